This is an optimization exercise on Yosys and OpenROAD, whose aim is small area, not a production implementation. Where RTL was checked, it was by simulation tests only, not by an equivalence proof against the original. Runs are listed by start time; runs that overlapped did not see each other's results, and the first one shown may already differ from the original design. Not every run is shown, and edits may drop behaviour that the tests do not exercise. The RTL of runs 3 and 5 was laid out without a check of its function. In runs 8, 9 and 11 the design's own scripts or RTL, not TritonCTS, make the clock network. The clock port is modelled as an ideal driver, which makes a skipped or thinned clock tree look cheaper than it is; a real chip needs a root buffer or a tree.

<file path="constraint.sdc">
create_clock -name core_clock -period 8.0 [get_ports {clk_in}]
set_input_delay 1.6000 -clock core_clock [delete_from_list [all_inputs] [get_ports {clk_in}]]
set_output_delay 1.6000 -clock core_clock [all_outputs]
set_load 0.01 [all_outputs]
</file>
<file path="run.sh">
#!/bin/bash
# synth_recipe.tcl (not shown) runs the flow's synth.tcl, then flattens the netlist and writes it again
# the make line also repeats each setting of config.mk as NAME=value (left out here)
make -C /OpenROAD-flow-scripts/flow DESIGN_CONFIG=/design/flow/config.mk WORK_HOME=/design/flow/orfs CLKGATE_MAP_FILE= SYNTH_SCRIPT=/design/flow/synth_recipe.tcl finish
</file>
<file path="config.mk">
export PLATFORM = sky130hd
export DESIGN_NAME = traffic_light_controller
export DESIGN_NICKNAME = traffic_light_controller
export VERILOG_FILES = /design/flow/design.v
export SDC_FILE = /design/flow/constraint.sdc
export NUM_CORES = 4
export LEC_CHECK = 0
export CAP_MARGIN = 20
export CORE_MARGIN = 2
export CORE_UTILIZATION = 40
export SLEW_MARGIN = 20
</file>
<file path="design.v">
module Clock_divider(clock_in,reset,tick
    );
input clock_in; 
input reset;
output tick; 
reg[31:0] counter;
parameter DIVISOR = 32'd16;
always @(posedge clock_in)
begin
 if (reset)
  counter <= 32'd0;
 else begin
  counter <= counter + 32'd1;
  if(counter>=(DIVISOR-1))
   counter <= 32'd0;
 end
end
assign tick = (counter == 32'd0);
endmodule
module traffic_light_controller(
    input clk_in,
    input rst,
    input sw0,
    input sw1,
    input [2:0] btn,
    output reg [6:0] seg,
    output reg red,
    output reg yellow,
    output reg green,
    output reg red2,
    output reg yellow2,
    output reg green2 
);
wire tick;
Clock_divider m1(clk_in, rst, tick);
parameter RED = 3'b001;
parameter YELLOW = 3'b010;
parameter GREEN = 3'b100;
reg [2:0] state;
reg [23:0] timer;
reg [23:0] count;
integer red_time;
integer yellow_time;
integer green_time;
always @(posedge clk_in) begin
    if (rst) begin
        red_time = 6;
        yellow_time = 1;
        green_time = 2;
        state <= RED;
        timer <= 0;
        count <= red_time;
        red <= 1;
        yellow <= 0;
        green <= 0;
        red2 <= 0;
        yellow2 <= 0;
        green2 <= 1;
    end else if (tick) begin
    if (!sw1) begin
        if(btn[0]) red_time = red_time-1;
        if(btn[1]) yellow_time = yellow_time-1;
        if(btn[2]) green_time = green_time-1;
    end else begin
        if(btn[0]) red_time = red_time+1;
        if(btn[1]) yellow_time = yellow_time+1;
        if(btn[2]) green_time = green_time+1;
    end
         if (!sw0) begin
            case (state)
                RED: begin
                    if(timer == 2)begin 
                        red2 <= 0; 
                        yellow2 <= 1; 
                        green2 <= 0;
                        end
                    if(timer == 4)begin 
                        red2 <= 1; 
                        yellow2 <= 0; 
                        green2 <= 0;
                        end
                    if (timer == red_time) begin
                        state <= GREEN;
                        timer <= 0;
                        count <= green_time;
                        red <= 0;
                        yellow <= 0;
                        green <= 1;
                        red2 <= 1;
                        yellow2 <= 0;
                        green2 <= 0;
                    end else begin
                        timer <= timer + 1;
                        count <= count - 1;
                    end
                end
                GREEN: begin
                    if (timer == green_time) begin
                        state <= YELLOW;
                        timer <= 0;
                        count <= yellow_time;
                        red <= 0;
                        yellow <= 1;
                        green <= 0;
                        red2 <= 1;
                        yellow2 <= 0;
                        green2 <= 0;
                    end else begin
                        timer <= timer + 1; 
                        count <= count - 1; 
                    end 
                end 
                YELLOW: begin 
                    if (timer == yellow_time) begin 
                        red <= 1; 
                        yellow <= 0; 
                        green <= 0;
                        red2 <= 1; 
                        yellow2 <= 0; 
                        green2 <= 0;
                        count <= red_time;
                        timer <= timer + 1; 
                    end
                    else if (timer == yellow_time + 1) begin 
                        state <= RED; 
                        timer <= 0; 
                        red <= 1; 
                        yellow <= 0; 
                        green <= 0;
                        red2 <= 0; 
                        yellow2 <= 0; 
                        green2 <= 1;
                    end else begin 
                        timer <= timer + 1; 
                        count <= count - 1; 
                    end 
                end 
            endcase 
        end else if (sw0) begin 
		  red <= 0;
		  green <= 0;
		  red2 <= 0;
		  green2 <= 0;
		  count <= 10;
		  yellow <= 0;
		  yellow2 <= 1;
            if (timer == 1) begin 
                yellow <= ~yellow;
                yellow2 <= ~yellow2;
                timer <= 0;
            end else if(timer > 1) begin
                timer <= 0;
            end else begin 
                timer <= timer + 1;
            end  
        end  
    end  
end  
always @(*) begin
    case(count)
        4'd0: seg = 7'b1000000;  
        4'd1: seg = 7'b1111001;  
        4'd2: seg = 7'b0100100;  
        4'd3: seg = 7'b0110000;  
        4'd4: seg = 7'b0011001; 
	    4'd5: seg = 7'b0010010;
	    4'd6: seg = 7'b0000010;
	    4'd7: seg = 7'b1111000;
	    4'd8: seg = 7'b0000000;
	    4'd9: seg = 7'b0010000;
        default: seg = 7'b1111111;  
    endcase
end
endmodule
</file>
==> results of run 1 <==
## metrics by stage
stage / std cells / instance area [um^2] / setup WS [ns] / util
2_1_floorplan: 2130 / 16000 / 1.53 / -
3_3_place_gp: 2540 / 16400 / 0.527 / 0.417
3_5_place_dp: 2540 / 16400 / 0.460 / 0.417
4_1_cts: 2572 / 17100 / 0.980 / 0.432
5_1_grt: 2572 / 17100 / 0.553 / 0.432
6_report: 2573 / 17100 / 0.832 / 0.432
## flip-flops by register name, summed over array words and instances (netlist names), named ones only
signal and flops:
yellow2 1, timer 24, count 24, red2 1, yellow 1, green 1, m1.counter 32, green2 1
red 1, red_time 32, state 3, yellow_time 32, green_time 32
## path summary, 6_finish.rpt
path         endpoint  depth (start not counted)
max          register                         20
max reg2reg  register                         22
min reg2reg    green2                          2
min            green2                          2
## cells in the mapped netlist, types with 26 or more instances
cell type,count
nor2_1,213
dfxtp_1,192
xnor2_1,150
nand2_1,148
clkbuf_1,135
a21oi_1,99
nor3_1,94
xor2_1,93
nor4_1,79
o21ai_0,79
or3_1,72
nand3_1,71
nand4_1,54
inv_1,48
mux2i_1,46
and3_1,37
a31oi_1,27
or4_1,26
## cell type report
cell class	count	area, um^2	area share
timing repair buffer	59	483	0.0283
sequential	192	3840	0.225
multi-input combinational	1716	11300	0.661
clock inverter	13	168	0.00982
inverter	48	180	0.0106
antenna	1	2.50	0.000147
clock buffer	19	453	0.0265
tap	525	657	0.0385
## logic make-up (layout without fill, tap and decap cells)
logic type,after synthesis,after routing,synth area share
and+or+nand+nor,962,962,0.327
AOI/OAI and AO/OA,390,390,0.164
xor gates and xnor gates,260,260,0.158
buffers and inverters,222,139,0.0554
DFF,192,192,0.242
muxes,56,56,0.0370
adders and majority gates,20,20,0.0158
other,1,29,0.000236
## routing by layer
| layer | routed length (um) | up-vias |
|---|---|---|
| li1 | - | 7496 |
| met1 | 25100 | 7670 |
| met2 | 26900 | 645 |
| met3 | 4260 | 127 |
| met4 | 2970 | 0 |
| met5 | 0 | - |
## tightest hold or removal path, delay by kind of cell, from the launching register on
kind	cells	cell delay [ns]
flops	1	0.32
simple gates	2	0.09
==> metrics.csv, run 1 <==
metric,value,unit
CP arrival,7.61,ns
Starting Density,0.403,
slowest cell delay on critical path,0.60,ns
"Cell Area, Synth",15900,um^2
H-Tree Depth,4,
worst r2r src,yellow_time[0],
CP bufs+invs,1,
Total Nets Final,2061,
max frequency,140,MHz
"Hold-fix buffers, CTS",0,
Fin. Hold Viols,0,
CTS tree,yes,
crit-path max FO,9,
global route overflow,0,
met2 usage,0.461,
Final Slew Violations,0,
initial antenna violation count,0,
clk latency of the worst-skew pair,0.51,ns
hold path startpoint,green2,
met3 Use GR,0.0582,
"leading cell type in the layout, fill and taps excluded",nor2_1,
Routed wire per std cell,23.0,um
DRT iter0 DRCs,1543,
dpl hpwl,43700,um
result of the run,timing/DRC/antenna clean,
CP max-delay cell,clkdlybuf4s50_1,
drt total wl,59200,um
cts bufs inserted,17,
Hold Slack,0.446,ns
Fin Clk Skew,0.0195,ns
Setup Viol. Count Final,0,
RSZ-0062 raised after global routing,false,
"FFs w/ async S/R, synth",0,
crit-path most repeated cell,nor2_1,
Core Footprint,39500,um^2
Detail Route Antenna Nets,0,
register-to-register setup slack,1.52,ns
max capacitance violation total,0,
yosys warns,2,
crit start category,primary input,
Placer Congestion,0.991,
hold crit path type,reg -> reg,
drt drc,0,
GR peak layer,met2,
Rel. slew slack,0.263,
vias in the first global route,14751,
Synth Register Bits,192,
post-synth top area share,0.242,
Synth area leaders,"dfxtp_1 (24%), xnor2_1 (8.3%), xor2_1 (5.1%)",
IO Port Bufs,19,
CTS Sinks,192,
first-pass GRT wire length,90600,um
CP required,8.44,ns
top cell family by delay on the critical path,simple AND/OR/NAND/NOR gates,
Post-Synthesis Mean Instance Area,7.55,um^2
"Reg clk slew, reported paths",0.08,ns
post-CTS setup buffers,0,
Row Count,73,
met1 GRT Util,0.370,
Die ar.,41300,um^2
clock root cell,clkbuf_16,
"area leader, netlist",dfxtp_1,
period utilisation layout,0.896,
count of cell types in the netlist,91,
crit-path cells,clkdlybuf4s50_1 -> or4b_1 -> nor3_1 -> nor3_1 -> a211oi_1 -> nand3_1 -> o31a_1 -> nor4_1 -> o211ai_1 -> or4_1 -> or2_0 -> o41a_2 -> mux2i_1 -> nor2_1 -> ha_1 -> nor2_1 -> a21oi_1 -> nor2_1 -> a21o_1 -> a21oi_1,
total number of vias,15938,
Mapped Cells,2103,
sequential area share after synthesis,0.242,
pin count of the biggest net entering global routing,94,
I/O pin cnt,20,
Worst setup startpoint,btn[1],
endpoint class of the critical path,register,
Post-synth EDFFs,0,
Worst Max-Slew Pin Slew,1.10,ns
min cycle time layout,7.17,ns
WS Path Type,in -> reg,
Die Width,203,um
Synth Flop Type,dfxtp_1,
Fill cells,4133,
Final TNS setup,0,ns
vias per std cell,6.19,
fraction of layout cells with a size suffix above 1,0.0655,
"commonest cells after routing, fill and taps aside","nor2_1 (213), dfxtp_1 (192), xnor2_1 (150)",
Clock Path Buffers,2,
drt pass-1 iters,5,
Post-CTS Resized,0,
Area Growth Syn to Fin,7.43,%
GRT Total Usage,0.289,
Die Y,203,um
Power of run 1 is not shown: the default activity estimate is doubtful for this run.
==> run 2, diff against run 1 <==
==> design.v (replaced) <==
module traffic_light_controller(
    input clk_in,
    input rst,
    input sw0,
    input sw1,
    input [2:0] btn,
    output reg [6:0] seg,
    output reg red,
    output reg yellow,
    output reg green,
    output reg red2,
    output reg yellow2,
    output reg green2
);
localparam RED = 2'd0, GREEN = 2'd1, YELLOW = 2'd2;
reg [3:0] cnt;
wire tick = (cnt == 4'd0);
always @(posedge clk_in)
    if (rst) cnt <= 4'd0;
    else     cnt <= cnt + 4'd1;
reg rst_d;      
reg fresh;      
always @(posedge clk_in) begin
    rst_d <= rst;
    fresh <= rst | (fresh & ~(tick & ~rst_d));
end
wire c0     = (cnt == 4'd1);                   
wire c1     = (cnt == 4'd2);                   
wire c2     = (cnt == 4'd3);                   
wire act_t8 = (cnt >= 4'd1) && (cnt <= 4'd8);   
wire act_t4 = (cnt >= 4'd9) && (cnt <= 4'd12);  
wire act_t  = act_t8 | act_t4;                  
wire act_c8 = (cnt >= 4'd3) && (cnt <= 4'd10);  
wire act_c2 = (cnt == 4'd11) || (cnt == 4'd12); 
wire act_c  = act_c8 | act_c2;                  
reg [2:0] q_btn;
reg       q_up;
reg       q_tclr, q_tinc;    
reg [1:0] q_csrc;            
reg       q_cclr;            
reg       q_cb;              
wire [3:0] r_lo, y_lo, g_lo;
wire rn0, rn1, yn0, yn1, gn0, gn1;
tl_time u_r (.clk(clk_in), .c0(c0), .fresh(fresh), .k0(c1), .k1(c0),
             .en(q_btn[0]), .up(q_up), .n0(rn0), .n1(rn1), .lo(r_lo));
tl_time u_y (.clk(clk_in), .c0(c0), .fresh(fresh), .k0(c0), .k1(1'b0),
             .en(q_btn[1]), .up(q_up), .n0(yn0), .n1(yn1), .lo(y_lo));
tl_time u_g (.clk(clk_in), .c0(c0), .fresh(fresh), .k0(1'b0), .k1(c0),
             .en(q_btn[2]), .up(q_up), .n0(gn0), .n1(gn1), .lo(g_lo));
reg [1:0] st;
reg xn0, xn1, ln0, ln1;
reg [3:0] l_lo;
always @(*) begin
    case (st)
        GREEN:   begin xn0 = gn0; xn1 = gn1; ln0 = yn0; ln1 = yn1; l_lo = y_lo; end
        YELLOW:  begin xn0 = yn0; xn1 = yn1; ln0 = rn0; ln1 = rn1; l_lo = r_lo; end
        default: begin xn0 = rn0; xn1 = rn1; ln0 = gn0; ln1 = gn1; l_lo = g_lo; end
    endcase
end
reg [7:0] te8, to8;      
reg [3:0] te4, to4;      
reg       tc;            
wire ta0 = (act_t8 ? te8[0] : te4[0]) & ~(fresh | q_tclr);
wire ta1 = (act_t8 ? to8[0] : to4[0]) & ~(fresh | q_tclr);
wire tcin = c0 ? q_tinc : tc;
wire tn0 = ta0 ^ tcin;
wire tk  = tcin & ta0;
wire tn1 = ta1 ^ tk;
always @(posedge clk_in) begin
    tc  <= tk & ta1;
    te8 <= {act_t8 ? tn0 : te8[0], te8[7:1]};
    to8 <= {act_t8 ? tn1 : to8[0], to8[7:1]};
    te4 <= {act_t4 ? tn0 : te4[0], te4[3:1]};
    to4 <= {act_t4 ? tn1 : to4[0], to4[3:1]};
end
wire tb0 = act_t & tn0;
wire tb1 = act_t & tn1;
reg tz3;
always @(posedge clk_in)
    if (c1)         tz3 <= ~tn1;
    else if (act_t) tz3 <= tz3 & ~tn0 & ~tn1;
reg [3:0] clo;           
reg       cz;            
reg [7:0] ce8, co8;      
reg [1:0] ce2, co2;      
reg       cbr;           
wire ca0 = (act_c8 ? ce8[0] : ce2[0]) & ~(fresh | q_cclr);
wire ca1 = (act_c8 ? co8[0] : co2[0]) & ~(fresh | q_cclr);
wire cbin = c2 ? q_cb : cbr;
wire ck  = cbin & ~ca0;
reg cn0, cn1;
always @(*) begin
    case (q_csrc)
        2'd1:    begin cn0 = rn0; cn1 = rn1; end
        2'd2:    begin cn0 = yn0; cn1 = yn1; end
        2'd3:    begin cn0 = gn0; cn1 = gn1; end
        default: begin cn0 = ca0 ^ cbin; cn1 = ca1 ^ ck; end
    endcase
end
always @(posedge clk_in) begin
    cbr <= ck & ~ca1;
    ce8 <= {act_c8 ? cn0 : ce8[0], ce8[7:1]};
    co8 <= {act_c8 ? cn1 : co8[0], co8[7:1]};
    ce2 <= {act_c2 ? cn0 : ce2[0], ce2[1]};
    co2 <= {act_c2 ? cn1 : co2[0], co2[1]};
end
reg c1f;
always @(posedge clk_in)
    if (c2)         c1f <= cn0 & ~cn1;
    else if (act_c) c1f <= c1f & ~cn0 & ~cn1;
reg lz, l1, lf;
always @(posedge clk_in)
    if (c2) begin
        lz <= ~ln0 & ~ln1;
        l1 <= ln0 & ~ln1;
        lf <= ln0 & ln1;
    end else if (act_c) begin
        lz <= lz & ~ln0 & ~ln1;
        l1 <= l1 & ~ln0 & ~ln1;
        lf <= lf & ln0 & ln1;
    end
reg db;                  
reg [1:0] dlo;           
reg dz, dones;           
wire dbin = c0 ? 1'b0 : db;
wire d0  = tb0 ^ xn0 ^ dbin;
wire db1 = (~tb0 & xn0) | (~(tb0 ^ xn0) & dbin);
wire d1  = tb1 ^ xn1 ^ db1;
always @(posedge clk_in) begin
    db <= (~tb1 & xn1) | (~(tb1 ^ xn1) & db1);
    if (c0) begin
        dlo   <= {d1, d0};
        dz    <= 1'b1;
        dones <= 1'b1;
    end else begin
        dz    <= dz & ~d0 & ~d1;
        dones <= dones & d0 & d1;
    end
end
wire dz_f  = ~rst_d & dz & ~d0 & ~d1;
wire do_f  = ~rst_d & dones & d0 & d1;
wire is_m1 = do_f & (dlo == 2'd3);
wire is_0  = dz_f & (dlo == 2'd0);
wire is_1  = dz_f & (dlo == 2'd1);
wire is_2  = dz_f & (dlo == 2'd2);
wire [2:0] tlo = rst_d ? 3'd0 : {te8[2], to8[1], te8[1]};
wire tz  = rst_d | tz3;
wire t_0 = tz & (tlo == 3'd0);
wire t_1 = tz & (tlo == 3'd1);
wire t_2 = tz & (tlo == 3'd2);
wire t_4 = tz & (tlo == 3'd4);
reg en_x, en_l;
always @(*) begin
    case (st)
        GREEN:   begin en_x = btn[2]; en_l = btn[1]; end
        YELLOW:  begin en_x = btn[1]; en_l = btn[0]; end
        default: begin en_x = btn[0]; en_l = btn[2]; end
    endcase
end
wire eq_a = ~en_x ? is_0 : (sw1 ? is_1 : is_m1);    
wire eq_b = ~en_x ? is_1 : (sw1 ? is_2 : is_0);     
wire [3:0] l_new = l_lo + (en_l ? (sw1 ? 4'd1 : 4'd15) : 4'd0);
wire l_cy = en_l & sw1 & (l_lo == 4'd15);
wire l_bw = en_l & ~sw1 & (l_lo == 4'd0);
wire c_bw = (clo == 4'd0);
always @(posedge clk_in) begin
    if (tick) begin
        q_btn <= btn;
        q_up  <= sw1;
    end
    if (rst) begin
        st <= RED;
        clo <= 4'd6;
        cz  <= 1'b1;
        red <= 1'b1; yellow <= 1'b0; green <= 1'b0;
        red2 <= 1'b0; yellow2 <= 1'b0; green2 <= 1'b1;
    end else if (tick) begin
        q_tclr <= 1'b0;
        q_tinc <= 1'b1;
        q_csrc <= 2'd0;
        q_cclr <= 1'b0;
        q_cb   <= c_bw;
        clo    <= clo - 4'd1;
        if (c_bw) cz <= c1f & ~rst_d;
        if (sw0) begin
            red <= 1'b0; green <= 1'b0; red2 <= 1'b0; green2 <= 1'b0;
            q_cclr <= 1'b1;
            q_cb   <= 1'b0;
            clo    <= 4'd10;
            cz     <= 1'b1;
            q_tclr <= 1'b1;
            q_tinc <= t_0;
            if (t_1) begin
                yellow  <= ~yellow;
                yellow2 <= ~yellow2;
            end else begin
                yellow  <= 1'b0;
                yellow2 <= 1'b1;
            end
        end else begin
            if (eq_a) begin
                q_csrc <= (st == GREEN) ? 2'd2 : (st == YELLOW) ? 2'd1 : 2'd3;
                q_cb   <= 1'b0;
                clo    <= l_new;
                cz     <= l_cy ? lf : l_bw ? l1 : lz;
            end
            case (st)
                GREEN: begin
                    if (eq_a) begin
                        st <= YELLOW;
                        q_tclr <= 1'b1; q_tinc <= 1'b0;
                        red <= 1'b0; yellow <= 1'b1; green <= 1'b0;
                        red2 <= 1'b1; yellow2 <= 1'b0; green2 <= 1'b0;
                    end
                end
                YELLOW: begin
                    if (eq_a) begin
                        red <= 1'b1; yellow <= 1'b0; green <= 1'b0;
                        red2 <= 1'b1; yellow2 <= 1'b0; green2 <= 1'b0;
                    end else if (eq_b) begin
                        st <= RED;
                        q_tclr <= 1'b1; q_tinc <= 1'b0;
                        q_cb <= 1'b0;
                        clo <= clo;
                        cz  <= cz;
                        red <= 1'b1; yellow <= 1'b0; green <= 1'b0;
                        red2 <= 1'b0; yellow2 <= 1'b0; green2 <= 1'b1;
                    end
                end
                default: begin
                    if (t_2) begin
                        red2 <= 1'b0; yellow2 <= 1'b1; green2 <= 1'b0;
                    end
                    if (t_4) begin
                        red2 <= 1'b1; yellow2 <= 1'b0; green2 <= 1'b0;
                    end
                    if (eq_a) begin
                        st <= GREEN;
                        q_tclr <= 1'b1; q_tinc <= 1'b0;
                        red <= 1'b0; yellow <= 1'b0; green <= 1'b1;
                        red2 <= 1'b1; yellow2 <= 1'b0; green2 <= 1'b0;
                    end
                end
            endcase
        end
    end
end
always @(*) begin
    if (!cz) seg = 7'b1111111;
    else case (clo)
        4'd0: seg = 7'b1000000;
        4'd1: seg = 7'b1111001;
        4'd2: seg = 7'b0100100;
        4'd3: seg = 7'b0110000;
        4'd4: seg = 7'b0011001;
        4'd5: seg = 7'b0010010;
        4'd6: seg = 7'b0000010;
        4'd7: seg = 7'b1111000;
        4'd8: seg = 7'b0000000;
        4'd9: seg = 7'b0010000;
        default: seg = 7'b1111111;
    endcase
end
endmodule
module tl_time(
    input clk,
    input c0,            
    input fresh,         
    input k0,
    input k1,
    input en,            
    input up,            
    output n0,           
    output n1,
    output [3:0] lo      
);
reg [15:0] e, o;
reg cy;
wire a0 = fresh ? k0 : e[0];
wire a1 = fresh ? k1 : o[0];
wire cin = c0 ? en : cy;
assign n0 = a0 ^ cin;
wire k = cin & ~(a0 ^ up);
assign n1 = a1 ^ k;
always @(posedge clk) begin
    cy <= k & ~(a1 ^ up);
    e <= {n0, e[15:1]};
    o <= {n1, o[15:1]};
end
assign lo = {o[2], e[2], o[1], e[1]};
endmodule
--- a/config.mk
+++ b/config.mk
@@ -5,6 +5,7 @@
 export SDC_FILE = /design/flow/constraint.sdc
 export NUM_CORES = 4
 export LEC_CHECK = 0
+export ABC_AREA = 1
 export CAP_MARGIN = 20
 export CORE_MARGIN = 2
 export CORE_UTILIZATION = 40
==> run 2 against run 1 <==
Effect of this change:
- maximum frequency increased by 40%
- global-route usage decreased by 14 points
- utilization increased by 3.8 points
- first-iteration DRC count decreased by 82%
- sequential share of layout area increased by 31 points
- synthesized cell count decreased by 68%
- via count decreased by 73%
- register-to-register slack improved by 1.3 ns
- clock-buffer cell count increased by 1
- largest cell class is now registers
==> metrics.csv, run 2 <==
metric,value,unit,change
slowest cell delay on critical path,0.50,ns,was 0.60 ns
Synth Register Bits,191,,was 192
result of the run,timing/DRC/antenna clean,,unchanged
RSZ-0062 raised after global routing,false,,unchanged
Mapped Cells,666,,was 2103
period utilisation layout,0.642,,was 0.896
Synth area leaders,"dfxtp_1 (54%), nand2_1 (8.2%), edfxtp_1 (7.9%)",,"was dfxtp_1 (24%), xnor2_1 (8.3%), xor2_1 (5.1%)"
max capacitance violation total,0,,unchanged
"FFs w/ async S/R, synth",0,,unchanged
post-CTS setup buffers,0,,unchanged
hold path cells,0,,was 2
Die ar.,17100,um^2,was 41300 um^2
Setup Viol. Count Final,0,,unchanged
Synth Flop Type,dfxtp_1,,unchanged
Starting Density,0.407,,was 0.403
clk latency of the worst-skew pair,0.43,ns,was 0.51 ns
Clock Path Buffers,2,,unchanged
clock root cell,clkbuf_16,,unchanged
H-Tree Depth,4,,unchanged
final core occ,0.471,,was 0.432
Row Count,46,,was 73
CTS tree,yes,,unchanged
"area leader, netlist",dfxtp_1,,unchanged
Fin Clk Skew,0.00675,ns,was 0.0195 ns
Routed wire per std cell,13.0,um,was 23.0 um
global route overflow,0,,unchanged
Die Width,131,um,was 203 um
WS Path Type,reg -> reg,,was in -> reg
dpl hpwl,8700,um,was 43700 um
count of cell types in the netlist,39,,was 91
CP required,8.32,ns,was 8.44 ns
Total Nets Final,728,,was 2061
Die Y,131,um,was 203 um
IO Port Bufs,19,,unchanged
crit-path max FO,12,,was 9
Fin. Hold Viols,0,,unchanged
CP arrival,5.46,ns,was 7.61 ns
CTS Sinks,191,,was 192
I/O pin cnt,20,,unchanged
Final Slew Violations,0,,unchanged
first-pass GRT wire length,19700,um,was 90600 um
hold path startpoint,u_r.e[4],,was green2
fraction of layout cells with a size suffix above 1,0.100,,was 0.0655
"Hold-fix buffers, CTS",0,,unchanged
vias in the first global route,4075,,was 14751
Final Instance Area,7430,um^2,was 17100 um^2
hold crit path type,reg -> reg,,unchanged
vias per std cell,4.62,,was 6.19
R2R cell count,30,,was 22
min cycle time layout,5.14,ns,was 7.17 ns
Post-synth top cells,"dfxtp_1 (174), nand2_1 (141), inv_1 (70), nor2_1 (52), nand3_1 (48)",,"was nor2_1 (213), dfxtp_1 (192), xnor2_1 (150), nand2_1 (148), clkbuf_1 (135)"
Core Footprint,15800,um^2,was 39500 um^2
max frequency,195,MHz,was 140 MHz
"leading cell type in the layout, fill and taps excluded",dfxtp_1,,was nor2_1
register-to-register setup slack,2.86,ns,was 1.52 ns
Post-synth EDFFs,17,,was 0
pin count of the biggest net entering global routing,22,,was 94
Detail Route Antenna Nets,0,,unchanged
yosys warns,2,,unchanged
cts bufs inserted,17,,unchanged
drt total wl,12100,um,was 59200 um
Placed Area,6850,um^2,was 16400 um^2
crit start category,register,,was primary input
GRT Total Usage,0.153,,was 0.289
hold path endpoint,u_r.e[3],,was green2
"Reg clk slew, reported paths",0.07,ns,was 0.08 ns
"commonest cells after routing, fill and taps aside","dfxtp_1 (174), nand2_1 (141), inv_1 (70)",,"was nor2_1 (213), dfxtp_1 (192), xnor2_1 (150)"
initial antenna violation count,0,,unchanged
Post-Synthesis Mean Instance Area,9.64,um^2,was 7.55 um^2
Area Growth Syn to Fin,15.6,%,was 7.43%
drt drc,0,,unchanged
Post-CTS Resized,0,,unchanged
sequential area share after synthesis,0.622,,was 0.242
endpoint class of the critical path,register,,unchanged
Rel. slew slack,0.539,,was 0.263
Placer Congestion,0.913,,was 0.991
Final TNS setup,0,ns,unchanged
"Cell Area, Synth",6420,um^2,was 15900 um^2
most common cell in the netlist,dfxtp_1,,was nor2_1
drt pass-1 iters,5,,unchanged
CP max-delay cell,nor2_2,,was clkdlybuf4s50_1
ant diodes,0,,was 1
worst r2r src,cnt[0],,was yellow_time[0]
total number of vias,4280,,was 15938
DRT iter0 DRCs,283,,was 1543
post-synth top area share,0.542,,was 0.242
Worst Max-Slew Pin Slew,0.688,ns,was 1.10 ns
## run 2: cell types whose count changed after synthesis, moves of 86 or more
| cell | before | now |
|---|---|---|
| nor2_1 | 213 | 52 |
| xnor2_1 | 150 | 4 |
| clkbuf_1 | 135 | 5 |
| nor3_1 | 94 | 4 |
| a21oi_1 | 99 | 13 |
| xor2_1 | 93 | 7 |
## run 2: cell families after synthesis
logic type | Yosys count | synth area share
flip-flops | 191 | 0.622
AND/OR/NAND/NOR | 288 | 0.204
buffers and inverters | 89 | 0.0534
XOR/XNOR | 12 | 0.0175
adder cells (fa/ha/maj) | 24 | 0.0503
AO/OA/AOI/OAI | 62 | 0.0526
## run 2: final cells by class
cell class,instances,area [um^2]
timing repair buffer,19,190
multi-input combinational,386,2090
tap,216,270
sequential,191,3990
inverter,82,308
clock inverter,12,123
clock buffer,20,457
fill,1438,8340
## run 2: worst max-delay path: cells and delay by family, from the launching register on
family,cells,cell delay [ns]
AO/OA/AOI/OAI,3,0.39
adder cells (fa/ha/maj),5,1.57
AND/OR/NAND/NOR,16,2.23
buffers and inverters,6,0.49
flip-flops,1,0.36
## run 2: worst max-delay path by stage
stage / cells past startpoint / from / endpoint
4_1_cts: 30 / cnt[0] / register
3_5_place_dp: 30 / cnt[0] / register
3_3_place_gp: 29 / cnt[0] / register
5_1_grt: 30 / cnt[0] / register
6_report: 30 / cnt[0] / register
2_1_floorplan: 30 / cnt[0] / register
## run 2: metal layers
metal	global-route usage	vias up	wire length, um
met2	0.249	80	5660
met4	0.0688	0	226
met5	0	-	0
met1	0.190	2009	5690
met3	0.0432	17	503
li1	-	2174	-
## run 2: through the flow
step                setup slack (ns)  hold slack (ns)  cells
CTS                             2.88            0.326    926
detailed placement              2.93            0.312    894
floorplan                       3.64            0.310    666
global placement                3.17            0.310    894
global route                    2.39            0.331    926
finish                          2.86            0.323    926
Power of run 2 is not shown: the default activity estimate is doubtful for this run.
==> run 3, diff against run 2 <==
--- a/design.v
+++ b/design.v
@@ -33,20 +33,18 @@
 wire act_c8 = (cnt >= 4'd3) && (cnt <= 4'd10);  
 wire act_c2 = (cnt == 4'd11) || (cnt == 4'd12); 
 wire act_c  = act_c8 | act_c2;                  
-reg [2:0] q_btn;
 reg       q_up;
-reg       q_tclr, q_tinc;    
+reg       q_tclr;            
 reg [1:0] q_csrc;            
 reg       q_cclr;            
-reg       q_cb;              
 wire [3:0] r_lo, y_lo, g_lo;
 wire rn0, rn1, yn0, yn1, gn0, gn1;
-tl_time u_r (.clk(clk_in), .c0(c0), .fresh(fresh), .k0(c1), .k1(c0),
-             .en(q_btn[0]), .up(q_up), .n0(rn0), .n1(rn1), .lo(r_lo));
-tl_time u_y (.clk(clk_in), .c0(c0), .fresh(fresh), .k0(c0), .k1(1'b0),
-             .en(q_btn[1]), .up(q_up), .n0(yn0), .n1(yn1), .lo(y_lo));
-tl_time u_g (.clk(clk_in), .c0(c0), .fresh(fresh), .k0(1'b0), .k1(c0),
-             .en(q_btn[2]), .up(q_up), .n0(gn0), .n1(gn1), .lo(g_lo));
+tl_time u_r (.clk(clk_in), .fresh(fresh), .k0(c1), .k1(c0),
+             .tick(tick), .en(btn[0]), .up(q_up), .n0(rn0), .n1(rn1), .lo(r_lo));
+tl_time u_y (.clk(clk_in), .fresh(fresh), .k0(c0), .k1(1'b0),
+             .tick(tick), .en(btn[1]), .up(q_up), .n0(yn0), .n1(yn1), .lo(y_lo));
+tl_time u_g (.clk(clk_in), .fresh(fresh), .k0(1'b0), .k1(c0),
+             .tick(tick), .en(btn[2]), .up(q_up), .n0(gn0), .n1(gn1), .lo(g_lo));
 reg [1:0] st;
 reg xn0, xn1, ln0, ln1;
 reg [3:0] l_lo;
@@ -62,12 +60,12 @@
 reg       tc;            
 wire ta0 = (act_t8 ? te8[0] : te4[0]) & ~(fresh | q_tclr);
 wire ta1 = (act_t8 ? to8[0] : to4[0]) & ~(fresh | q_tclr);
-wire tcin = c0 ? q_tinc : tc;
+wire tcin = tc;
 wire tn0 = ta0 ^ tcin;
 wire tk  = tcin & ta0;
 wire tn1 = ta1 ^ tk;
 always @(posedge clk_in) begin
-    tc  <= tk & ta1;
+    tc  <= tick ? t_inc : (tk & ta1);
     te8 <= {act_t8 ? tn0 : te8[0], te8[7:1]};
     to8 <= {act_t8 ? tn1 : to8[0], to8[7:1]};
     te4 <= {act_t4 ? tn0 : te4[0], te4[3:1]};
@@ -84,9 +82,9 @@
 reg [7:0] ce8, co8;      
 reg [1:0] ce2, co2;      
 reg       cbr;           
-wire ca0 = (act_c8 ? ce8[0] : ce2[0]) & ~(fresh | q_cclr);
-wire ca1 = (act_c8 ? co8[0] : co2[0]) & ~(fresh | q_cclr);
-wire cbin = c2 ? q_cb : cbr;
+wire ca0 = (act_c8 ? ce8[0] : act_c2 & ce2[0]) & ~(fresh | q_cclr);
+wire ca1 = (act_c8 ? co8[0] : act_c2 & co2[0]) & ~(fresh | q_cclr);
+wire cbin = cbr;
 wire ck  = cbin & ~ca0;
 reg cn0, cn1;
 always @(*) begin
@@ -98,7 +96,7 @@
     endcase
 end
 always @(posedge clk_in) begin
-    cbr <= ck & ~ca1;
+    cbr <= tick ? c_b : (ck & ~ca1);
     ce8 <= {act_c8 ? cn0 : ce8[0], ce8[7:1]};
     co8 <= {act_c8 ? cn1 : co8[0], co8[7:1]};
     ce2 <= {act_c2 ? cn0 : ce2[0], ce2[1]};
@@ -122,12 +120,12 @@
 reg db;                  
 reg [1:0] dlo;           
 reg dz, dones;           
-wire dbin = c0 ? 1'b0 : db;
+wire dbin = db;
 wire d0  = tb0 ^ xn0 ^ dbin;
 wire db1 = (~tb0 & xn0) | (~(tb0 ^ xn0) & dbin);
 wire d1  = tb1 ^ xn1 ^ db1;
 always @(posedge clk_in) begin
-    db <= (~tb1 & xn1) | (~(tb1 ^ xn1) & db1);
+    db <= ~tick & ((~tb1 & xn1) | (~(tb1 ^ xn1) & db1));
     if (c0) begin
         dlo   <= {d1, d0};
         dz    <= 1'b1;
@@ -163,11 +161,11 @@
 wire l_cy = en_l & sw1 & (l_lo == 4'd15);
 wire l_bw = en_l & ~sw1 & (l_lo == 4'd0);
 wire c_bw = (clo == 4'd0);
-always @(posedge clk_in) begin
-    if (tick) begin
-        q_btn <= btn;
-        q_up  <= sw1;
-    end
+wire t_inc = sw0 ? t_0 :
+             ~(eq_a & (st != YELLOW)) & ~((st == YELLOW) & ~eq_a & eq_b);
+wire c_b   = ~sw0 & ~eq_a & ~((st == YELLOW) & eq_b) & c_bw;
+always @(posedge clk_in) begin
+    if (tick) q_up <= sw1;
     if (rst) begin
         st <= RED;
         clo <= 4'd6;
@@ -176,20 +174,16 @@
         red2 <= 1'b0; yellow2 <= 1'b0; green2 <= 1'b1;
     end else if (tick) begin
         q_tclr <= 1'b0;
-        q_tinc <= 1'b1;
         q_csrc <= 2'd0;
         q_cclr <= 1'b0;
-        q_cb   <= c_bw;
         clo    <= clo - 4'd1;
         if (c_bw) cz <= c1f & ~rst_d;
         if (sw0) begin
             red <= 1'b0; green <= 1'b0; red2 <= 1'b0; green2 <= 1'b0;
             q_cclr <= 1'b1;
-            q_cb   <= 1'b0;
             clo    <= 4'd10;
             cz     <= 1'b1;
             q_tclr <= 1'b1;
-            q_tinc <= t_0;
             if (t_1) begin
                 yellow  <= ~yellow;
                 yellow2 <= ~yellow2;
@@ -200,7 +194,6 @@
         end else begin
             if (eq_a) begin
                 q_csrc <= (st == GREEN) ? 2'd2 : (st == YELLOW) ? 2'd1 : 2'd3;
-                q_cb   <= 1'b0;
                 clo    <= l_new;
                 cz     <= l_cy ? lf : l_bw ? l1 : lz;
             end
@@ -208,7 +201,7 @@
                 GREEN: begin
                     if (eq_a) begin
                         st <= YELLOW;
-                        q_tclr <= 1'b1; q_tinc <= 1'b0;
+                        q_tclr <= 1'b1;
                         red <= 1'b0; yellow <= 1'b1; green <= 1'b0;
                         red2 <= 1'b1; yellow2 <= 1'b0; green2 <= 1'b0;
                     end
@@ -219,8 +212,7 @@
                         red2 <= 1'b1; yellow2 <= 1'b0; green2 <= 1'b0;
                     end else if (eq_b) begin
                         st <= RED;
-                        q_tclr <= 1'b1; q_tinc <= 1'b0;
-                        q_cb <= 1'b0;
+                        q_tclr <= 1'b1;
                         clo <= clo;
                         cz  <= cz;
                         red <= 1'b1; yellow <= 1'b0; green <= 1'b0;
@@ -236,7 +228,7 @@
                     end
                     if (eq_a) begin
                         st <= GREEN;
-                        q_tclr <= 1'b1; q_tinc <= 1'b0;
+                        q_tclr <= 1'b1;
                         red <= 1'b0; yellow <= 1'b0; green <= 1'b1;
                         red2 <= 1'b1; yellow2 <= 1'b0; green2 <= 1'b0;
                     end
@@ -264,7 +256,7 @@
 endmodule
 module tl_time(
     input clk,
-    input c0,            
+    input tick,          
     input fresh,         
     input k0,
     input k1,
@@ -278,12 +270,12 @@
 reg cy;
 wire a0 = fresh ? k0 : e[0];
 wire a1 = fresh ? k1 : o[0];
-wire cin = c0 ? en : cy;
+wire cin = cy;
 assign n0 = a0 ^ cin;
 wire k = cin & ~(a0 ^ up);
 assign n1 = a1 ^ k;
 always @(posedge clk) begin
-    cy <= k & ~(a1 ^ up);
+    cy <= tick ? en : (k & ~(a1 ^ up));
     e <= {n0, e[15:1]};
     o <= {n1, o[15:1]};
 end
==> flow/run.sh (new file) <==
#!/bin/bash
# Own layout flow: the standard synthesis, then the combinational logic
# re-mapped for area (registers untouched), then the standard ORFS steps with
# a clock tree without dummy loads and minimum-size port buffers.
set -euo pipefail
W=$PWD
F=$W/flow
R=$W/orfs/results/$FLOW_PLATFORM/traffic_light_controller/base
LIB=$FLOW_HOME/platforms/$FLOW_PLATFORM/lib/sky130_fd_sc_hd__tt_025C_1v80.lib

bash standard.sh synth > $W/log_1_synth.log 2>&1
cp $R/1_2_yosys.v $W/std_1_2_yosys.v

REOPT_LIB=$LIB REOPT_IN=$W/std_1_2_yosys.v REOPT_OUT=$W/reopt.v REOPT_TOP=$FLOW_TOP \
REOPT_ABC=$F/abc.script REOPT_DONTUSE=$F/dontuse.txt REOPT_STAT=$W/reopt_stat.txt \
  yosys -c $F/reopt.tcl > $W/log_2_reopt.log 2>&1

cp $W/reopt.v $R/1_2_yosys.v
rm -f $R/1_synth.odb $R/1_synth.sdc

bash standard.sh \
  "CTS_ARGS=-sink_clustering_enable -repair_clock_nets -dont_use_dummy_load" \
  "BUFFER_PORTS_ARGS=-buffer_cell sky130_fd_sc_hd__buf_1" \
  finish > $W/log_3_layout.log 2>&1
==> flow/abc.script (new file) <==
strash; &get -n; &dch -f; &nf -a -R 1000; &put; topo
==> flow/dontuse.txt (new file) <==
-dont_use sky130_fd_sc_hd__probe_p_8 -dont_use sky130_fd_sc_hd__probec_p_8 -dont_use sky130_fd_sc_hd__lpflow_bleeder_1 -dont_use sky130_fd_sc_hd__lpflow_clkbufkapwr_1 -dont_use sky130_fd_sc_hd__lpflow_clkbufkapwr_16 -dont_use sky130_fd_sc_hd__lpflow_clkbufkapwr_2 -dont_use sky130_fd_sc_hd__lpflow_clkbufkapwr_4 -dont_use sky130_fd_sc_hd__lpflow_clkbufkapwr_8 -dont_use sky130_fd_sc_hd__lpflow_clkinvkapwr_1 -dont_use sky130_fd_sc_hd__lpflow_clkinvkapwr_16 -dont_use sky130_fd_sc_hd__lpflow_clkinvkapwr_2 -dont_use sky130_fd_sc_hd__lpflow_clkinvkapwr_4 -dont_use sky130_fd_sc_hd__lpflow_clkinvkapwr_8 -dont_use sky130_fd_sc_hd__lpflow_decapkapwr_12 -dont_use sky130_fd_sc_hd__lpflow_decapkapwr_3 -dont_use sky130_fd_sc_hd__lpflow_decapkapwr_4 -dont_use sky130_fd_sc_hd__lpflow_decapkapwr_6 -dont_use sky130_fd_sc_hd__lpflow_decapkapwr_8 -dont_use sky130_fd_sc_hd__lpflow_inputiso0n_1 -dont_use sky130_fd_sc_hd__lpflow_inputiso0p_1 -dont_use sky130_fd_sc_hd__lpflow_inputiso1n_1 -dont_use sky130_fd_sc_hd__lpflow_inputiso1p_1 -dont_use sky130_fd_sc_hd__lpflow_inputisolatch_1 -dont_use sky130_fd_sc_hd__lpflow_isobufsrc_1 -dont_use sky130_fd_sc_hd__lpflow_isobufsrc_16 -dont_use sky130_fd_sc_hd__lpflow_isobufsrc_2 -dont_use sky130_fd_sc_hd__lpflow_isobufsrc_4 -dont_use sky130_fd_sc_hd__lpflow_isobufsrc_8 -dont_use sky130_fd_sc_hd__lpflow_isobufsrckapwr_16 -dont_use sky130_fd_sc_hd__lpflow_lsbuf_lh_hl_isowell_tap_1 -dont_use sky130_fd_sc_hd__lpflow_lsbuf_lh_hl_isowell_tap_2 -dont_use sky130_fd_sc_hd__lpflow_lsbuf_lh_hl_isowell_tap_4 -dont_use sky130_fd_sc_hd__lpflow_lsbuf_lh_isowell_4 -dont_use sky130_fd_sc_hd__lpflow_lsbuf_lh_isowell_tap_1 -dont_use sky130_fd_sc_hd__lpflow_lsbuf_lh_isowell_tap_2 -dont_use sky130_fd_sc_hd__lpflow_lsbuf_lh_isowell_tap_4 
==> flow/reopt.tcl (new file) <==
# Re-map the combinational logic of the standard synthesis netlist with a
# plain area-oriented ABC script. Every register instance keeps its name and
# cell; only the gates between registers and ports change.
yosys -import
set lib $::env(REOPT_LIB)
# combinational cells as logic, sequential cells as black boxes
read_liberty -overwrite -ignore_miss_func $lib
delete sky130_fd_sc_hd__df* sky130_fd_sc_hd__edf* sky130_fd_sc_hd__sdf* sky130_fd_sc_hd__sedf* sky130_fd_sc_hd__dl* sky130_fd_sc_hd__conb*
read_liberty -lib -ignore_redef $lib
read_verilog $::env(REOPT_IN)
hierarchy -top $::env(REOPT_TOP)
scratchpad -set flatten.separator __
flatten -noscopeinfo
# nets get private names (cells keep theirs)
yosys rename -hide w:* i:* o:* %u %d
opt_clean -purge
yosys abc -script $::env(REOPT_ABC) -liberty $lib {*}[split [string trim [read [open $::env(REOPT_DONTUSE)]]]]
read_liberty -lib -ignore_redef $lib
opt_clean -purge
splitnets
opt_clean -purge
hilomap -singleton -hicell sky130_fd_sc_hd__conb_1 HI -locell sky130_fd_sc_hd__conb_1 LO
insbuf -buf sky130_fd_sc_hd__buf_4 A X
tee -o $::env(REOPT_STAT) stat -liberty $lib
check -assert
write_verilog -noattr -nohex -nodec $::env(REOPT_OUT)
==> standard.sh (new file) <==
#!/bin/bash
# synth_recipe.tcl (not shown) runs the flow's synth.tcl, then flattens the netlist and writes it again
# the make line also repeats each setting of config.mk as NAME=value (left out here)
make -C /OpenROAD-flow-scripts/flow DESIGN_CONFIG=/design/flow/config.mk WORK_HOME=/design/flow/orfs CLKGATE_MAP_FILE= SYNTH_SCRIPT=/design/flow/synth_recipe.tcl "${@:-finish}"
removed: run.sh
==> run 3 against run 2 <==
Effect of this change:
- clock skew grew 0.013 ns
- sequential cell count fell by 5
- hold slack worse by 0.012 ns
- register-to-register slack worse by 0.40 ns
- worst setup slack worse by 0.40 ns
- design area shrank 15%
- maximum frequency is 7.2% lower
- via count fell by 18%
- synthesized cell count down 27%
- area after synthesis shrank 13%
- first-iteration DRC count is 8.5% higher
- largest cell class unchanged
==> metrics.csv, run 3 <==
metric,value,unit,change
post-CTS setup buffers,0,,unchanged
H-Tree Depth,4,,unchanged
worst r2r src,cnt[0],,unchanged
result of the run,timing/DRC/antenna clean,,unchanged
Placer Congestion,0.838,,was 0.913
CP required,8.27,ns,was 8.32 ns
vias per std cell,4.96,,was 4.62
Area Growth Syn to Fin,13.4,%,was 15.6%
pin count of the biggest net entering global routing,22,,unchanged
"Hold-fix buffers, CTS",0,,unchanged
Detail Route Antenna Nets,0,,unchanged
DRT iter0 DRCs,307,,was 283
Final Slew Violations,0,,unchanged
Core Footprint,13700,um^2,was 15800 um^2
max capacitance violation total,0,,unchanged
dpl ws,2.55,ns,was 2.93 ns
Fin. Hold Viols,0,,unchanged
"Cell Area, Synth",5560,um^2,was 6420 um^2
cts bufs inserted,17,,unchanged
endpoint class of the critical path,register,,unchanged
Rel. slew slack,0.386,,was 0.539
"commonest cells after routing, fill and taps aside","dfxtp_1 (174), nor2_1 (51), o21ai_0 (36)",,"was dfxtp_1 (174), nand2_1 (141), inv_1 (70)"
crit-path max FO,9,,was 12
Total Nets Final,534,,was 728
clk latency of the worst-skew pair,0.43,ns,about the same
CP arrival,5.81,ns,was 5.46 ns
total number of vias,3500,,was 4280
hold crit path type,reg -> reg,,unchanged
CTS Sinks,186,,was 191
min cycle time layout,5.54,ns,was 5.14 ns
period utilisation layout,0.692,,was 0.642
fraction of layout cells with a size suffix above 1,0.0381,,was 0.100
WS Path Type,reg -> reg,,unchanged
"leading cell type in the layout, fill and taps excluded",dfxtp_1,,unchanged
"Reg clk slew, reported paths",0.06,ns,was 0.07 ns
vias in the first global route,3424,,was 4075
Post-Synthesis Mean Instance Area,11.4,um^2,was 9.64 um^2
Final TNS setup,0,ns,unchanged
drt pass-1 iters,5,,unchanged
hold path cells,0,,unchanged
CTS tree,yes,,unchanged
Die Y,122,um,was 131 um
I/O pin cnt,20,,unchanged
Die Width,122,um,was 131 um
Starting Density,0.405,,was 0.407
drt drc,0,,unchanged
PnR worst setup slack,2.46,ns,was 2.86 ns
dpl cells,688,,was 894
R2R cell count,19,,was 30
dpl hpwl,6950,um,was 8700 um
initial antenna violation count,0,,unchanged
first-pass GRT wire length,16500,um,was 19700 um
crit start category,register,,unchanged
yosys warns,2,,unchanged
hold path startpoint,u_y.o[3],,was u_r.e[4]
Setup Viol. Count Final,0,,unchanged
Die ar.,14900,um^2,was 17100 um^2
final cell count without fillers,705,,was 926
Post-CTS Resized,0,,unchanged
Mapped Cells,486,,was 666
Hold Slack,0.311,ns,was 0.323 ns
IO Port Bufs,19,,unchanged
Clock Path Buffers,2,,unchanged
GRT Total Usage,0.149,,was 0.153
Worst Max-Slew Pin Slew,0.908,ns,was 0.688 ns
clock root cell,clkbuf_16,,unchanged
register-to-register setup slack,2.46,ns,was 2.86 ns
max frequency,181,MHz,was 195 MHz
Row Count,43,,was 46
drt total wl,10000,um,was 12100 um
hold path endpoint,u_y.o[2],,was u_r.e[3]
ant diodes,0,,unchanged
global route overflow,0,,unchanged
RSZ-0062 raised after global routing,false,,unchanged
Fin Clk Skew,0.0198,ns,was 0.00675 ns
Routed wire per std cell,14.2,um,was 13.0 um
[run 3: cell type report]
class                           count  area (um^2)
Timing Repair Buffer               22         93.8
Tap cell                          180          225
Multi-Input combinational cell    288         1670
Inverter                           12         45.0
Clock buffer                       17          425
Fill cell                        1288         7420
Sequential cell                   186         3840
[run 3: metrics by stage]
step | area [um^2] | utilization
final | 6300 | 0.459
after global routing | 6300 | 0.459
after CTS | 6300 | 0.459
after detailed placement | 5880 | 0.428
after global placement | 5880 | 0.428
after floorplan | 5560 | -
[run 3: how the worst max path moves through the flow]
stage,from,end,depth (start not counted)
after global placement,cnt[3],register,21
after floorplan,cnt[0],register,19
after global routing,cnt[0],register,19
after CTS,cnt[0],register,19
after detailed placement,cnt[0],register,19
final,cnt[0],register,19
[run 3: per-layer routing]
metal	global-route usage	routed length, um	share of wire
met5	0	0	0
met4	0.0754	302	0.030
met3	0.0562	538	0.054
met2	0.221	4340	0.43
met1	0.189	4840	0.48
[run 3: worst max-delay path, stage by stage, from the launching register on]
cell	delay, ns
dfxtp_1	0.45
nor4b_1	0.77
and2_0	0.29
a21oi_1	0.09
xnor2_1	0.33
o22ai_1	0.14
nor2_1	0.20
maj3_1	0.29
xnor2_1	0.11
xnor2_1	0.18
nor2_1	0.16
nand2_1	0.09
nor4b_1	0.42
a21oi_1	0.21
o31ai_1	0.30
a21oi_1	0.07
a211oi_1	0.39
clkinv_1	0.23
o21ai_0	0.50
o21ai_0	0.17
Power of run 3 is not shown: the default activity estimate is doubtful for this run.
==> run 4, diff against run 3 <==
==> design.v (replaced) <==
module traffic_light_controller(
    input clk_in,
    input rst,
    input sw0,
    input sw1,
    input [2:0] btn,
    output reg [6:0] seg,
    output reg red,
    output reg yellow,
    output reg green,
    output reg red2,
    output reg yellow2,
    output reg green2
);
localparam RED = 2'd0, GREEN = 2'd1, YELLOW = 2'd2;
reg [3:0] p;                        
wire tick = (p == 4'd15);
always @(posedge clk_in)
    if (rst) p <= 4'd15;
    else     p <= p + 4'd1;
reg rst_d;      
reg fresh;      
always @(posedge clk_in) begin
    rst_d <= rst;
    fresh <= rst | (fresh & ~(tick & ~rst_d));
end
wire c0     = (p == 4'd0);             
wire c1     = (p == 4'd1);             
wire c2     = (p == 4'd2);             
wire act_t8 = ~p[3];                   
wire act_t4 = p[3] & ~p[2];            
wire act_t  = ~(p[3] & p[2]);          
wire act_c2 = ~p[3] & ~p[2] & p[1];    
wire act_c8 = p[3] ^ p[2];             
wire act_c  = act_c2 | act_c8;         
reg       q_up;              
reg       q_tclr;            
reg       q_cclr;            
reg       q_cload;           
wire      rot = q_tclr & ~q_cclr;    
wire [3:0] s0_lo, s1_lo, s2_lo;
wire s0n0, s0n1, s1n0, s1n1, s2n0, s2n1;
wire s0h0, s0h1, s1h0, s1h1, s2h0, s2h1;
reg  en0, en1, en2;          
tl_time u_s0 (.clk(clk_in), .tick(tick), .fresh(fresh), .k0(c1), .k1(c0),
              .rot(rot), .r0(s1h0), .r1(s1h1), .en(en0), .up(q_up),
              .h0(s0h0), .h1(s0h1), .n0(s0n0), .n1(s0n1), .lo(s0_lo));
tl_time u_s1 (.clk(clk_in), .tick(tick), .fresh(fresh), .k0(1'b0), .k1(c0),
              .rot(rot), .r0(s2h0), .r1(s2h1), .en(en1), .up(q_up),
              .h0(s1h0), .h1(s1h1), .n0(s1n0), .n1(s1n1), .lo(s1_lo));
tl_time u_s2 (.clk(clk_in), .tick(tick), .fresh(fresh), .k0(c0), .k1(1'b0),
              .rot(rot), .r0(s0h0), .r1(s0h1), .en(en2), .up(q_up),
              .h0(s2h0), .h1(s2h1), .n0(s2n0), .n1(s2n1), .lo(s2_lo));
reg [1:0] st;
reg [7:0] te8, to8;      
reg [3:0] te4, to4;      
reg       tc;            
wire ta0 = (act_t8 ? te8[0] : te4[0]) & ~(fresh | q_tclr);
wire ta1 = (act_t8 ? to8[0] : to4[0]) & ~(fresh | q_tclr);
wire tn0 = ta0 ^ tc;
wire tk  = tc & ta0;
wire tn1 = ta1 ^ tk;
reg  t_inc;
always @(posedge clk_in) begin
    tc  <= tick ? t_inc : (tk & ta1);
    te8 <= {act_t8 ? tn0 : te8[0], te8[7:1]};
    to8 <= {act_t8 ? tn1 : to8[0], to8[7:1]};
    te4 <= {act_t4 ? tn0 : te4[0], te4[3:1]};
    to4 <= {act_t4 ? tn1 : to4[0], to4[3:1]};
end
wire tb0 = act_t & tn0;
wire tb1 = act_t & tn1;
reg tz3;
always @(posedge clk_in)
    if (c1)         tz3 <= ~tn1;
    else if (act_t) tz3 <= tz3 & ~tn0 & ~tn1;
reg [3:0] clo;           
reg       cz;            
reg [1:0] ce2, co2;      
reg [7:0] ce8, co8;      
reg       cbr;           
wire ca0 = (act_c2 & ce2[0] | act_c8 & ce8[0]) & ~(fresh | q_cclr);
wire ca1 = (act_c2 & co2[0] | act_c8 & co8[0]) & ~(fresh | q_cclr);
wire ck  = cbr & ~ca0;
wire cn0 = q_cload ? (rot ? s0n0 : s1n0) : ca0 ^ cbr;
wire cn1 = q_cload ? (rot ? s0n1 : s1n1) : ca1 ^ ck;
reg  c_b;
always @(posedge clk_in) begin
    cbr <= tick ? c_b : (ck & ~ca1);
    ce2 <= {act_c2 ? cn0 : ce2[0], ce2[1]};
    co2 <= {act_c2 ? cn1 : co2[0], co2[1]};
    ce8 <= {act_c8 ? cn0 : ce8[0], ce8[7:1]};
    co8 <= {act_c8 ? cn1 : co8[0], co8[7:1]};
end
reg c1f;
always @(posedge clk_in)
    if (c2)         c1f <= cn0 & ~cn1;
    else if (act_c) c1f <= c1f & ~cn0 & ~cn1;
reg lz, l1, lf;
always @(posedge clk_in)
    if (c2) begin
        lz <= ~s1n0 & ~s1n1;
        l1 <= s1n0 & ~s1n1;
        lf <= s1n0 & s1n1;
    end else if (act_c) begin
        lz <= lz & ~s1n0 & ~s1n1;
        l1 <= l1 & ~s1n0 & ~s1n1;
        lf <= lf & s1n0 & s1n1;
    end
reg db;                  
reg [1:0] dlo;           
reg dz, dones;           
wire d0  = tb0 ^ s0n0 ^ db;
wire db1 = (~tb0 & s0n0) | (~(tb0 ^ s0n0) & db);
wire d1  = tb1 ^ s0n1 ^ db1;
always @(posedge clk_in) begin
    db <= ~tick & ((~tb1 & s0n1) | (~(tb1 ^ s0n1) & db1));
    if (c0) begin
        dlo   <= {d1, d0};
        dz    <= 1'b1;
        dones <= 1'b1;
    end else begin
        dz    <= dz & ~d0 & ~d1;
        dones <= dones & d0 & d1;
    end
end
wire dz_f  = ~rst_d & dz & ~d0 & ~d1;
wire do_f  = ~rst_d & dones & d0 & d1;
wire is_m1 = do_f & (dlo == 2'd3);
wire is_0  = dz_f & (dlo == 2'd0);
wire is_1  = dz_f & (dlo == 2'd1);
wire is_2  = dz_f & (dlo == 2'd2);
wire [2:0] tlo = rst_d ? 3'd0 : {te8[2], to8[1], te8[1]};
wire tz  = rst_d | tz3;
wire t_0 = tz & (tlo == 3'd0);
wire t_1 = tz & (tlo == 3'd1);
wire t_2 = tz & (tlo == 3'd2);
wire t_4 = tz & (tlo == 3'd4);
reg b0, b1, b2;
always @(*) begin
    case (st)
        GREEN:   begin b0 = btn[2]; b1 = btn[1]; b2 = btn[0]; end
        YELLOW:  begin b0 = btn[1]; b1 = btn[0]; b2 = btn[2]; end
        default: begin b0 = btn[0]; b1 = btn[2]; b2 = btn[1]; end
    endcase
end
wire eq_a = ~b0 ? is_0 : (sw1 ? is_1 : is_m1);    
wire eq_b = ~b0 ? is_1 : (sw1 ? is_2 : is_0);     
wire [3:0] l_new = s1_lo + (b1 ? (sw1 ? 4'd1 : 4'd15) : 4'd0);
wire l_cy = b1 & sw1 & (s1_lo == 4'd15);
wire l_bw = b1 & ~sw1 & (s1_lo == 4'd0);
wire c_bw = (clo == 4'd0);
wire go   = ~sw0 & eq_a & (st != YELLOW);                
wire back = ~sw0 & ~eq_a & eq_b & (st == YELLOW);         
wire move = go | back;
always @(*) begin
    t_inc = sw0 ? t_0 : ~move;
    c_b   = ~sw0 & ~eq_a & ~back & c_bw;
    en0   = move ? b1 : b0;
    en1   = move ? b2 : b1;
    en2   = move ? b0 : b2;
end
always @(posedge clk_in) begin
    if (tick) q_up <= sw1;
    if (rst) begin
        st <= RED;
        clo <= 4'd6;
        cz  <= 1'b1;
        red <= 1'b1; yellow <= 1'b0; green <= 1'b0;
        red2 <= 1'b0; yellow2 <= 1'b0; green2 <= 1'b1;
    end else if (tick) begin
        q_tclr  <= move;
        q_cclr  <= 1'b0;
        q_cload <= 1'b0;
        clo     <= clo - 4'd1;
        if (c_bw) cz <= c1f & ~rst_d;
        if (sw0) begin
            red <= 1'b0; green <= 1'b0; red2 <= 1'b0; green2 <= 1'b0;
            q_tclr <= 1'b1;
            q_cclr <= 1'b1;
            clo    <= 4'd10;
            cz     <= 1'b1;
            if (t_1) begin
                yellow  <= ~yellow;
                yellow2 <= ~yellow2;
            end else begin
                yellow  <= 1'b0;
                yellow2 <= 1'b1;
            end
        end else begin
            if (eq_a) begin
                q_cload <= 1'b1;
                clo     <= l_new;
                cz      <= l_cy ? lf : l_bw ? l1 : lz;
            end
            case (st)
                GREEN: begin
                    if (eq_a) begin
                        st <= YELLOW;
                        red <= 1'b0; yellow <= 1'b1; green <= 1'b0;
                        red2 <= 1'b1; yellow2 <= 1'b0; green2 <= 1'b0;
                    end
                end
                YELLOW: begin
                    if (eq_a) begin
                        red <= 1'b1; yellow <= 1'b0; green <= 1'b0;
                        red2 <= 1'b1; yellow2 <= 1'b0; green2 <= 1'b0;
                    end else if (eq_b) begin
                        st <= RED;
                        clo <= clo;
                        cz  <= cz;
                        red <= 1'b1; yellow <= 1'b0; green <= 1'b0;
                        red2 <= 1'b0; yellow2 <= 1'b0; green2 <= 1'b1;
                    end
                end
                default: begin
                    if (t_2) begin
                        red2 <= 1'b0; yellow2 <= 1'b1; green2 <= 1'b0;
                    end
                    if (t_4) begin
                        red2 <= 1'b1; yellow2 <= 1'b0; green2 <= 1'b0;
                    end
                    if (eq_a) begin
                        st <= GREEN;
                        red <= 1'b0; yellow <= 1'b0; green <= 1'b1;
                        red2 <= 1'b1; yellow2 <= 1'b0; green2 <= 1'b0;
                    end
                end
            endcase
        end
    end
end
always @(*) begin
    if (!cz) seg = 7'b1111111;
    else case (clo)
        4'd0: seg = 7'b1000000;
        4'd1: seg = 7'b1111001;
        4'd2: seg = 7'b0100100;
        4'd3: seg = 7'b0110000;
        4'd4: seg = 7'b0011001;
        4'd5: seg = 7'b0010010;
        4'd6: seg = 7'b0000010;
        4'd7: seg = 7'b1111000;
        4'd8: seg = 7'b0000000;
        4'd9: seg = 7'b0010000;
        default: seg = 7'b1111111;
    endcase
end
endmodule
module tl_time(
    input clk,
    input tick,          
    input fresh,         
    input k0,
    input k1,
    input rot,           
    input r0,
    input r1,
    input en,            
    input up,            
    output h0,           
    output h1,
    output n0,           
    output n1,
    output [3:0] lo      
);
reg [15:0] e, o;
reg cy;
assign h0 = e[0];
assign h1 = o[0];
wire a0 = fresh ? k0 : (rot ? r0 : e[0]);
wire a1 = fresh ? k1 : (rot ? r1 : o[0]);
assign n0 = a0 ^ cy;
wire k = cy & ~(a0 ^ up);
assign n1 = a1 ^ k;
always @(posedge clk) begin
    cy <= tick ? en : (k & ~(a1 ^ up));
    e <= {n0, e[15:1]};
    o <= {n1, o[15:1]};
end
assign lo = {o[2], e[2], o[1], e[1]};
endmodule
--- a/flow/run.sh
+++ b/flow/run.sh
@@ -19,6 +19,6 @@
 rm -f $R/1_synth.odb $R/1_synth.sdc
 
 bash standard.sh \
-  "CTS_ARGS=-sink_clustering_enable -repair_clock_nets -dont_use_dummy_load" \
+  "CTS_ARGS=-sink_clustering_enable -repair_clock_nets -dont_use_dummy_load -buf_list sky130_fd_sc_hd__clkbuf_8" \
   "BUFFER_PORTS_ARGS=-buffer_cell sky130_fd_sc_hd__buf_1" \
   finish > $W/log_3_layout.log 2>&1
==> run 4 against run 3 <==
Effect of this change:
- via count shrank 6.3%
- area after synthesis decreased by 2.0%
- maximum frequency is 5.7% higher
- final cell count down 3.0%
- worst setup slack improved by 0.30 ns
- synthesized cell count down 3.1%
- sequential cell count decreased by 1
- clock skew up 0.0025 ns
- non-clock buffer count is 2 lower
==> metrics.csv, run 4 <==
metric,value,unit,change
Clock Path Buffers,2,,unchanged
crit start category,register,,unchanged
"Hold-fix buffers, CTS",0,,unchanged
"Reg clk slew, reported paths",0.08,ns,was 0.06 ns
Fin. Hold Viols,0,,unchanged
Die Width,121,um,was 122 um
first-pass GRT wire length,14800,um,was 16500 um
dpl ws,2.83,ns,was 2.55 ns
area of the multi-input gates,1610,um^2,was 1670 um^2
Final Slew Violations,0,,unchanged
final core occ,0.450,,was 0.459
CP max-delay cell,nor4_1,,was nor4b_1
Total Nets Final,517,,was 534
Die ar.,14600,um^2,was 14900 um^2
post-CTS setup buffers,0,,unchanged
Placer Congestion,0.875,,was 0.838
CP arrival,5.51,ns,was 5.81 ns
max capacitance violation total,0,,unchanged
min cycle time layout,5.24,ns,was 5.54 ns
initial antenna violation count,1,,was 0
Row Count,42,,was 43
H-Tree Depth,4,,unchanged
hold crit path type,reg -> reg,,unchanged
GRT Total Usage,0.133,,was 0.149
endpoint class of the critical path,register,,unchanged
Post-CTS Resized,0,,unchanged
drt pass-1 iters,6,,was 5
DRT iter0 DRCs,216,,was 307
yosys warns,2,,unchanged
crit-path cells,nor4_1 -> nor2b_1 -> a21oi_1 -> xnor2_1 -> xnor2_1 -> or3b_1 -> nor3_1 -> and2_0 -> nand2b_1 -> a2111oi_0 -> a211oi_1 -> clkinv_1 -> o21ai_0 -> o21ai_0,,was nor4b_1 -> and2_0 -> a21oi_1 -> xnor2_1 -> o22ai_1 -> nor2_1 -> maj3_1 -> xnor2_1 -> xnor2_1 -> nor2_1 -> nand2_1 -> nor4b_1 -> a21oi_1 -> o31ai_1 -> a21oi_1 -> a211oi_1 -> clkinv_1 -> o21ai_0 -> o21ai_0
register area,3810,um^2,was 3840 um^2
result of the run,timing/DRC/antenna clean,,unchanged
Fill cells,1275,,was 1288
Mapped Cells,471,,was 486
"Cell Area, Synth",5450,um^2,was 5560 um^2
CTS Sinks,185,,was 186
Routed wire per std cell,13.1,um,was 14.2 um
Setup Viol. Count Final,0,,unchanged
Starting Density,0.410,,was 0.405
WS Path Type,reg -> reg,,unchanged
CP required,8.27,ns,about the same
clock root cell,clkbuf_8,,was clkbuf_16
Final TNS setup,0,ns,unchanged
fraction of layout cells with a size suffix above 1,0.0354,,was 0.0381
pin count of the biggest net entering global routing,21,,was 22
drt drc,0,,unchanged
ant diodes,0,,unchanged
cts bufs inserted,17,,unchanged
Die Y,121,um,was 122 um
total number of vias,3280,,was 3500
final cell count without fillers,684,,was 705
period utilisation layout,0.655,,was 0.692
vias per std cell,4.80,,was 4.96
I/O pin cnt,20,,unchanged
global route overflow,0,,unchanged
Post-Synthesis Mean Instance Area,11.6,um^2,was 11.4 um^2
Worst Max-Slew Pin Slew,0.922,ns,was 0.908 ns
dpl cells,667,,was 688
Detail Route Antenna Nets,0,,unchanged
CTS tree,yes,,unchanged
RSZ-0062 raised after global routing,false,,unchanged
Fin Clk Skew,0.0223,ns,was 0.0198 ns
vias in the first global route,3100,,was 3424
"commonest cells after routing, fill and taps aside","dfxtp_1 (174), nor2_1 (49), nand2_1 (37)",,"was dfxtp_1 (174), nor2_1 (51), o21ai_0 (36)"
"leading cell type in the layout, fill and taps excluded",dfxtp_1,,unchanged
PnR worst setup slack,2.76,ns,was 2.46 ns
max frequency,191,MHz,was 181 MHz
Core Footprint,13300,um^2,was 13700 um^2
drt total wl,8990,um,was 10000 um
slowest cell delay on critical path,0.76,ns,was 0.77 ns
Area Growth Syn to Fin,9.78,%,was 13.4%
crit-path max FO,15,,was 9
IO Port Bufs,19,,unchanged
clk latency of the worst-skew pair,0.43,ns,about the same
dpl hpwl,6240,um,was 6950 um
Rel. slew slack,0.380,,was 0.386
-- run 4: through the flow --
step	cell area, um^2	hold slack (ns)
2_1_floorplan	5450	0.310
3_3_place_gp	5750	0.310
6_report	5980	0.313
5_1_grt	5980	0.320
3_5_place_dp	5750	0.312
4_1_cts	5980	0.317
-- run 4: routing by layer --
| layer | global-route usage | vias to the layer above | wire (um) |
|---|---|---|---|
| met1 | 0.178 | 1517 | 4570 |
| met3 | 0.0425 | 6 | 473 |
| li1 | - | 1690 | - |
| met5 | 0 | - | 0 |
| met2 | 0.195 | 67 | 3900 |
| met4 | 0.0603 | 0 | 46 |
-- run 4: final timing paths --
kind	endpoint	slack [ns]	start	cells after the start
worst max register to register	register	2.76	p[3]	14
worst max-delay path	register	2.76	p[3]	14
worst min-delay path	u_s0.e[6]	0.31	u_s0.e[7]	0
worst min register to register	u_s0.e[6]	0.31	u_s0.e[7]	0
-- run 4: worst max-delay path: cells and delay by family (launching register included) --
| family | cells | cell delay [ns] |
|---|---|---|
| AND/OR/NAND/NOR | 6 | 2.25 |
| buffers and inverters | 1 | 0.21 |
| flip-flops | 1 | 0.47 |
| XOR/XNOR | 2 | 0.62 |
| AO/OA/AOI/OAI | 5 | 1.53 |
-- run 4: area by class of cell --
type | count | area share
multi-input combinational | 279 | 0.269
timing repair buffer | 20 | 0.0132
inverter | 7 | 0.00439
sequential | 185 | 0.638
clock buffer | 17 | 0.0391
tap | 176 | 0.0368
Power of run 4 is not shown: the default activity estimate is doubtful for this run.
==> run 5, diff against run 4 <==
--- a/design.v
+++ b/design.v
@@ -108,7 +108,6 @@
         lf <= lf & s1n0 & s1n1;
     end
 reg db;                  
-reg [1:0] dlo;           
 reg dz, dones;           
 wire d0  = tb0 ^ s0n0 ^ db;
 wire db1 = (~tb0 & s0n0) | (~(tb0 ^ s0n0) & db);
@@ -116,7 +115,6 @@
 always @(posedge clk_in) begin
     db <= ~tick & ((~tb1 & s0n1) | (~(tb1 ^ s0n1) & db1));
     if (c0) begin
-        dlo   <= {d1, d0};
         dz    <= 1'b1;
         dones <= 1'b1;
     end else begin
@@ -124,6 +122,7 @@
         dones <= dones & d0 & d1;
     end
 end
+wire [1:0] dlo = {to8[1] ^ s0_lo[1] ^ (~te8[1] & s0_lo[0]), te8[1] ^ s0_lo[0]};
 wire dz_f  = ~rst_d & dz & ~d0 & ~d1;
 wire do_f  = ~rst_d & dones & d0 & d1;
 wire is_m1 = do_f & (dlo == 2'd3);
@@ -230,21 +229,17 @@
         end
     end
 end
+localparam [15:0] SEG_A = 16'hfc12, SEG_B = 16'hfc60, SEG_C = 16'hfc04,
+                  SEG_D = 16'hfc92, SEG_E = 16'hfeba, SEG_F = 16'hfc8e,
+                  SEG_G = 16'hfc83;
 always @(*) begin
-    if (!cz) seg = 7'b1111111;
-    else case (clo)
-        4'd0: seg = 7'b1000000;
-        4'd1: seg = 7'b1111001;
-        4'd2: seg = 7'b0100100;
-        4'd3: seg = 7'b0110000;
-        4'd4: seg = 7'b0011001;
-        4'd5: seg = 7'b0010010;
-        4'd6: seg = 7'b0000010;
-        4'd7: seg = 7'b1111000;
-        4'd8: seg = 7'b0000000;
-        4'd9: seg = 7'b0010000;
-        default: seg = 7'b1111111;
-    endcase
+    seg[0] = ~cz | SEG_A[clo];
+    seg[1] = ~cz | SEG_B[clo];
+    seg[2] = ~cz | SEG_C[clo];
+    seg[3] = ~cz | SEG_D[clo];
+    seg[4] = ~cz | SEG_E[clo];
+    seg[5] = ~cz | SEG_F[clo];
+    seg[6] = ~cz | SEG_G[clo];
 end
 endmodule
 module tl_time(
--- a/flow/run.sh
+++ b/flow/run.sh
@@ -19,6 +19,6 @@
 rm -f $R/1_synth.odb $R/1_synth.sdc
 
 bash standard.sh \
-  "CTS_ARGS=-sink_clustering_enable -repair_clock_nets -dont_use_dummy_load -buf_list sky130_fd_sc_hd__clkbuf_8" \
+  "CTS_ARGS=-sink_clustering_enable -repair_clock_nets -dont_use_dummy_load -buf_list sky130_fd_sc_hd__buf_6" \
   "BUFFER_PORTS_ARGS=-buffer_cell sky130_fd_sc_hd__buf_1" \
   finish > $W/log_3_layout.log 2>&1
--- a/config.mk
+++ b/config.mk
@@ -8,5 +8,5 @@
 export ABC_AREA = 1
 export CAP_MARGIN = 20
 export CORE_MARGIN = 2
-export CORE_UTILIZATION = 40
+export CORE_UTILIZATION = 60
 export SLEW_MARGIN = 20
==> run 5 against run 4 <==
Effect of this change:
- still clean on timing, DRC and antenna
- worst setup slack better by 0.17 ns
- utilization up 20 points
- routed wire length decreased by 3.6%
- largest cell class unchanged
- sequential share of layout area grew 0.50 points
- maximum frequency is 3.4% higher
==> metrics.csv, run 5 <==
metric,value,unit,change
result of the run,timing/DRC/antenna clean,,unchanged
Fill cells,699,,was 1275
period utilisation layout,0.633,,was 0.655
Setup Viol. Count Final,0,,unchanged
clock root cell,buf_6,,was clkbuf_8
register area,3610,um^2,was 3810 um^2
max capacitance violation total,0,,unchanged
Worst setup startpoint,q_tclr,,was p[3]
pin count of the biggest net entering global routing,21,,unchanged
Core Footprint,8590,um^2,was 13300 um^2
CTS tree,yes,,unchanged
worst r2r src,q_tclr,,was p[3]
Die Y,97.3,um,was 121 um
Fin. Hold Viols,0,,unchanged
Post-CTS Resized,0,,unchanged
hold path cells,0,,unchanged
global route overflow,0,,unchanged
initial antenna violation count,0,,was 1
hold path startpoint,u_s2.e[12],,was u_s0.e[7]
Total Nets Final,505,,was 517
"leading cell type in the layout, fill and taps excluded",dfxtp_1,,unchanged
hold crit path type,reg -> reg,,unchanged
DRT iter0 DRCs,178,,was 216
worst flop-to-flop path endpoint,st[1],,
"Cell Area, Synth",5220,um^2,was 5450 um^2
GR peak layer,met2,,unchanged
"Hold-fix buffers, CTS",0,,unchanged
Final Slew Violations,0,,unchanged
met2 usage,0.296,,was 0.195
H-Tree Depth,4,,unchanged
Mapped Cells,459,,was 471
I/O pin cnt,20,,unchanged
Rel. slew slack,0.403,,was 0.380
Worst Max-Slew Pin Slew,0.888,ns,was 0.922 ns
Die Width,97.3,um,was 121 um
cts bufs inserted,17,,unchanged
Row Count,34,,was 42
R2R cell count,18,,was 14
yosys warns,2,,unchanged
CP arrival,5.35,ns,was 5.51 ns
vias in the first global route,2946,,was 3100
"commonest cells after routing, fill and taps aside","dfxtp_1 (167), nand2_1 (46), nor2_1 (45)",,"was dfxtp_1 (174), nor2_1 (49), nand2_1 (37)"
ant diodes,0,,unchanged
met3 Use GR,0.0626,,was 0.0425
first-pass GRT wire length,14700,um,was 14800 um
Placer Congestion,0.832,,was 0.875
post-CTS setup buffers,0,,unchanged
min cycle time layout,5.07,ns,was 5.24 ns
Post-Synthesis Mean Instance Area,11.4,um^2,was 11.6 um^2
Final TNS setup,0,ns,unchanged
fraction of layout cells with a size suffix above 1,0.0363,,was 0.0354
met1 GRT Util,0.280,,was 0.178
Detail Route Antenna Nets,0,,unchanged
RSZ-0062 raised after global routing,false,,unchanged
Starting Density,0.607,,was 0.410
WS Path Type,reg -> reg,,unchanged
dpl hpwl,5840,um,was 6240 um
GRT Total Usage,0.199,,was 0.133
drt total wl,8660,um,was 8990 um
total number of vias,3182,,was 3280
CTS Sinks,176,,was 185
max frequency,197,MHz,was 191 MHz
Routed wire per std cell,14.3,um,was 13.1 um
vias per std cell,5.27,,was 4.80
crit start category,register,,unchanged
register-to-register setup slack,2.93,ns,was 2.76 ns
drt drc,0,,unchanged
Die ar.,9460,um^2,was 14600 um^2
"Reg clk slew, reported paths",0.11,ns,was 0.08 ns
area of the multi-input gates,1580,um^2,was 1610 um^2
Clock Path Buffers,2,,unchanged
IO Port Bufs,19,,unchanged
drt pass-1 iters,5,,was 6
hold path endpoint,u_s2.e[11],,was u_s0.e[6]
Area Growth Syn to Fin,7.77,%,was 9.78%
clk latency of the worst-skew pair,0.42,ns,was 0.43 ns
Fin Clk Skew,0.0480,ns,was 0.0223 ns
CP required,8.28,ns,was 8.27 ns
crit-path max FO,9,,was 15
endpoint class of the critical path,register,,unchanged
==> run 5: per-stage QoR <==
| stage | std cells | cell area (um^2) | util | hold WS, ns | setup WS (ns) |
|---|---|---|---|---|---|
| finish | 604 | 5620 | 0.654 | 0.300 | 2.93 |
| global route | 604 | 5620 | 0.654 | 0.306 | 2.29 |
| CTS | 604 | 5620 | 0.654 | 0.302 | 2.99 |
| detailed placement | 587 | 5430 | 0.632 | 0.312 | 3.01 |
| global placement | 587 | 5430 | 0.632 | 0.310 | 3.22 |
| floorplan | 459 | 5220 | - | 0.310 | 3.69 |
==> run 5: cell type report <==
type                       instances  share of cell area
tap                              108              0.0240
sequential                       176               0.642
inverter                           6             0.00400
timing repair buffer              20              0.0140
multi-input combinational        277               0.281
clock buffer                      17              0.0340
==> run 5: how the worst max path moves through the flow <==
stage,slack [ns],endpoint,cells after the start
global placement,3.22,st[1],18
global route,2.29,st[1],18
finish,2.93,st[1],18
detailed placement,3.01,st[1],18
floorplan,3.69,st[1],18
CTS,2.99,st[1],18
==> run 5: critical path, stage by stage (launching register included) <==
cell      delay [ns]
edfxtp_1        0.39
nor2b_1         0.45
mux2i_1         0.14
o21ai_0         0.31
xor2_1          0.20
maj3_1          0.40
nor2_1          0.17
nor2_1          0.08
xnor2_1         0.13
nor2_1          0.16
nand2_1         0.09
nor3_1          0.24
a31oi_1         0.12
o22ai_1         0.44
nand2b_1        0.23
o21ai_0         0.74
o211ai_1        0.25
nor2b_1         0.21
a311oi_1        0.22
==> run 5: layer usage <==
layer / vias to the layer above / routed length, um
met5: - / 0
met4: 0 / 81
met3: 11 / 491
met2: 81 / 3850
met1: 1445 / 4240
li1: 1645 / -
Power of run 5 is not shown: the default activity estimate is doubtful for this run.
==> run 6, diff against run 5 <==
--- a/design.v
+++ b/design.v
@@ -145,10 +145,15 @@
 end
 wire eq_a = ~b0 ? is_0 : (sw1 ? is_1 : is_m1);    
 wire eq_b = ~b0 ? is_1 : (sw1 ? is_2 : is_0);     
-wire [3:0] l_new = s1_lo + (b1 ? (sw1 ? 4'd1 : 4'd15) : 4'd0);
-wire l_cy = b1 & sw1 & (s1_lo == 4'd15);
-wire l_bw = b1 & ~sw1 & (s1_lo == 4'd0);
-wire c_bw = (clo == 4'd0);
+wire       ld    = ~sw0 & eq_a;
+wire [3:0] a_op  = ld ? s1_lo : clo;
+wire       a_inc = ld & b1 & sw1;
+wire       a_dec = ~ld | (b1 & ~sw1);
+wire [3:0] a_sum = a_op + {a_dec, a_dec, a_dec, a_dec | a_inc};
+wire       a_cy  = a_inc & (a_op == 4'd15);
+wire       a_bw  = a_dec & (a_op == 4'd0);
+wire       c_bw  = ~ld & a_bw;
+wire       a_z   = ld ? (a_cy ? lf : a_bw ? l1 : lz) : (a_bw ? c1f & ~rst_d : cz);
 wire go   = ~sw0 & eq_a & (st != YELLOW);                
 wire back = ~sw0 & ~eq_a & eq_b & (st == YELLOW);         
 wire move = go | back;
@@ -171,8 +176,8 @@
         q_tclr  <= move;
         q_cclr  <= 1'b0;
         q_cload <= 1'b0;
-        clo     <= clo - 4'd1;
-        if (c_bw) cz <= c1f & ~rst_d;
+        clo     <= a_sum;
+        cz      <= a_z;
         if (sw0) begin
             red <= 1'b0; green <= 1'b0; red2 <= 1'b0; green2 <= 1'b0;
             q_tclr <= 1'b1;
@@ -189,8 +194,6 @@
         end else begin
             if (eq_a) begin
                 q_cload <= 1'b1;
-                clo     <= l_new;
-                cz      <= l_cy ? lf : l_bw ? l1 : lz;
             end
             case (st)
                 GREEN: begin
==> flow/abc.script (replaced) <==
strash; &get -n; &deepsyn -T 20; &put; &get -n; &dch -f; &nf -a -R 1000; &put; &get -n; &dch -f; &nf -a -R 1000; &put
==> run 6 against run 5 <==
Effect of this change:
- global-route usage up 1.3 points
- highest routed layer unchanged
- clock skew shrank 0.0098 ns
- hold slack worse by 0.0010 ns
- sequential cell count unchanged
- first-iteration DRC count shrank 13%
- synthesized cell count down 2.0%
- design area shrank 1.6%
- critical path type unchanged
- critical path depth fell by 2
==> metrics.csv, run 6 <==
metric,value,unit,change
clock root cell,buf_6,,unchanged
area of the multi-input gates,1470,um^2,was 1580 um^2
CTS tree,yes,,unchanged
post-CTS setup buffers,0,,unchanged
pin count of the biggest net entering global routing,21,,unchanged
Die Y,96.6,um,was 97.3 um
H-Tree Depth,4,,unchanged
"commonest cells after routing, fill and taps aside","dfxtp_1 (167), nor2_1 (45), nand2_1 (43)",,"was dfxtp_1 (167), nand2_1 (46), nor2_1 (45)"
Row Count,33,,was 34
max frequency,228,MHz,was 197 MHz
Total Nets Final,495,,was 505
drt total wl,8850,um,was 8660 um
RSZ-0062 raised after global routing,false,,unchanged
Placer Congestion,0.932,,was 0.832
global route overflow,0,,unchanged
Die Width,96.6,um,was 97.3 um
"Hold-fix buffers, CTS",0,,unchanged
dpl hpwl,6150,um,was 5840 um
Post-Synthesis Mean Instance Area,11.4,um^2,about the same
Area Growth Syn to Fin,7.67,%,was 7.77%
Post-CTS Resized,0,,unchanged
CP arrival,4.67,ns,was 5.35 ns
clk latency of the worst-skew pair,0.42,ns,about the same
cts bufs inserted,17,,unchanged
drt drc,0,,unchanged
DRT iter0 DRCs,154,,was 178
"Reg clk slew, reported paths",0.10,ns,was 0.11 ns
max capacitance violation total,0,,unchanged
CP required,8.27,ns,was 8.28 ns
crit-path max FO,7,,was 9
Fin Clk Skew,0.0382,ns,was 0.0480 ns
Final Instance Area,5540,um^2,was 5620 um^2
result of the run,timing/DRC/antenna clean,,unchanged
initial antenna violation count,0,,unchanged
WS Path Type,reg -> reg,,unchanged
register area,3610,um^2,unchanged
Worst Max-Slew Pin Slew,0.894,ns,was 0.888 ns
Setup Viol. Count Final,0,,unchanged
Die ar.,9320,um^2,was 9460 um^2
"Cell Area, Synth",5140,um^2,was 5220 um^2
Clock Path Buffers,2,,unchanged
Fin. Hold Viols,0,,unchanged
drt pass-1 iters,5,,unchanged
Mapped Cells,450,,was 459
Placed Area,5340,um^2,was 5430 um^2
first-pass GRT wire length,14600,um,was 14700 um
min cycle time layout,4.39,ns,was 5.07 ns
hold crit path type,reg -> reg,,unchanged
fraction of layout cells with a size suffix above 1,0.0350,,was 0.0363
IO Port Bufs,19,,unchanged
vias in the first global route,3049,,was 2946
Rel. slew slack,0.404,,was 0.403
Detail Route Antenna Nets,0,,unchanged
Final Slew Violations,0,,unchanged
Routed wire per std cell,15.0,um,was 14.3 um
Core Footprint,8260,um^2,was 8590 um^2
I/O pin cnt,20,,unchanged
CTS Sinks,176,,unchanged
crit start category,register,,unchanged
Fill cells,641,,was 699
period utilisation layout,0.549,,was 0.633
Starting Density,0.623,,was 0.607
ant diodes,0,,unchanged
"leading cell type in the layout, fill and taps excluded",dfxtp_1,,unchanged
total number of vias,3139,,was 3182
vias per std cell,5.31,,was 5.27
yosys warns,2,,unchanged
endpoint class of the critical path,register,,unchanged
Final TNS setup,0,ns,unchanged
GRT Total Usage,0.212,,was 0.199
==> run 6: metal layers <==
layer	share of wire	global-route usage	up-vias
met3	0.054	0.0605	7
met4	0.0061	0.0681	0
met2	0.46	0.336	75
met1	0.48	0.281	1448
li1	-	-	1609
met5	0	0	-
==> run 6: worst paths after layout <==
check	from	end	slack, ns	depth (start not counted)
setup / recovery	q_tclr	cz	3.61	16
hold / removal	to8[5]	to8[4]	0.30	0
setup reg to reg	q_tclr	cz	3.61	16
hold reg to reg	to8[5]	to8[4]	0.30	0
==> run 6: stage by stage <==
stage | setup WS (ns) | util | hold slack [ns] | std cells
2_1_floorplan | 4.11 | - | 0.310 | 450
3_3_place_gp | 3.84 | 0.647 | 0.310 | 574
3_5_place_dp | 3.62 | 0.647 | 0.312 | 574
4_1_cts | 3.65 | 0.670 | 0.303 | 591
5_1_grt | 3.05 | 0.670 | 0.293 | 591
6_report | 3.61 | 0.670 | 0.299 | 591
==> run 6: worst max-delay path: stages (launching register included) <==
cell,delay [ns]
edfxtp_1,0.43
nor2b_1,0.18
o31ai_1,0.50
xnor2_1,0.18
nand2_1,0.08
xnor2_1,0.34
xor2_1,0.28
and3_1,0.19
o21ai_0,0.08
or4_1,0.46
o21ai_0,0.14
and2_0,0.35
nor2b_1,0.34
a21oi_1,0.18
a311oi_1,0.26
o21ai_0,0.10
a21o_1,0.19
==> run 6: area by class of cell <==
class | instances | share of cell area
clock buffers | 17 | 0.0346
inverters | 15 | 0.0102
multi-input cells | 259 | 0.266
flip-flops and latches | 176 | 0.653
well taps | 105 | 0.0237
repair buffers | 19 | 0.0129
Power of run 6 is not shown: the default activity estimate is doubtful for this run.
==> run 7, diff against run 6 <==
--- a/config.mk
+++ b/config.mk
@@ -8,5 +8,5 @@
 export ABC_AREA = 1
 export CAP_MARGIN = 20
 export CORE_MARGIN = 2
-export CORE_UTILIZATION = 60
+export CORE_UTILIZATION = 75
 export SLEW_MARGIN = 20
==> run 7 against run 6 <==
Effect of this change:
- routed wire length rose by 13%
- global-route usage up 7.4 points
- maximum frequency down 1.3%
- largest cell class unchanged
==> metrics.csv, run 7 <==
metric,value,unit,change
result of the run,timing/DRC/antenna clean,,unchanged
crit start category,register,,unchanged
Die ar.,7510,um^2,was 9320 um^2
Area Growth Syn to Fin,7.23,%,was 7.67%
R2R cell count,16,,unchanged
hold path cells,0,,unchanged
Detail Route Antenna Nets,0,,unchanged
Placer Congestion,0.873,,was 0.932
"Reg clk slew, reported paths",0.10,ns,about the same
met1 GRT Util,0.345,,was 0.281
GR peak layer,met2,,unchanged
Starting Density,0.766,,was 0.623
met2 usage,0.462,,was 0.336
Total Nets Final,491,,was 495
CP required,8.35,ns,was 8.27 ns
Die Y,86.6,um,was 96.6 um
max capacitance violation total,0,,unchanged
GRT Total Usage,0.286,,was 0.212
period utilisation layout,0.556,,was 0.549
Rel. slew slack,0.478,,was 0.404
first-pass GRT wire length,16000,um,was 14600 um
CTS tree,yes,,unchanged
post-CTS setup buffers,0,,unchanged
WS Path Type,reg -> reg,,unchanged
pin count of the biggest net entering global routing,21,,unchanged
vias in the first global route,3317,,was 3049
Final TNS setup,0,ns,unchanged
Row Count,30,,was 33
IO Port Bufs,19,,unchanged
"Hold-fix buffers, CTS",0,,unchanged
"Cell Area, Synth",5120,um^2,was 5140 um^2
met3 Use GR,0.0971,,was 0.0605
"leading cell type in the layout, fill and taps excluded",dfxtp_1,,unchanged
vias per std cell,6.02,,was 5.31
hold path startpoint,u_s1.o[10],,was to8[5]
I/O pin cnt,20,,unchanged
CP bufs+invs,0,,unchanged
Fin. Hold Viols,0,,unchanged
worst flop-to-flop path endpoint,yellow2,,was cz
Die Width,86.6,um,was 96.6 um
RSZ-0062 raised after global routing,false,,unchanged
"commonest cells after routing, fill and taps aside","dfxtp_1 (167), nand2_1 (42), nor2_1 (41)",,"was dfxtp_1 (167), nor2_1 (45), nand2_1 (43)"
drt pass-1 iters,5,,unchanged
Worst Max-Slew Pin Slew,0.775,ns,was 0.894 ns
final core occ,0.822,,was 0.670
worst r2r src,p[3],,was q_tclr
fraction of layout cells with a size suffix above 1,0.0373,,was 0.0350
hold crit path type,reg -> reg,,unchanged
min cycle time layout,4.45,ns,was 4.39 ns
Final Slew Violations,0,,unchanged
clock root cell,buf_6,,unchanged
ant diodes,0,,unchanged
Routed wire per std cell,17.8,um,was 15.0 um
Setup Viol. Count Final,0,,unchanged
yosys warns,2,,unchanged
crit-path cells,nor3_1 -> nand2_1 -> a211o_1 -> xnor2_1 -> nand2_1 -> xnor2_1 -> nor3_1 -> or3_1 -> o2111ai_1 -> or2_0 -> o22a_1 -> nor2b_1 -> a21boi_0 -> o21bai_1 -> nor2_1 -> a22o_1,,was nor2b_1 -> o31ai_1 -> xnor2_1 -> nand2_1 -> xnor2_1 -> xor2_1 -> and3_1 -> o21ai_0 -> or4_1 -> o21ai_0 -> and2_0 -> nor2b_1 -> a21oi_1 -> a311oi_1 -> o21ai_0 -> a21o_1
Fin Clk Skew,0.0444,ns,was 0.0382 ns
Mapped Cells,445,,was 450
global route overflow,0,,unchanged
CP arrival,4.80,ns,was 4.67 ns
crit-path max FO,12,,was 7
clk latency of the worst-skew pair,0.42,ns,about the same
DRT iter0 DRCs,292,,was 154
top cell family by delay on the critical path,simple AND/OR/NAND/NOR gates,,unchanged
max frequency,225,MHz,was 228 MHz
CTS Sinks,176,,unchanged
register-to-register setup slack,3.55,ns,was 3.61 ns
slowest cell delay on critical path,0.44,ns,was 0.50 ns
Core Footprint,6680,um^2,was 8260 um^2
Clock Path Buffers,2,,unchanged
initial antenna violation count,0,,unchanged
Post-Synthesis Mean Instance Area,11.5,um^2,was 11.4 um^2
drt drc,0,,unchanged
dpl hpwl,6840,um,was 6150 um
total number of vias,3381,,was 3139
endpoint class of the critical path,register,,unchanged
drt total wl,10000,um,was 8850 um
cts bufs inserted,17,,unchanged
Critical Path Stages,16,,unchanged
Hold Slack,0.295,ns,was 0.299 ns
CP max-delay cell,dfxtp_1,,was o31ai_1
hold path endpoint,u_s1.o[9],,was to8[4]
H-Tree Depth,4,,unchanged
Post-CTS Resized,0,,unchanged
## run 7: metrics by stage
| step | setup WS [ns] | area (um^2) | instances |
|---|---|---|---|
| 3_5_place_dp | 3.75 | 5300 | 545 |
| 3_3_place_gp | 4.08 | 5300 | 545 |
| 5_1_grt | 3.21 | 5490 | 562 |
| 6_report | 3.55 | 5490 | 562 |
| 2_1_floorplan | 4.37 | 5120 | 445 |
| 4_1_cts | 3.71 | 5490 | 562 |
## run 7: worst max-delay path by stage
stage	startpoint	end	slack (ns)
final	p[3]	yellow2	3.55
after global routing	p[3]	yellow2	3.21
after detailed placement	p[3]	yellow2	3.75
after floorplan	q_cclr	yellow2	4.37
after CTS	p[3]	yellow2	3.71
after global placement	q_cclr	red2	4.08
## run 7: per-layer routing
metal	routed length, um	part of all wire
met1	4100	0.41
met2	4880	0.49
met3	738	0.074
met4	288	0.029
met5	0	0
## run 7: area by class of cell
| type | count | area, um^2 |
|---|---|---|
| flip-flops and latches | 176 | 3610 |
| fillers | 372 | 1190 |
| clock buffers | 17 | 191 |
| well taps | 80 | 100 |
| inverters | 11 | 41.3 |
| multi-input cells | 258 | 1470 |
| repair buffers | 20 | 78.8 |
Power of run 7 is not shown: the default activity estimate is doubtful for this run.
==> run 8, diff against run 7 <==
--- a/flow/run.sh
+++ b/flow/run.sh
@@ -1,7 +1,8 @@
 #!/bin/bash
 # Own layout flow: the standard synthesis, then the combinational logic
 # re-mapped for area (registers untouched), then the standard ORFS steps with
-# a clock tree without dummy loads and minimum-size port buffers.
+# a clock tree of one root and 16 leaf buffers (flow/mancts.tcl) and
+# minimum-size port buffers.
 set -euo pipefail
 W=$PWD
 F=$W/flow
@@ -19,6 +20,6 @@
 rm -f $R/1_synth.odb $R/1_synth.sdc
 
 bash standard.sh \
-  "CTS_ARGS=-sink_clustering_enable -repair_clock_nets -dont_use_dummy_load -buf_list sky130_fd_sc_hd__buf_6" \
+  "PRE_CTS_TCL=$F/mancts.tcl" \
   "BUFFER_PORTS_ARGS=-buffer_cell sky130_fd_sc_hd__buf_1" \
   finish > $W/log_3_layout.log 2>&1
==> flow/mancts.tcl (new file) <==
# Clock tree built here instead of by clock_tree_synthesis (ORFS calls this
# proc in its CTS step): the clock port drives one root buffer, which drives
# NB leaf buffers; each leaf drives the registers of one group, the groups
# split by position (NX columns by x, each cut into rows by y) and each leaf
# placed at the centre of its group. Detailed placement legalizes them.
proc clock_tree_synthesis { args } {
  set nx 4
  set ny 4
  set leaf_cell sky130_fd_sc_hd__buf_4
  set root_cell sky130_fd_sc_hd__buf_12
  set block [ord::get_db_block]
  set dbu [$block getDbUnitsPerMicron]
  set src [get_full_name [lindex [get_property [lindex [all_clocks] 0] sources] 0]]
  set clk [get_nets $src]
  set net [$block findNet $src]
  set pts {}
  foreach it [$net getITerms] {
    set inst [$it getInst]
    set bb [$inst getBBox]
    set x [expr {([$bb xMin] + [$bb xMax]) / 2.0 / $dbu}]
    set y [expr {([$bb yMin] + [$bb yMax]) / 2.0 / $dbu}]
    lappend pts [list $x $y "[$inst getName]/[[$it getMTerm] getName]"]
  }
  set groups {}
  set cols [lsort -real -index 0 $pts]
  set n [llength $cols]
  for {set i 0} {$i < $nx} {incr i} {
    set col [lrange $cols [expr {$i * $n / $nx}] [expr {($i + 1) * $n / $nx - 1}]]
    set col [lsort -real -index 1 $col]
    set m [llength $col]
    for {set j 0} {$j < $ny} {incr j} {
      lappend groups [lrange $col [expr {$j * $m / $ny}] [expr {($j + 1) * $m / $ny - 1}]]
    }
  }
  set leafs {}
  set g 0
  foreach grp $groups {
    if {[llength $grp] == 0} { continue }
    set sx 0; set sy 0; set pins {}
    foreach p $grp {
      set sx [expr {$sx + [lindex $p 0]}]
      set sy [expr {$sy + [lindex $p 1]}]
      lappend pins [get_pins [lindex $p 2]]
    }
    set cx [expr {$sx / [llength $grp]}]
    set cy [expr {$sy / [llength $grp]}]
    lappend leafs [insert_buffer -buffer_cell $leaf_cell -net $clk -load_pins $pins \
      -location [list $cx $cy] -buffer_name clkbuf_leaf_$g -net_name clknet_leaf_$g]
    incr g
  }
  set pins {}
  set sx 0; set sy 0
  foreach p $pts { set sx [expr {$sx + [lindex $p 0]}]; set sy [expr {$sy + [lindex $p 1]}] }
  foreach b $leafs { lappend pins [get_pins [get_full_name $b]/A] }
  insert_buffer -buffer_cell $root_cell -net $clk -load_pins $pins \
    -location [list [expr {$sx / [llength $pts]}] [expr {$sy / [llength $pts]}]] \
    -buffer_name clkbuf_root -net_name clknet_root
  set_propagated_clock [all_clocks]
  puts "manual clock tree: root $root_cell, [llength $leafs] x $leaf_cell for [llength $pts] registers"
}
==> run 8 against run 7 <==
Effect of this change:
- routed wire length increased by 8.1%
- first-iteration DRC count decreased by 26%
- critical path depth increased by 2
- global-route usage increased by 1.0 points
- utilization decreased by 1.2 points
- area after synthesis about the same
- design area decreased by 0.89%
- synthesized cell count decreased by 1.6%
- maximum frequency about the same
- sequential share of layout area increased by 0.59 points
- final cell count decreased by 1.2%
- register-to-register slack about the same
- critical endpoint is now red2
- largest cell class unchanged
==> metrics.csv, run 8 <==
metric,value,unit,change
pin count of the biggest net entering global routing,19,,was 21
final cell count without fillers,555,,was 562
Final TNS setup,0,ns,unchanged
Worst setup startpoint,q_cclr,,was p[3]
"Reg clk slew, reported paths",0.12,ns,was 0.10 ns
Fin Clk Skew,0.0286,ns,was 0.0444 ns
drt drc,0,,unchanged
Worst Setup EP,red2,,was yellow2
drt pass-1 iters,6,,was 5
clk latency of the worst-skew pair,0.34,ns,was 0.42 ns
PnR worst setup slack,3.55,ns,about the same
worst r2r src,q_cclr,,was p[3]
routed length on met1,4420,um,was 4100 um
global route overflow,0,,unchanged
Starting Density,0.763,,was 0.766
Placer Congestion,0.946,,was 0.873
Post-CTS Resized,0,,unchanged
Final Slew Violations,0,,unchanged
worst flop-to-flop path endpoint,red2,,was yellow2
Core Footprint,6720,um^2,was 6680 um^2
post-CTS setup buffers,0,,unchanged
"commonest cells after routing, fill and taps aside","dfxtp_1 (167), nor2_1 (39), nand2_1 (31)",,"was dfxtp_1 (167), nand2_1 (42), nor2_1 (41)"
Area Growth Syn to Fin,6.23,%,was 7.23%
Post-Synthesis Mean Instance Area,11.7,um^2,was 11.5 um^2
vias per std cell,6.13,,was 6.02
Detail Route Antenna Nets,0,,unchanged
max frequency,225,MHz,about the same
CP arrival,4.73,ns,was 4.80 ns
initial antenna violation count,0,,unchanged
total number of vias,3403,,was 3381
crit start category,register,,unchanged
max layer used,met4,,unchanged
drt total wl,10800,um,was 10000 um
Rel. slew slack,0.371,,was 0.478
"leading cell type in the layout, fill and taps excluded",dfxtp_1,,unchanged
first-pass GRT wire length,17300,um,was 16000 um
Worst Max-Slew Pin Slew,0.934,ns,was 0.775 ns
Final Instance Area,5440,um^2,was 5490 um^2
crit-path max FO,6,,was 12
register area,3610,um^2,unchanged
yosys warns,2,,unchanged
R2R cell count,18,,was 16
area of the multi-input gates,1470,um^2,about the same
Placed Area,5300,um^2,about the same
period utilisation layout,0.556,,about the same
Die Width,86.7,um,was 86.6 um
fraction of layout cells with a size suffix above 1,0.0379,,was 0.0373
WS Path Type,reg -> reg,,unchanged
register-to-register setup slack,3.55,ns,about the same
Die ar.,7510,um^2,about the same
ant diodes,0,,unchanged
Fin. Hold Viols,0,,unchanged
DRT iter0 DRCs,215,,was 292
GRT Total Usage,0.296,,was 0.286
hold crit path type,reg -> reg,,unchanged
dpl ws,3.63,ns,was 3.75 ns
"Cell Area, Synth",5120,um^2,about the same
Setup Viol. Count Final,0,,unchanged
met2 routed WL,5140,um,was 4880 um
dpl cells,538,,was 545
result of the run,timing/DRC/antenna clean,,unchanged
"Hold-fix buffers, CTS",0,,unchanged
dpl hpwl,7460,um,was 6840 um
Fill cells,371,,was 372
CP required,8.28,ns,was 8.35 ns
IO Port Bufs,19,,unchanged
met3 WL,768,um,was 738 um
Die Y,86.7,um,was 86.6 um
vias in the first global route,3431,,was 3317
I/O pin cnt,20,,unchanged
Row Count,30,,unchanged
min cycle time layout,4.45,ns,about the same
max capacitance violation total,0,,unchanged
RSZ-0062 raised after global routing,false,,unchanged
endpoint class of the critical path,register,,unchanged
Total Nets Final,484,,was 491
Mapped Cells,438,,was 445
Routed wire per std cell,19.5,um,was 17.8 um
==> run 8: layout make-up, clock buffers not listed <==
type	instances	share of cell area
Sequential cell	176	0.664
Multi-Input combinational cell	251	0.270
Inverter	11	0.00759
Tap cell	80	0.0184
Timing Repair Buffer	20	0.0145
==> run 8: worst max-delay path: stages, from the launching register on <==
cell and delay (ns):
edfxtp_1 0.51, nand2b_1 0.23, nor2_1 0.33, a22oi_1 0.15, nand2_1 0.18, and2_0 0.15, o21ai_0 0.11, xnor2_1 0.42
xor2_1 0.29, o21ai_0 0.13, nand2_1 0.10, nor2_1 0.05, nand2_1 0.08, nand2_1 0.07, or2_0 0.29, o21ai_0 0.54
a21boi_0 0.33, nor2b_1 0.25, a22o_1 0.17
==> run 8: worst min-delay path by stage <==
stage	startpoint	depth (start not counted)	slack [ns]	endpoint
after floorplan	ce2[1]	0	0.31	ce2[0]
after global placement	te4[1]	0	0.31	te4[0]
after detailed placement	te8[3]	0	0.31	te8[2]
after CTS	co2[1]	0	0.33	co2[0]
after global routing	u_s2.o[1]	0	0.33	u_s2.o[0]
final	co2[1]	0	0.32	co2[0]
==> run 8: stage by stage <==
| stage | utilization | hold slack [ns] |
|---|---|---|
| 6_report | 0.810 | 0.323 |
| 5_1_grt | 0.810 | 0.332 |
| 4_1_cts | 0.810 | 0.328 |
| 3_5_place_dp | 0.789 | 0.312 |
| 3_3_place_gp | 0.789 | 0.310 |
| 2_1_floorplan | - | 0.310 |
==> run 8: per-layer routing <==
| metal | up-vias | GRT usage |
|---|---|---|
| met5 | - | 0 |
| met1 | 1593 | 0.382 |
| li1 | 1588 | - |
| met3 | 49 | 0.0467 |
| met4 | 0 | 0.136 |
| met2 | 173 | 0.495 |
Power of run 8 is not shown: the default activity estimate is doubtful for this run.
==> run 9, diff against run 8 <==
--- a/design.v
+++ b/design.v
@@ -5,14 +5,22 @@
     input sw1,
     input [2:0] btn,
     output reg [6:0] seg,
-    output reg red,
-    output reg yellow,
-    output reg green,
-    output reg red2,
-    output reg yellow2,
-    output reg green2
+    output red,
+    output yellow,
+    output green,
+    output red2,
+    output yellow2,
+    output green2
 );
 localparam RED = 2'd0, GREEN = 2'd1, YELLOW = 2'd2;
+localparam L_OFF = 2'd0, L_R = 2'd1, L_Y = 2'd2, L_G = 2'd3;
+reg [1:0] ml, sl;        
+assign red     = ml[0] & ~ml[1];
+assign yellow  = ml[1] & ~ml[0];
+assign green   = ml[0] & ml[1];
+assign red2    = sl[0] & ~sl[1];
+assign yellow2 = sl[1] & ~sl[0];
+assign green2  = sl[0] & sl[1];
 reg [3:0] p;                        
 wire tick = (p == 4'd15);
 always @(posedge clk_in)
@@ -72,8 +80,7 @@
 wire tb1 = act_t & tn1;
 reg tz3;
 always @(posedge clk_in)
-    if (c1)         tz3 <= ~tn1;
-    else if (act_t) tz3 <= tz3 & ~tn0 & ~tn1;
+    tz3 <= c1 ? ~tn1 : tz3 & ~(act_t & (tn0 | tn1));
 reg [3:0] clo;           
 reg       cz;            
 reg [1:0] ce2, co2;      
@@ -94,19 +101,13 @@
 end
 reg c1f;
 always @(posedge clk_in)
-    if (c2)         c1f <= cn0 & ~cn1;
-    else if (act_c) c1f <= c1f & ~cn0 & ~cn1;
+    c1f <= c2 ? cn0 & ~cn1 : c1f & ~(act_c & (cn0 | cn1));
 reg lz, l1, lf;
-always @(posedge clk_in)
-    if (c2) begin
-        lz <= ~s1n0 & ~s1n1;
-        l1 <= s1n0 & ~s1n1;
-        lf <= s1n0 & s1n1;
-    end else if (act_c) begin
-        lz <= lz & ~s1n0 & ~s1n1;
-        l1 <= l1 & ~s1n0 & ~s1n1;
-        lf <= lf & s1n0 & s1n1;
-    end
+always @(posedge clk_in) begin
+    lz <= c2 ? ~s1n0 & ~s1n1 : lz & ~(act_c & (s1n0 | s1n1));
+    l1 <= c2 ? s1n0 & ~s1n1  : l1 & ~(act_c & (s1n0 | s1n1));
+    lf <= c2 ? s1n0 & s1n1   : lf & ~(act_c & ~(s1n0 & s1n1));
+end
 reg db;                  
 reg dz, dones;           
 wire d0  = tb0 ^ s0n0 ^ db;
@@ -165,67 +166,52 @@
     en2   = move ? b0 : b2;
 end
 always @(posedge clk_in) begin
-    if (tick) q_up <= sw1;
+    if (tick) begin
+        q_up    <= sw1;
+        q_tclr  <= sw0 | move;
+        q_cclr  <= sw0;
+        q_cload <= ld;
+    end
     if (rst) begin
         st <= RED;
         clo <= 4'd6;
         cz  <= 1'b1;
-        red <= 1'b1; yellow <= 1'b0; green <= 1'b0;
-        red2 <= 1'b0; yellow2 <= 1'b0; green2 <= 1'b1;
+        ml <= L_R;
+        sl <= L_G;
     end else if (tick) begin
-        q_tclr  <= move;
-        q_cclr  <= 1'b0;
-        q_cload <= 1'b0;
         clo     <= a_sum;
         cz      <= a_z;
         if (sw0) begin
-            red <= 1'b0; green <= 1'b0; red2 <= 1'b0; green2 <= 1'b0;
-            q_tclr <= 1'b1;
-            q_cclr <= 1'b1;
             clo    <= 4'd10;
             cz     <= 1'b1;
-            if (t_1) begin
-                yellow  <= ~yellow;
-                yellow2 <= ~yellow2;
-            end else begin
-                yellow  <= 1'b0;
-                yellow2 <= 1'b1;
-            end
+            ml <= (t_1 & ~yellow) ? L_Y : L_OFF;
+            sl <= (t_1 & yellow2) ? L_OFF : L_Y;
         end else begin
             if (eq_a) begin
-                q_cload <= 1'b1;
             end
             case (st)
                 GREEN: begin
                     if (eq_a) begin
                         st <= YELLOW;
-                        red <= 1'b0; yellow <= 1'b1; green <= 1'b0;
-                        red2 <= 1'b1; yellow2 <= 1'b0; green2 <= 1'b0;
+                        ml <= L_Y; sl <= L_R;
                     end
                 end
                 YELLOW: begin
                     if (eq_a) begin
-                        red <= 1'b1; yellow <= 1'b0; green <= 1'b0;
-                        red2 <= 1'b1; yellow2 <= 1'b0; green2 <= 1'b0;
+                        ml <= L_R; sl <= L_R;
                     end else if (eq_b) begin
                         st <= RED;
                         clo <= clo;
                         cz  <= cz;
-                        red <= 1'b1; yellow <= 1'b0; green <= 1'b0;
-                        red2 <= 1'b0; yellow2 <= 1'b0; green2 <= 1'b1;
+                        ml <= L_R; sl <= L_G;
                     end
                 end
                 default: begin
-                    if (t_2) begin
-                        red2 <= 1'b0; yellow2 <= 1'b1; green2 <= 1'b0;
-                    end
-                    if (t_4) begin
-                        red2 <= 1'b1; yellow2 <= 1'b0; green2 <= 1'b0;
-                    end
+                    if (t_2) sl <= L_Y;
+                    if (t_4) sl <= L_R;
                     if (eq_a) begin
                         st <= GREEN;
-                        red <= 1'b0; yellow <= 1'b0; green <= 1'b1;
-                        red2 <= 1'b1; yellow2 <= 1'b0; green2 <= 1'b0;
+                        ml <= L_G; sl <= L_R;
                     end
                 end
             endcase
--- a/flow/run.sh
+++ b/flow/run.sh
@@ -13,7 +13,7 @@
 cp $R/1_2_yosys.v $W/std_1_2_yosys.v
 
 REOPT_LIB=$LIB REOPT_IN=$W/std_1_2_yosys.v REOPT_OUT=$W/reopt.v REOPT_TOP=$FLOW_TOP \
-REOPT_ABC=$F/abc.script REOPT_DONTUSE=$F/dontuse.txt REOPT_STAT=$W/reopt_stat.txt \
+REOPT_ABC=$F/abc.script REOPT_SEEDS="1 2 3 4 5" REOPT_DONTUSE=$F/dontuse.txt REOPT_STAT=$W/reopt_stat.txt \
   yosys -c $F/reopt.tcl > $W/log_2_reopt.log 2>&1
 
 cp $W/reopt.v $R/1_2_yosys.v
==> flow/abc.script (replaced) <==
strash; &get -n; &deepsyn -T 15 -S SEED; &put; &get -n; &dch -f; &nf -a -R 1000; &put; &get -n; &dch -f; &nf -a -R 1000; &put
--- a/flow/reopt.tcl
+++ b/flow/reopt.tcl
@@ -14,8 +14,28 @@
 # nets get private names (cells keep theirs)
 yosys rename -hide w:* i:* o:* %u %d
 opt_clean -purge
-yosys abc -script $::env(REOPT_ABC) -liberty $lib {*}[split [string trim [read [open $::env(REOPT_DONTUSE)]]]]
-read_liberty -lib -ignore_redef $lib
+# several ABC runs (the script's SEED replaced by 1, 2, ...), the smallest kept
+set dontuse [split [string trim [read [open $::env(REOPT_DONTUSE)]]]]
+set template [read [open $::env(REOPT_ABC)]]
+design -save pre
+set best 1e12
+foreach seed $::env(REOPT_SEEDS) {
+  design -load pre
+  set f [open abc_seed_$seed.script w]
+  puts $f [string map [list SEED $seed] $template]
+  close $f
+  yosys abc -script abc_seed_$seed.script -liberty $lib {*}$dontuse
+  read_liberty -lib -ignore_redef $lib
+  set out [tee -q -s result.string stat -liberty $lib]
+  regexp {Chip area for module [^:]*: ([0-9.]+)} $out -> area
+  puts "REOPT seed $seed area $area"
+  if {$area < $best} {
+    set best $area
+    design -save best
+  }
+}
+design -load best
+puts "REOPT best area $best"
 opt_clean -purge
 splitnets
 opt_clean -purge
--- a/config.mk
+++ b/config.mk
@@ -8,5 +8,5 @@
 export ABC_AREA = 1
 export CAP_MARGIN = 20
 export CORE_MARGIN = 2
-export CORE_UTILIZATION = 75
+export CORE_UTILIZATION = 85
 export SLEW_MARGIN = 20
==> run 9 against run 8 <==
Effect of this change:
- still clean
- design area is 1.3% lower
- maximum frequency is 24% lower
- sequential cell count is 2 lower
- utilization is 11 points higher
- hold slack worse by 0.010 ns
- routed wire length is 31% higher
- synthesized cell count is 1.6% higher
- via count is 18% higher
- critical path type unchanged
- critical endpoint is now cz
- highest routed layer unchanged
==> metrics.csv, run 9 <==
metric,value,unit,change
result of the run,timing/DRC/antenna clean,,unchanged
"Reg clk slew, reported paths",0.12,ns,about the same
initial antenna violation count,2,,was 0
Mapped Cells,445,,was 438
Fin Clk Skew,0.0257,ns,was 0.0286 ns
register area,3520,um^2,was 3610 um^2
hold path startpoint,u_s2.o[13],,was co2[1]
worst r2r src,q_cclr,,unchanged
met2 routed WL,6250,um,was 5140 um
drt total wl,14200,um,was 10800 um
Row Count,28,,was 30
Placer Congestion,0.904,,was 0.946
Fill cells,174,,was 371
area of the multi-input gates,1500,um^2,was 1470 um^2
total number of vias,4018,,was 3403
hold path endpoint,u_s2.o[12],,was co2[0]
R2R cell count,21,,was 18
post-CTS setup buffers,0,,unchanged
hold crit path type,reg -> reg,,unchanged
GRT Total Usage,0.442,,was 0.296
"Hold-fix buffers, CTS",0,,unchanged
Hold Slack,0.313,ns,was 0.323 ns
vias in the first global route,3864,,was 3431
PnR worst setup slack,2.16,ns,was 3.55 ns
endpoint class of the critical path,register,,unchanged
hold path cells,0,,unchanged
Detail Route Antenna Nets,0,,unchanged
Fin. Hold Viols,0,,unchanged
Die Width,81.2,um,was 86.7 um
Area Growth Syn to Fin,6.03,%,was 6.23%
met3 WL,2040,um,was 768 um
"leading cell type in the layout, fill and taps excluded",dfxtp_1,,unchanged
final cell count without fillers,556,,was 555
period utilisation layout,0.729,,was 0.556
worst flop-to-flop path endpoint,cz,,was red2
ant diodes,0,,unchanged
Die ar.,6590,um^2,was 7510 um^2
Worst Max-Slew Pin Slew,0.898,ns,was 0.934 ns
fraction of layout cells with a size suffix above 1,0.0353,,was 0.0379
Routed wire per std cell,25.5,um,was 19.5 um
Post-Synthesis Mean Instance Area,11.4,um^2,was 11.7 um^2
Total Nets Final,490,,was 484
dpl ws,3.30,ns,was 3.63 ns
WS Path Type,reg -> reg,,unchanged
pin count of the biggest net entering global routing,18,,was 19
global route overflow,0,,unchanged
crit start category,register,,unchanged
vias per std cell,7.23,,was 6.13
drt drc,0,,unchanged
dpl cells,539,,was 538
Core Footprint,5850,um^2,was 6720 um^2
Setup Viol. Count Final,0,,unchanged
Starting Density,0.866,,was 0.763
Post-CTS Resized,0,,unchanged
register-to-register setup slack,2.16,ns,was 3.55 ns
crit-path max FO,6,,unchanged
min cycle time layout,5.84,ns,was 4.45 ns
RSZ-0062 raised after global routing,false,,unchanged
yosys warns,2,,unchanged
routed length on met1,4780,um,was 4420 um
IO Port Bufs,19,,unchanged
Final TNS setup,0,ns,unchanged
clk latency of the worst-skew pair,0.35,ns,was 0.34 ns
I/O pin cnt,20,,unchanged
max frequency,171,MHz,was 225 MHz
max layer used,met4,,unchanged
first-pass GRT wire length,21300,um,was 17300 um
Rel. slew slack,0.402,,was 0.371
"Cell Area, Synth",5060,um^2,was 5120 um^2
CP required,8.23,ns,was 8.28 ns
"commonest cells after routing, fill and taps aside","dfxtp_1 (170), nand2_1 (41), nor2_1 (37)",,"was dfxtp_1 (167), nor2_1 (39), nand2_1 (31)"
drt pass-1 iters,6,,unchanged
dpl hpwl,8250,um,was 7460 um
CP arrival,6.07,ns,was 4.73 ns
DRT iter0 DRCs,569,,was 215
max capacitance violation total,0,,unchanged
Final Slew Violations,0,,unchanged
Die Y,81.2,um,was 86.7 um
==> run 9: per-layer routing <==
metal  vias to the layer above  global-route usage
met1                      1784               0.508
met2                       463               0.683
met5                         -              0.0833
met3                       161               0.188
li1                       1610                   -
met4                         0               0.256
==> run 9: worst max-delay path, stage by stage, from the launching register on <==
cell and delay (ns):
edfxtp_1 0.52, nor2b_1 0.30, nand2b_1 0.19, o22ai_1 0.27
a21oi_1 0.16, nor3b_1 0.45, nor2_1 0.13, xor2_1 0.35
xnor2_1 0.27, nand2_1 0.20, a21oi_1 0.22, o21ai_0 0.19
o32a_1 0.21, a211o_1 0.35, nor2_1 0.46, nand2_1 0.14
o21ai_0 0.36, nand2_1 0.33, mux2i_1 0.24, a31oi_1 0.06
a41oi_1 0.21, a21oi_1 0.12
==> run 9: area by class of cell, clock buffers not listed <==
type | count | area share
Sequential cell | 174 | 0.656
Timing Repair Buffer | 19 | 0.0133
Tap cell | 75 | 0.0175
Multi-Input combinational cell | 261 | 0.280
Inverter | 10 | 0.00699
==> run 9: how the worst max path moves through the flow <==
| stage | from | to | slack, ns | cells past startpoint |
|---|---|---|---|---|
| final | q_cclr | cz | 2.16 | 21 |
| after global routing | q_cclr | cz | 2.11 | 21 |
| after CTS | q_cclr | cz | 2.84 | 21 |
| after detailed placement | btn[1] | st[0] | 3.30 | 11 |
| after global placement | btn[1] | sl[1] | 3.61 | 14 |
| after floorplan | btn[1] | cz | 4.24 | 13 |
==> run 9: metrics by stage <==
step | area, um^2 | util
final | 5370 | 0.918
after floorplan | 5060 | -
after global placement | 5230 | 0.894
after CTS | 5370 | 0.918
after global routing | 5370 | 0.918
after detailed placement | 5230 | 0.894
Power of run 9 is not shown: the default activity estimate is doubtful for this run.
==> run 10, diff against run 9 <==
--- a/flow/mancts.tcl
+++ b/flow/mancts.tcl
@@ -57,4 +57,25 @@
     -buffer_name clkbuf_root -net_name clknet_root
   set_propagated_clock [all_clocks]
   puts "manual clock tree: root $root_cell, [llength $leafs] x $leaf_cell for [llength $pts] registers"
+  # a leaf whose registers see a slow clock edge gets the next larger buffer
+  estimate_parasitics -placement
+  foreach b $leafs {
+    set name [get_full_name $b]
+    foreach cell $::mancts_upsizes {
+      set worst 0
+      foreach pin [get_pins -of_objects [get_nets -of_objects [get_pins $name/X]]] {
+        if {[get_property $pin direction] ne "input"} { continue }
+        foreach e {slew_max_rise slew_max_fall} {
+          set v [get_property $pin $e]
+          if {$v > $worst} { set worst $v }
+        }
+      }
+      if {$worst <= $::mancts_slew_target} { break }
+      puts "manual clock tree: $name slew $worst, now $cell"
+      replace_cell [get_cells $name] $cell
+      estimate_parasitics -placement
+    }
+  }
 }
+set mancts_slew_target 0.095
+set mancts_upsizes {sky130_fd_sc_hd__buf_6 sky130_fd_sc_hd__buf_8}
--- a/config.mk
+++ b/config.mk
@@ -8,5 +8,5 @@
 export ABC_AREA = 1
 export CAP_MARGIN = 20
 export CORE_MARGIN = 2
-export CORE_UTILIZATION = 85
+export CORE_UTILIZATION = 75
 export SLEW_MARGIN = 20
==> run 10 against run 9 <==
Effect of this change:
- the flow now stops in clock tree synthesis
- area after synthesis stayed put
- synthesized cell count stayed put
==> metrics.csv, run 10 <==
metric,value,unit,change
yosys warns,2,,unchanged
"Cell Area, Synth",5060,um^2,unchanged
Fail Step,clock tree synthesis,,
Placer Congestion,0.890,,was 0.904
I/O pin cnt,20,,unchanged
Die Width,86.2,um,was 81.2 um
Die Y,86.2,um,was 81.2 um
Mapped Cells,445,,unchanged
Starting Density,0.789,,was 0.866
Halt Reason,"Error: cts.tcl, 36 can't read ""::mancts_upsizes"": no such variable",,
result of the run,stopped before the end,,was timing/DRC/antenna clean
IO Port Bufs,19,,unchanged
Row Count,29,,was 28
dpl hpwl,7160,um,was 8250 um
Post-Synthesis Mean Instance Area,11.4,um^2,unchanged
## run 10: how the worst max path moves through the flow
stage,startpoint,end,slack [ns],cells after the start
after floorplan,btn[1],cz,4.24,13
after global placement,btn[1],sl[1],3.53,14
after detailed placement,btn[1],sl[1],3.43,14
## run 10: stage by stage
stage | area (um^2) | instances | setup WS, ns | utilization | hold WS, ns
global placement | 5230 | 541 | 3.53 | 0.815 | 0.310
detailed placement | 5230 | 541 | 3.43 | 0.815 | 0.312
floorplan | 5060 | 445 | 4.24 | - | 0.310
==> run 11, diff against run 10 <==
--- a/flow/mancts.tcl
+++ b/flow/mancts.tcl
@@ -8,6 +8,10 @@
   set ny 4
   set leaf_cell sky130_fd_sc_hd__buf_4
   set root_cell sky130_fd_sc_hd__buf_12
+  # leaves whose registers see a clock slew above this (ns, estimated from
+  # placement) get the next larger buffer
+  set slew_target 0.095
+  set upsizes {sky130_fd_sc_hd__buf_6 sky130_fd_sc_hd__buf_8}
   set block [ord::get_db_block]
   set dbu [$block getDbUnitsPerMicron]
   set src [get_full_name [lindex [get_property [lindex [all_clocks] 0] sources] 0]]
@@ -61,7 +65,7 @@
   estimate_parasitics -placement
   foreach b $leafs {
     set name [get_full_name $b]
-    foreach cell $::mancts_upsizes {
+    foreach cell $upsizes {
       set worst 0
       foreach pin [get_pins -of_objects [get_nets -of_objects [get_pins $name/X]]] {
         if {[get_property $pin direction] ne "input"} { continue }
@@ -70,12 +74,11 @@
           if {$v > $worst} { set worst $v }
         }
       }
-      if {$worst <= $::mancts_slew_target} { break }
+      if {$worst <= $slew_target} { break }
       puts "manual clock tree: $name slew $worst, now $cell"
       replace_cell [get_cells $name] $cell
       estimate_parasitics -placement
     }
   }
 }
-set mancts_slew_target 0.095
-set mancts_upsizes {sky130_fd_sc_hd__buf_6 sky130_fd_sc_hd__buf_8}
+
==> run 11 against run 10 <==
Effect of this change:
- now clean on timing, DRC and antenna
- area after synthesis unchanged
- synthesized cell count is the same
==> metrics.csv, run 11 <==
metric,value,unit,change
result of the run,timing/DRC/antenna clean,,was stopped before the end
vias per std cell,6.31,,
Die Y,86.2,um,unchanged
"leading cell type in the layout, fill and taps excluded",dfxtp_1,,
worst r2r src,q_tclr,,
worst flop-to-flop path endpoint,cz,,
period utilisation layout,0.579,,
I/O pin cnt,20,,unchanged
Worst setup startpoint,q_tclr,,
Worst Max-Slew Pin Slew,0.783,ns,
Rel. slew slack,0.478,,
hold crit path type,reg -> reg,,
"Cell Area, Synth",5060,um^2,unchanged
Placed Area,5230,um^2,unchanged
Fill cells,324,,
drt total wl,10600,um,
first-pass GRT wire length,16900,um,
Row Count,29,,unchanged
Die Width,86.2,um,unchanged
PnR worst setup slack,3.37,ns,
crit start category,register,,
yosys warns,2,,unchanged
Starting Density,0.789,,unchanged
CP arrival,4.83,ns,
DRT iter0 DRCs,366,,
WS Path Type,reg -> reg,,
drt pass-1 iters,5,,
vias in the first global route,3366,,
Post-CTS Resized,0,,
Final TNS setup,0,ns,
pin count of the biggest net entering global routing,18,,
CP required,8.20,ns,
"Reg clk slew, reported paths",0.09,ns,
total number of vias,3519,,
Worst Setup EP,cz,,
IO Port Bufs,19,,unchanged
Die ar.,7430,um^2,
global route overflow,0,,
Placer Congestion,0.890,,unchanged
Mapped Cells,445,,unchanged
Total Nets Final,490,,
Final Instance Area,5390,um^2,
max capacitance violation total,0,,
Detail Route Antenna Nets,0,,
Fin. Hold Viols,0,,
Area Growth Syn to Fin,6.45,%,
"commonest cells after routing, fill and taps aside","dfxtp_1 (170), nand2_1 (41), nor2_1 (37)",,
R2R cell count,21,,
Final Slew Violations,0,,
Fin Clk Skew,0.0264,ns,
dpl ws,3.43,ns,unchanged
Post-Synthesis Mean Instance Area,11.4,um^2,unchanged
endpoint class of the critical path,register,,
min cycle time layout,4.63,ns,
drt drc,0,,
RSZ-0062 raised after global routing,false,,
register-to-register setup slack,3.37,ns,
post-CTS setup buffers,0,,
max frequency,216,MHz,
final core occ,0.839,,
clk latency of the worst-skew pair,0.33,ns,
crit-path max FO,6,,
dpl hpwl,7160,um,unchanged
fraction of layout cells with a size suffix above 1,0.0353,,
ant diodes,0,,
Core Footprint,6420,um^2,
Setup Viol. Count Final,0,,
GRT Total Usage,0.287,,
"Hold-fix buffers, CTS",0,,
Routed wire per std cell,19.1,um,
initial antenna violation count,0,,
[run 11: layout make-up, clock buffers not listed]
type,count,area (um^2),share of cell area
inverters,10,37.5,0.00696
well taps,77,96.3,0.0179
repair buffers,19,71.3,0.0132
flip-flops and latches,174,3520,0.654
multi-input cells,261,1500,0.279
[run 11: layer usage]
layer  share of wire  GRT usage  routed length, um  up-vias
met5               0          0                  0        -
li1                -          -                  -     1612
met3           0.076     0.0343                814       53
met1            0.41      0.380               4360     1623
met2            0.47      0.494               5030      231
met4           0.041     0.0994                438        0
[run 11: worst min path at each step]
stage,startpoint,endpoint,slack [ns],depth (start not counted)
2_1_floorplan,ce2[1],ce2[0],0.31,0
3_5_place_dp,co8[1],co8[0],0.31,0
6_report,u_s0.e[4],u_s0.e[3],0.31,0
4_1_cts,u_s0.e[4],u_s0.e[3],0.31,0
5_1_grt,te4[1],te4[0],0.32,0
3_3_place_gp,u_s0.e[10],u_s0.e[9],0.31,0
[run 11: worst max-delay path, cell delays in order, from the launching register on]
cell and delay (ns):
edfxtp_1 0.54, nor2b_1 0.29, nand2b_1 0.17, o22ai_1 0.17, a21oi_1 0.11, nor3b_1 0.39
nor2_1 0.12, xor2_1 0.32, xnor2_1 0.22, nand2_1 0.14, a21oi_1 0.13, o21ai_0 0.15
o32a_1 0.20, a211o_1 0.32, nor2_1 0.28, nand2_1 0.10, o21ai_0 0.12, nand2_1 0.20
mux2i_1 0.19, a31oi_1 0.06, a41oi_1 0.21, a21oi_1 0.10
[run 11: stage by stage]
step	instances	hold slack [ns]
global route	558	0.317
CTS	558	0.309
detailed placement	541	0.312
floorplan	445	0.310
finish	558	0.315
global placement	541	0.310
Power of run 11 is not shown: the default activity estimate is doubtful for this run.

## port drivers added, routing unchanged
The flow's constraints put no driver on any port. The routed layouts listed below were extracted and timed again, unchanged, in two steps. Step 1 sets driving cells, clkbuf_16 on the clock port and buf_2 on the other inputs (assumed; they add their load-dependent delay and slew). Step 2 also shifts input and output timing later by t, the mid clock arrival at the registers, as if the neighbouring blocks saw the same clock. Three values: ideal ports, drivers, drivers and shift; two values: the first two.
| run | t, ns | slack for setup (ns) | hold slack, ns | cell pins on the clock port's net |
|---|---|---|---|---|
| run 1 | 0.562 | 0.832 / 0.857 / 0.295 | 0.446 / 0.446 / 0.446 | 1 |
| run 2 | 0.464 | 2.862 / 2.862 / 2.862 | 0.323 / 0.323 / 0.323 | 1 |
| run 3 | 0.457 | 2.461 / 2.461 / 2.461 | 0.311 / 0.311 / 0.311 | 1 |
| run 4 | 0.454 | 2.761 / 2.761 / 2.761 | 0.313 / 0.313 / 0.313 | 1 |
| run 5 | 0.427 | 2.933 / 2.933 / 2.933 | 0.300 / 0.300 / 0.300 | 1 |
| run 6 | 0.428 | 3.607 / 3.607 / 3.607 | 0.299 / 0.299 / 0.299 | 1 |
| run 7 | 0.434 | 3.550 / 3.550 / 3.550 | 0.295 / 0.295 / 0.295 | 1 |
| run 8 | 0.358 | 3.550 / 3.550 / 3.550 | 0.323 / 0.323 / 0.323 | 1 |
| run 9 | 0.370 | 2.164 / 2.164 / 2.164 | 0.313 / 0.313 / 0.313 | 1 |
| run 11 | 0.354 | 3.371 / 3.371 / 3.280 | 0.315 / 0.315 / 0.315 | 1 |
After both steps every run listed still meets setup and hold. The setup slack of run 1, which loses most, moves by +0.025 ns with the drivers and by -0.537 ns with both steps.
